From an optimization exercise on the open Yosys and OpenROAD flow, aimed at small area, a short achievable clock period and few clock cycles per item; shortcuts taken in it are not production practice.
RTL that was checked went through simulation tests only; none was proved equivalent to the original.
Runs are listed by start time; runs that overlapped did not see each other's results, and the first one shown may already differ from the original design.
The series may have gaps, and a smaller design here may also do less where the tests do not look.
For runs 2, 3 and 5, only the layout was checked, not whether the RTL still works.

$ cat flow/config.mk
export PLATFORM = sky130hd
export DESIGN_NAME = fft
export DESIGN_NICKNAME = fft
export VERILOG_FILES = /design/flow/design.v
export SDC_FILE = /design/flow/constraint.sdc
export NUM_CORES = 4
export LEC_CHECK = 0
export CAP_MARGIN = 20
export CORE_MARGIN = 2
export CORE_UTILIZATION = 40
export SLEW_MARGIN = 20
$ cat flow/constraint.sdc
create_clock -name core_clock -period 10.0 [get_ports {clk}]
set_input_delay 2.0000 -clock core_clock [delete_from_list [all_inputs] [get_ports {clk}]]
set_output_delay 2.0000 -clock core_clock [all_outputs]
set_load 0.01 [all_outputs]
$ cat flow/design.v
module fft (
    input wire clk,
    input wire rst_n,
    input wire start,
    input wire [127:0] x_real_flat,
    input wire [127:0] x_imag_flat,
    output wire [127:0] X_real_flat,
    output wire [127:0] X_imag_flat,
    output logic done
);
    logic signed [15:0] x_real [0:7];
    logic signed [15:0] x_imag [0:7];
    logic signed [15:0] X_real [0:7];
    logic signed [15:0] X_imag [0:7];
    genvar g;
    generate
        for (g = 0; g < 8; g++) begin : g_flat
            assign x_real[g] = x_real_flat[16*g +: 16];
            assign x_imag[g] = x_imag_flat[16*g +: 16];
            assign X_real_flat[16*g +: 16] = X_real[g];
            assign X_imag_flat[16*g +: 16] = X_imag[g];
        end
    endgenerate
    logic signed [15:0] stage0_real [0:7];
    logic signed [15:0] stage0_imag [0:7];
    logic signed [15:0] stage1_real [0:7];
    logic signed [15:0] stage1_imag [0:7];
    logic signed [15:0] stage2_real [0:7];
    logic signed [15:0] stage2_imag [0:7];
    parameter signed [15:0] W8_0_REAL = 16'h0100;  
    parameter signed [15:0] W8_0_IMAG = 16'h0000;  
    parameter signed [15:0] W8_1_REAL = 16'h00B5;  
    parameter signed [15:0] W8_1_IMAG = 16'hFF4B;  
    parameter signed [15:0] W8_2_REAL = 16'h0000;  
    parameter signed [15:0] W8_2_IMAG = 16'hFF00;  
    parameter signed [15:0] W8_3_REAL = 16'hFF4B;  
    parameter signed [15:0] W8_3_IMAG = 16'hFF4B;  
    typedef enum logic [2:0] {
        IDLE,
        STAGE0,
        STAGE1,
        STAGE2,
        DONE
    } state_t;
    state_t state, next_state;
    function [2:0] bit_reverse;
        input [2:0] index;
        begin
            bit_reverse = {index[0], index[1], index[2]};
        end
    endfunction
    function void complex_mult;
        input signed [15:0] a_real; 
        input signed [15:0] a_imag;
        input signed [15:0] b_real;
        input signed [15:0] b_imag;
        output signed [15:0] result_real;
        output signed [15:0] result_imag;
        logic signed [31:0] temp_real;
        logic signed [31:0] temp_imag;
        begin
            temp_real = (a_real * b_real) - (a_imag * b_imag);
            temp_imag = (a_real * b_imag) + (a_imag * b_real);
            result_real = temp_real[23:8];  
            result_imag = temp_imag[23:8];  
        end
    endfunction
    task butterfly;
        input signed [15:0] a_real, a_imag;
        input signed [15:0] b_real, b_imag;
        input signed [15:0] w_real, w_imag;
        output signed [15:0] out1_real, out1_imag;
        output signed [15:0] out2_real, out2_imag;
        logic signed [15:0] wb_real, wb_imag;
        begin
            complex_mult(w_real, w_imag, b_real, b_imag, wb_real, wb_imag);
            out1_real = a_real + wb_real;
            out1_imag = a_imag + wb_imag;
            out2_real = a_real - wb_real;
            out2_imag = a_imag - wb_imag;
        end
    endtask
    always_ff @(posedge clk or negedge rst_n) begin
        if (!rst_n) begin
            state <= IDLE;
        end else begin
            state <= next_state;
        end
    end
    always_comb begin
        case (state)
            IDLE: next_state = start ? STAGE0 : IDLE;
            STAGE0: next_state = STAGE1;
            STAGE1: next_state = STAGE2;
            STAGE2: next_state = DONE;
            DONE: next_state = IDLE;
            default: next_state = IDLE;
        endcase
    end
    always_ff @(posedge clk) begin
        case (state)
            IDLE: begin
                done <= 1'b0;
                for (int i = 0; i < 8; i++) begin
                    stage0_real[i] <= x_real[bit_reverse(i)]; 
                    stage0_imag[i] <= x_imag[bit_reverse(i)];  
                end
            end
            STAGE0: begin
                butterfly(stage0_real[0], stage0_imag[0], stage0_real[1], stage0_imag[1], 
                         W8_0_REAL, W8_0_IMAG, stage1_real[0], stage1_imag[0], stage1_real[1], stage1_imag[1]);
                butterfly(stage0_real[2], stage0_imag[2], stage0_real[3], stage0_imag[3], 
                         W8_0_REAL, W8_0_IMAG, stage1_real[2], stage1_imag[2], stage1_real[3], stage1_imag[3]);
                butterfly(stage0_real[4], stage0_imag[4], stage0_real[5], stage0_imag[5], 
                         W8_0_REAL, W8_0_IMAG, stage1_real[4], stage1_imag[4], stage1_real[5], stage1_imag[5]);
                butterfly(stage0_real[6], stage0_imag[6], stage0_real[7], stage0_imag[7], 
                         W8_0_REAL, W8_0_IMAG, stage1_real[6], stage1_imag[6], stage1_real[7], stage1_imag[7]);
            end
            STAGE1: begin
                butterfly(stage1_real[0], stage1_imag[0], stage1_real[2], stage1_imag[2], 
                         W8_0_REAL, W8_0_IMAG, stage2_real[0], stage2_imag[0], stage2_real[2], stage2_imag[2]);
                butterfly(stage1_real[1], stage1_imag[1], stage1_real[3], stage1_imag[3], 
                         W8_2_REAL, W8_2_IMAG, stage2_real[1], stage2_imag[1], stage2_real[3], stage2_imag[3]);
                butterfly(stage1_real[4], stage1_imag[4], stage1_real[6], stage1_imag[6], 
                         W8_0_REAL, W8_0_IMAG, stage2_real[4], stage2_imag[4], stage2_real[6], stage2_imag[6]);
                butterfly(stage1_real[5], stage1_imag[5], stage1_real[7], stage1_imag[7], 
                         W8_2_REAL, W8_2_IMAG, stage2_real[5], stage2_imag[5], stage2_real[7], stage2_imag[7]);
            end
            STAGE2: begin
                butterfly(stage2_real[0], stage2_imag[0], stage2_real[4], stage2_imag[4], 
                         W8_0_REAL, W8_0_IMAG, X_real[0], X_imag[0], X_real[4], X_imag[4]);
                butterfly(stage2_real[1], stage2_imag[1], stage2_real[5], stage2_imag[5], 
                         W8_1_REAL, W8_1_IMAG, X_real[1], X_imag[1], X_real[5], X_imag[5]);
                butterfly(stage2_real[2], stage2_imag[2], stage2_real[6], stage2_imag[6], 
                         W8_2_REAL, W8_2_IMAG, X_real[2], X_imag[2], X_real[6], X_imag[6]);
                butterfly(stage2_real[3], stage2_imag[3], stage2_real[7], stage2_imag[7], 
                         W8_3_REAL, W8_3_IMAG, X_real[3], X_imag[3], X_real[7], X_imag[7]);
            end
            DONE: begin
                done <= 1'b1;
            end
        endcase
    end
endmodule
$ cat flow/run.sh
#!/bin/bash
# synth_recipe.tcl (not shown) runs the flow's synth.tcl, then flattens the netlist and writes it again
# the make line also repeats each setting of config.mk as NAME=value (left out here)
make -C /OpenROAD-flow-scripts/flow DESIGN_CONFIG=/design/flow/config.mk WORK_HOME=/design/flow/orfs CLKGATE_MAP_FILE= SYNTH_SCRIPT=/design/flow/synth_recipe.tcl finish
==> results.txt, run 1 <==
Setup path
The worst path required time is 10.52 ns. STA classifies the critical path startpoint as a flop. The classification of the worst setup path is flop to flop. STA classifies the critical path endpoint as a flop. Along the worst path, the maximum fanout reaches 8. The data arrival time at the worst-slack endpoint is 9.00 ns. The beginning of the worst register-to-register path is stage2_imag[5][6]$_DFFE_PN_.

The most critical setup path has its startpoint at stage2_imag[5][6]$_DFFE_PN_. The cell repeated most along the worst path is sky130_fd_sc_hd__inv_1. The largest individual stage delay along the critical path comes from the cell sky130_fd_sc_hd__edfxtp_1.

The largest stage delay on the critical path is 0.59 ns.

Detailed routing
In the routed design, unresolved DRC markers number 0. The wire length per cell after detailed routing is 21.17 um. The number of vias per cell is 5.148. Summed over all nets, wire length on met3 after detailed routing comes to 10,420 um. The total iterations of the first detailed-routing run is 7. Wire segments on met2 add up to 110,300 um in the final route. The number of vias after detailed routing is 57,380.

The wire length after detailed routing is 235,900 um. In the final routing, the length of wire on met1 measures 106,200 um. The number of nets with antenna violations after routing is 0.

The first routing iteration left 3,974 violations. The highest metal layer carrying signal wires in the routed design is met4.

Synthesis
The biggest area contributor in the post-synthesis netlist is sky130_fd_sc_hd__edfxtp_1. Of all flip-flops after synthesis, the portion carrying an async set or reset was 0.2988%. Summed over its instances, the top area cell type makes up 36.25% of the synthesized netlist area. For this run, the number of Yosys warnings is 11. The post-synthesis cell count is 7,859.

Yosys attributes the largest share of cell area to sky130_fd_sc_hd__edfxtp_1 (36%), sky130_fd_sc_hd__ha_1 (19%), sky130_fd_sc_hd__fa_1 (8.8%), sky130_fd_sc_hd__xnor2_1 (6.4%), sky130_fd_sc_hd__inv_1 (6.0%). The share of the Yosys chip area taken by registers is 36.34%. The summed instance area of the synthesized netlist is 0.08292 sq mm. Among all flip-flop cells after synthesis, the most frequent one is sky130_fd_sc_hd__edfxtp_1. The number of nets in the synthesized netlist is 9,709. Synthesis inferred 1,004 register bits.

Averaged over all synthesized cells, the footprint is 10.55 sq um. In this run, distinct cell masters in the synthesized netlist total 82. The number of enable flip-flop cells after synthesis is 1,001. Counting instances in the post-synthesis netlist gives the leading cell types as sky130_fd_sc_hd__inv_1 (1,316), sky130_fd_sc_hd__ha_1 (1,227), sky130_fd_sc_hd__edfxtp_1 (1,001). The library cell with the highest instance count after synthesis is sky130_fd_sc_hd__inv_1.

Run status
The flow ran to the end and the layout has no timing, DRC or antenna violations.

Timing
The post-route worst hold slack is 0.6911 ns. For the final routed database, the setup TNS stands at 0 ns. The maximum clock frequency is 0.1180 GHz.

Setup repair after global routing left no endpoint under its margin. Of the available clock period, the critical path in the final layout requires 84.78%. Measured against its own limit, the worst slew margin works out to 18.02%.

The slew at the pin closest to its max-slew limit is 1.230 ns. The final number of hold-violating endpoints is 0. The shortest period the worst path allows is 8.478 ns. The final number of max-transition violations was 0. The worst clock skew is 0.06745 ns.

The setup-violating endpoint count in the final report is 0.

Clock tree
The number of setup buffers added after CTS is 0. The buffer cell driving the clock tree root is sky130_fd_sc_hd__clkbuf_16. Counting along the longest clock path gives a buffer depth of 3. The number of sinks on the clock net is 1,004. The number of buffers added to fix hold violations after cts is 0.

The number of levels the H-tree was split into is 3. At the later pin of the worst-skew pair, clock insertion delay measures 0.80 ns. The number of clock buffers inserted by TritonCTS is 116.

TritonCTS built the clock tree. After clock tree synthesis, the clock-pin slew on the worst setup and hold paths is 0.06 ns. After clock tree synthesis, the repair step resized 0 gates.

Cells and area
Summing all multi-input logic gate instances after layout gives 0.04718 sq mm. The final layout net count is 10,190. Compared with the post-synthesis result, the final layout area differs by 14.53%. The fraction of final layout cells with drive strength greater than 1 is 3.544%. The number of filler instances in the final layout is 18,990.

The register cell area after layout is 0.03013 sq mm.

Place
Buffers placed on the I/O ports in this run total 515. Routability-driven placement finished with a final weighted congestion of 0.9284. The detailed placement HPWL is 195,200 um.

Global routing
Global routing used 21.97% of the available tracks across all layers. Summed over all layers, the global routing overflow is 0. The initial antenna violation count came to 21. The first global-routing pass estimated 348,300 um of wire.

The via count of the first global-routing pass is 57,330. The largest net degree at the start of global routing is 146.

Worst hold path
The worst hold path startpoint is state[0]$_DFF_PN0_. The tightest min-delay check is of the flop to flop type.

Floorplan
From bottom edge to top edge, the die measures 459.3 um. Row generation in the floorplan step produced 167 rows. After floorplanning, the core was sized to cover 0.2067 sq mm. The die extent in x is 459.3 um. The count of boundary I/O pins is 516. The die covers 0.2110 sq mm.

The initial utilization of the core area, before any placement, comes to 40.13%.

Flow run
Max-cap violations in this run came to 0.
through the flow:
stage          utilization, %  std cells  cell area (sq um)  worst slack, ns
2_1_floorplan               -       7859              82940            2.463
3_3_place_gp            44.01      10920              90950            1.614
3_5_place_dp            44.01      10920              90950            1.549
4_1_cts                 45.94      11140              94930            1.529
5_1_grt                 45.95      11140              94960            1.031
6_report                45.96      11150              94970            1.522
state kept, by name (all words and copies together), names as in the netlist:
register / cells
stage0_imag: 128
stage0_real: 128
X_imag: 124
X_real: 124
stage1_imag: 124
stage1_real: 124
stage2_imag: 124
stage2_real: 124
state: 3
done: 1
placed cells by master, fill, tap and decap left out, types with 43 or more instances in the layout:
cell	count
sky130_fd_sc_hd__a21o_1	89
sky130_fd_sc_hd__a21oi_1	435
sky130_fd_sc_hd__a31oi_1	59
sky130_fd_sc_hd__and3_1	72
sky130_fd_sc_hd__clkbuf_16	116
sky130_fd_sc_hd__clkdlybuf4s50_1	515
sky130_fd_sc_hd__edfxtp_1	1001
sky130_fd_sc_hd__fa_1	364
sky130_fd_sc_hd__ha_1	1227
sky130_fd_sc_hd__inv_1	1316
sky130_fd_sc_hd__nand2_1	314
sky130_fd_sc_hd__nand2b_1	97
sky130_fd_sc_hd__nand3_1	54
sky130_fd_sc_hd__nor2_1	401
sky130_fd_sc_hd__nor2b_1	116
sky130_fd_sc_hd__nor3_1	211
sky130_fd_sc_hd__o21a_1	49
sky130_fd_sc_hd__o21ai_0	202
sky130_fd_sc_hd__o21bai_1	159
sky130_fd_sc_hd__o311ai_0	59
sky130_fd_sc_hd__or2_2	43
sky130_fd_sc_hd__xnor2_1	606
sky130_fd_sc_hd__xor2_1	266
cell families after synthesis:
family / share of synthesized area (%)
adder cells (fa/ha/maj): 27.30
AO/OA/AOI/OAI: 10.91
buffers and inverters: 6.796
flip-flops: 36.34
XOR/XNOR: 9.238
AND/OR/NAND/NOR: 8.992
multiplexers: 0.4165
per-layer routing:
layer,GRT usage [%],up-vias
met5,0,-
met3,2.614,245
met4,8.163,0
met2,36.31,1316
met1,29.52,28040
li1,-,27770
path summary, 6_finish.rpt:
check                                           to  slack (ns)  cells after the start
max                        X_real[5][15]$_DFFE_PP_        1.52                     29
min                             state[2]$_DFF_PN0_        0.69                      1
max reg2reg                X_real[5][15]$_DFFE_PP_        1.52                     29
min reg2reg                     state[2]$_DFF_PN0_        0.69                      1
max in group asynchronous       state[2]$_DFF_PN0_        8.44                      1
min in group asynchronous       state[0]$_DFF_PN0_        1.41                      1
layout make-up:
type	count	area share, %
antenna	5	0.01317
clock buffer	132	3.120
clock inverter	86	1.068
inverter	1317	5.205
multi-input combinational	5365	49.68
sequential	1004	31.73
tap	2704	3.562
timing repair buffer	532	5.623
critical path, delay by kind of cell (launching register included):
| family | cells | cell delay (ns) |
|---|---|---|
| fa+ha+maj | 8 | 3.27 |
| xor+xnor | 2 | 0.23 |
| flops | 1 | 0.59 |
| compound gates | 11 | 2.87 |
| simple gates | 3 | 0.86 |
| buf+inv | 5 | 0.41 |
Testbench counts, summed over its fixed seeds: cycles 12,008, items 2,400.
Power of run 1 is not shown: default switching activity piles up to over one toggle a cycle in this logic, so the estimate is an artifact.
==> inputs of run 2 (changes only) <==
==> flow/design.v (replaced) <==
module fft (
    input wire clk,
    input wire rst_n,
    input wire start,
    input wire [127:0] x_real_flat,
    input wire [127:0] x_imag_flat,
    output wire [127:0] X_real_flat,
    output wire [127:0] X_imag_flat,
    output logic done
);
    logic signed [15:0] xr [0:7];
    logic signed [15:0] xi [0:7];
    logic signed [15:0] yr [0:7];
    logic signed [15:0] yi [0:7];
    genvar g;
    generate
        for (g = 0; g < 8; g++) begin : g_flat
            assign xr[g] = x_real_flat[16*g +: 16];
            assign xi[g] = x_imag_flat[16*g +: 16];
            assign X_real_flat[16*g +: 16] = yr[g];
            assign X_imag_flat[16*g +: 16] = yi[g];
        end
    endgenerate
    logic signed [15:0] ar [0:7];
    logic signed [15:0] ai [0:7];
    assign ar[0] = xr[0] + xr[4];  assign ai[0] = xi[0] + xi[4];
    assign ar[1] = xr[0] - xr[4];  assign ai[1] = xi[0] - xi[4];
    assign ar[2] = xr[2] + xr[6];  assign ai[2] = xi[2] + xi[6];
    assign ar[3] = xr[2] - xr[6];  assign ai[3] = xi[2] - xi[6];
    assign ar[4] = xr[1] + xr[5];  assign ai[4] = xi[1] + xi[5];
    assign ar[5] = xr[1] - xr[5];  assign ai[5] = xi[1] - xi[5];
    assign ar[6] = xr[3] + xr[7];  assign ai[6] = xi[3] + xi[7];
    assign ar[7] = xr[3] - xr[7];  assign ai[7] = xi[3] - xi[7];
    logic signed [15:0] br [0:7];
    logic signed [15:0] bi [0:7];
    assign br[0] = ar[0] + ar[2];  assign bi[0] = ai[0] + ai[2];
    assign br[2] = ar[0] - ar[2];  assign bi[2] = ai[0] - ai[2];
    assign br[4] = ar[4] + ar[6];  assign bi[4] = ai[4] + ai[6];
    assign br[6] = ar[4] - ar[6];  assign bi[6] = ai[4] - ai[6];
    assign br[1] = ar[1] + ai[3];  assign bi[1] = ai[1] - ar[3];
    assign br[3] = ar[1] - ai[3];  assign bi[3] = ai[1] + ar[3];
    assign br[5] = ar[5] + ai[7];  assign bi[5] = ai[5] - ar[7];
    assign br[7] = ar[5] - ai[7];  assign bi[7] = ai[5] + ar[7];
    logic signed [16:0] s5, d5, d7, n7;
    assign s5 = br[5] + bi[5];
    assign d5 = bi[5] - br[5];
    assign d7 = bi[7] - br[7];
    assign n7 = -br[7] - bi[7];
    logic signed [15:0] qr [0:7];
    logic signed [15:0] qi [0:7];
    logic signed [16:0] qs5, qd5, qd7, qn7;
    always_ff @(posedge clk) begin
        for (int i = 0; i < 8; i++) begin
            if (i != 5 && i != 7) begin
                qr[i] <= br[i];
                qi[i] <= bi[i];
            end
        end
        qs5 <= s5;
        qd5 <= d5;
        qd7 <= d7;
        qn7 <= n7;
    end
    always_ff @(posedge clk or negedge rst_n) begin
        if (!rst_n) done <= 1'b0;
        else        done <= start;
    end
    function automatic logic signed [15:0] m181(input logic signed [16:0] v);
        logic signed [24:0] p;
        begin
            p = (25'(v) <<< 7) + (25'(v) <<< 5) + (25'(v) <<< 4) + (25'(v) <<< 2) + 25'(v);
            m181 = p[23:8];
        end
    endfunction
    logic signed [15:0] p1r, p1i, p3r, p3i;
    assign p1r = m181(qs5);    
    assign p1i = m181(qd5);
    assign p3r = m181(qd7);    
    assign p3i = m181(qn7);
    assign yr[0] = qr[0] + qr[4];  assign yi[0] = qi[0] + qi[4];
    assign yr[4] = qr[0] - qr[4];  assign yi[4] = qi[0] - qi[4];
    assign yr[1] = qr[1] + p1r;    assign yi[1] = qi[1] + p1i;
    assign yr[5] = qr[1] - p1r;    assign yi[5] = qi[1] - p1i;
    assign yr[2] = qr[2] + qi[6];  assign yi[2] = qi[2] - qr[6];
    assign yr[6] = qr[2] - qi[6];  assign yi[6] = qi[2] + qr[6];
    assign yr[3] = qr[3] + p3r;    assign yi[3] = qi[3] + p3i;
    assign yr[7] = qr[3] - p3r;    assign yi[7] = qi[3] - p3i;
endmodule
==> run 2 against run 1 <==
Utilization grew 0.84 points. Setup slack lost 1.1 ns. First-iteration DRC count shrank 36%. Synthesized cell count shrank 22%. Critical endpoint is now X_imag_flat[62]. Via count shrank 27%. Critical path type is now flop to output pin. Final cell count shrank 27%. Design area shrank 41%. Sequential share of layout area shrank 23 points. Non-clock buffer count shrank 16. Area after synthesis shrank 42%. Count of clock-buffer cells in the layout shrank 86. Worst hold slack gained 0.84 ns.
==> results.txt, run 2 <==
Synthesis
The summed instance area of the synthesized netlist is 0.04850 sq mm. The number of enable flip-flop cells after synthesis is 0. Ranked by instance count, the synthesized netlist is headed by sky130_fd_sc_hd__inv_1 (1,078), sky130_fd_sc_hd__ha_1 (936), sky130_fd_sc_hd__xnor2_1 (536). The number of synthesized register bits is 253.

The async set-reset flop share out of synthesis is 0.3953%. In this run the mean area of a mapped cell was 7.914 sq um. Yosys printed 11 warnings.

The largest area contributor in the synthesized netlist is sky130_fd_sc_hd__ha_1. After synthesis, the largest area contributor takes up 24.15% of total cell area. Among all flip-flop cells after synthesis, the most frequent one is sky130_fd_sc_hd__dfxtp_1. The number of nets in the synthesized netlist is 7,544. The cell count after synthesis came out at 6,129. After synthesis, the cell types taking the most area are sky130_fd_sc_hd__ha_1 (24%), sky130_fd_sc_hd__dfxtp_1 (10%), sky130_fd_sc_hd__xnor2_1 (9.7%), sky130_fd_sc_hd__fa_1 (9.1%), sky130_fd_sc_hd__inv_1 (8.3%).

The library cell with the highest instance count after synthesis is sky130_fd_sc_hd__inv_1. The number of distinct library cells after synthesis is 93. The fraction of the yosys area taken by sequential cells is 10.45%.

Global routing
The global routing usage summed across all routing layers is 24.36%. The sum of overflow across all layers after global routing is 0. Entering global routing, the biggest net connects 14 pins. The first global-routing pass estimated 236,500 um of wire. The via count of the first global-routing pass is 40,550. The initial antenna violation count came to 13.

Floorplan
The die is 352.2 um tall. The effective utilization at floorplan is 40.38%. In this run the core area contains 127 standard-cell rows. The die extent in x is 352.2 um. The placeable core area is 0.1201 sq mm. 516 I/O pins were placed.

The die covers 0.1241 sq mm.

Run status
The run finished with no timing, DRC or antenna violations.

Timing
The slew at the pin closest to its max-slew limit is 1.105 ns. The maximum clock frequency is 0.1045 GHz. The final number of hold-violating endpoints is 0. For the final routed database, the setup TNS stands at 0 ns.

The final number of max-transition violations is 0. Across all hold checks on the routed design, the worst slack comes to 1.529 ns. Setup violations remaining at the end of the flow were counted as 0. Counting I/O delays and the setup requirement, the final critical path takes 9.574 ns. The worst pin sits at a relative slew slack of 25.17%.

Dividing the final minimum period by the clock period gives 95.74%. Setup repair after global routing left no endpoint under its margin.

Clock tree
The clock tree from TritonCTS is built. After clock tree synthesis, the clock-pin slew on the worst setup and hold paths is 0.07 ns. After clock tree synthesis, the repair step resized 0 gates. The post-CTS setup-driven buffer insertion count is 0.

The number of sinks on the clock net is 253. In this run the clock root is driven by a sky130_fd_sc_hd__clkbuf_16. Hold repair after CTS inserted 0 buffers. The number of clock buffers inserted by TritonCTS is 37. The number of buffers on the longest clock path is 3. The number of levels the H-tree was split into is 2.

Cells and area
Of the cells placed in the final design, the portion with a size suffix greater than 1 is 2.126%. The area growth from synthesis to layout is 15.91%. In the layout the commonest cells are sky130_fd_sc_hd__inv_1 (1,078), sky130_fd_sc_hd__ha_1 (936), sky130_fd_sc_hd__xnor2_1 (536). The number of filler instances in the final layout is 11,980. The most common cell after layout, fill and taps aside is sky130_fd_sc_hd__inv_1. In the final layout, the registers with the most flip-flops are qi: 93 flops, qr: 93 flops. For this run, the post-layout net count is 7,927.

Setup path
The worst path required time is 8.00 ns. The worst setup path is launched from a flop. The kind of cell adding the most delay to the critical path is compound AO/OA/AOI/OAI gates. The critical path goes through inv_1, fa_1, inv_1, fa_1, fa_1, ha_1, a21o_1, a21oi_1, or4b_1, a41oi_2, nor2_1, or2_1, a21oi_1, o21ba_2, xnor2_1, ha_1, and3_1, a21oi_1, o21ai_0, o41ai_1, nand4b_1, o211ai_1, clkdlybuf4s50_1. Along the worst path, the maximum fanout reaches 8. The data arrival time at the worst-slack endpoint is 7.57 ns. The slowest stage of the critical path belongs to the cell sky130_fd_sc_hd__o41ai_1. The endpoint type of the worst setup path is an output pin.

The largest stage delay on the critical path is 0.83 ns. The buffer and inverter count on the worst path is 3. The classification of the worst setup path is flop to output pin. The first element of the critical path is qn7[0]$_DFF_P_.

Detailed routing
For this run, design rule violations remaining after detail routing come to 0. The first detailed-routing pass ran for 6 iterations. The wire length after detailed routing is 156,100 um. Detailed routing inserted a total of 41,890 vias. The number of nets with antenna violations after routing is 0. The initial detailed-routing violation count is 2,534.

Dividing the detail-routed wire length by the instance count gives 19.14 um. The number of vias per cell is 5.136.

Flow run
The count of maximum capacitance violations is 0.

Place
The HPWL after detailed placement is 137,500 um. At the end of routability-driven placement, the weighted congestion stood at 0.9422. The count of buffers from port buffering is 515.

Worst hold path
The worst min-delay path category is primary input to asynchronous set/reset pin.
run 2: cell types whose count changed in the layout (fill, tap and decap cells not counted), moves of 70 or more:
cell and delta:
sky130_fd_sc_hd__inv_1 -238, sky130_fd_sc_hd__nand2_1 -162, sky130_fd_sc_hd__xnor2_1 -70, sky130_fd_sc_hd__clkbuf_16 -77, sky130_fd_sc_hd__fa_1 -144, sky130_fd_sc_hd__edfxtp_1 -1001
sky130_fd_sc_hd__dfxtp_1 +252, sky130_fd_sc_hd__ha_1 -291
run 2: path summary, 6_finish.rpt:
path	to	slack (ns)	depth (start not counted)
hold / removal	done$_DFF_PN0_	1.53	1
setup / recovery	X_imag_flat[62]	0.43	23
max in group asynchronous	done$_DFF_PN0_	8.38	1
min in group core_clock	done$_DFF_PN0_	1.83	1
run 2: through the flow:
| step | util [%] | setup slack (ns) | instance area (sq um) | instances |
|---|---|---|---|---|
| 4_1_cts | 46.78 | 0.3973 | 56200 | 8149 |
| 2_1_floorplan | - | 2.182 | 48500 | 6129 |
| 6_report | 46.80 | 0.4264 | 56220 | 8156 |
| 5_1_grt | 46.79 | 0.002975 | 56210 | 8152 |
| 3_5_place_dp | 45.76 | 1.051 | 54970 | 8085 |
| 3_3_place_gp | 45.76 | 1.101 | 54970 | 8085 |
run 2: layout make-up:
| type | count | area, sq um | area share, % |
|---|---|---|---|
| clock buffers | 46 | 1042 | 1.854 |
| well taps | 1612 | 2017 | 3.588 |
| diodes | 7 | 17.52 | 0.03116 |
| repair buffers | 516 | 5162 | 9.183 |
| clock inverters | 18 | 191.4 | 0.3405 |
| multi-input cells | 4626 | 38670 | 68.79 |
| flip-flops and latches | 253 | 5070 | 9.018 |
| inverters | 1078 | 4046 | 7.198 |
run 2: kinds of logic (layout without fill, tap and decap cells):
| kind of cell | count (synthesis) | count (layout) | share of synthesized area [%] |
|---|---|---|---|
| compound gates | 1360 | 1360 | 18.89 |
| simple gates | 1332 | 1332 | 13.50 |
| buf+inv | 1250 | 1658 | 9.816 |
| fa+ha+maj | 1158 | 1158 | 33.27 |
| xor+xnor | 769 | 769 | 13.93 |
| flops | 253 | 253 | 10.45 |
| mux | 7 | 7 | 0.1445 |
| other cells | 0 | 7 | 0 |
run 2: metal layers:
metal  up-vias  GRT usage, %  share of wire [%]
li1      21140             -                  -
met1     19570         32.99                 46
met2      1030         40.80                 46
met3       143         2.970                5.0
met4         6         6.299                2.7
met5         -             0              0.026
Power of run 2 is left out for the same reason.
--- run 3: outline of the changes from run 2 ---
flow/design.v: 88 -> 3425 lines; modules unchanged: 0
  fft: edited, 88 -> 3425 lines, shown in part
==> module fft as of run 3, first 36 of 3425 lines <==
module fft (
    input wire clk,
    input wire rst_n,
    input wire start,
    input wire [127:0] x_real_flat,
    input wire [127:0] x_imag_flat,
    output wire [127:0] X_real_flat,
    output wire [127:0] X_imag_flat,
    output logic done
);
    always_ff @(posedge clk or negedge rst_n) begin
        if (!rst_n) done <= 1'b0;
        else        done <= start;
    end
    wire n259 = x_real_flat[0] ^ x_real_flat[64];
    wire n260 = x_real_flat[0] & x_real_flat[64];
    wire n262 = ~x_real_flat[65];
    wire n263 = x_real_flat[1] ^ x_real_flat[65] ^ n260;
    wire n264 = (x_real_flat[1] & x_real_flat[65]) | (x_real_flat[1] & n260) | (x_real_flat[65] & n260);
    wire n266 = ~x_real_flat[66];
    wire n267 = x_real_flat[2] ^ x_real_flat[66] ^ n264;
    wire n268 = (x_real_flat[2] & x_real_flat[66]) | (x_real_flat[2] & n264) | (x_real_flat[66] & n264);
    wire n270 = ~x_real_flat[67];
    wire n271 = x_real_flat[3] ^ x_real_flat[67] ^ n268;
    wire n272 = (x_real_flat[3] & x_real_flat[67]) | (x_real_flat[3] & n268) | (x_real_flat[67] & n268);
    wire n274 = ~x_real_flat[68];
    wire n275 = x_real_flat[4] ^ x_real_flat[68] ^ n272;
    wire n276 = (x_real_flat[4] & x_real_flat[68]) | (x_real_flat[4] & n272) | (x_real_flat[68] & n272);
    wire n278 = ~x_real_flat[69];
    wire n279 = x_real_flat[5] ^ x_real_flat[69] ^ n276;
    wire n280 = (x_real_flat[5] & x_real_flat[69]) | (x_real_flat[5] & n276) | (x_real_flat[69] & n276);
    wire n282 = ~x_real_flat[70];
    wire n283 = x_real_flat[6] ^ x_real_flat[70] ^ n280;
    wire n284 = (x_real_flat[6] & x_real_flat[70]) | (x_real_flat[6] & n280) | (x_real_flat[70] & n280);
    wire n286 = ~x_real_flat[71];
    wire n287 = x_real_flat[7] ^ x_real_flat[71] ^ n284;
==> run 3 against run 2 <==
Via count decreased by 51%. Setup slack worse by 0.075 ns. Non-clock buffer count rose by 7. Final cell count shrank 42%. Die area shrank 28%. Worst hold slack improved by 0.036 ns. Flip-flop and latch count rose by 78. Still clean on timing, DRC and antenna. Area after synthesis is 28% lower.
==> results.txt, run 3 <==
Place
The last weighted congestion value of the routability-driven placer is 0.9593. Port buffering added 515 buffers. In this run the cell area measured after placement is 0.03962 sq mm. The detailed placement HPWL is 89,700 um. The number of placed cells counting well taps is 4,661.

Synthesis
Sequential cells were found to cover 19.01% of the synthesized design area. sky130_fd_sc_hd__inv_1 is the most common cell in the netlist. The summed instance area of the synthesized netlist is 0.03489 sq mm. The number of different library cells used by synthesis comes to 55. The mean post-synth cell area is 10.77 sq um.

For this run, asynchronously set or reset flops after synthesis account for 0.3021%. Sorting the synthesized cells by area gives the leading types as sky130_fd_sc_hd__fa_1 (43%), sky130_fd_sc_hd__dfxtp_1 (19%), sky130_fd_sc_hd__inv_1 (11%), sky130_fd_sc_hd__ha_1 (6.7%), sky130_fd_sc_hd__buf_4 (5.5%). The largest area contributor in the synthesized netlist is sky130_fd_sc_hd__fa_1.

The most used flip-flop cell after synthesis is sky130_fd_sc_hd__dfxtp_1. The number of nets handed over by synthesis was 4,441. Counting every instance in the synthesized netlist gives 3,240.

In this run, synthesis produced a sequential element count of 331. The number of enable flip-flop cells after synthesis is 0. The top cell type's share of synthesized area is 43.33%. For this run, the number of Yosys warnings is 1. Counting instances in the post-synthesis netlist gives the leading cell types as sky130_fd_sc_hd__inv_1 (1,000), sky130_fd_sc_hd__fa_1 (755), sky130_fd_sc_hd__dfxtp_1 (330).

Setup path
The sort of element at the start of the critical path is a flop. The critical path is of the flop to output pin type. Of all nets on the critical path, the largest fanout is 3.

For the worst setup path, the data arrival time is 7.65 ns. The endpoint type of the worst setup path is an output pin. The worst path required time is 8.00 ns.

Global routing
The total overflow left after global routing is 0. The first global-routing pass estimated 144,900 um of wire. The via count of the first global-routing pass is 23,250.

The global routing usage summed across all routing layers is 22.41%. Entering global routing, the biggest net connects 14 pins. The initial antenna violation count is 23.

Cells and area
From synthesis to final layout, the design area changed by 17.70%. The finished layout holds 4,753 standard cells, fillers aside. Leaving out fill and tap cells, the most frequent cells in the layout are sky130_fd_sc_hd__inv_1 (1,000), sky130_fd_sc_hd__fa_1 (754), sky130_fd_sc_hd__clkdlybuf4s50_1 (515). The most common cell after layout, fill and taps aside is sky130_fd_sc_hd__inv_1. Summing all non-filler instances in the final layout gives an area of 0.04106 sq mm. The fraction of final layout cells with drive strength greater than 1 is 3.154%. The final layout net count is 4,751.

Clock tree
The clock tree from TritonCTS is built. The number of levels the H-tree was split into is 2. The number of buffers added to fix hold violations after cts is 0.

The tree built by TritonCTS fans out to 331 sinks. The number of buffers on the longest clock path is 3. The clock slew seen by the registers of the worst setup and hold paths is 0.06 ns.

CTS placed an instance of sky130_fd_sc_hd__clkbuf_16 at the clock tree root. Clock tree synthesis inserted a total of 42 buffers.

Timing
Counting I/O delays and the setup requirement, the final critical path takes 9.648 ns. The final number of max-transition violations is 0. At the pin with the least slew margin, the transition time is 0.6815 ns.

Adding up every negative setup slack in the final design gives 0 ns. The final number of hold-violating endpoints was 0. Dividing the final minimum period by the clock period gives 96.48%. The setup-violating endpoint count in the final report is 0. The worst slew slack as a fraction of its limit is 54.57%. Setup repair after global routing left no endpoint under its margin.

Timing would allow up to 0.1036 GHz.

Floorplan
In this run the vertical extent of the chip is 299.3 um. The effective utilization at floorplan is 40.28%. For this design the top-level I/O count stands at 516.

The core region is 0.08662 sq mm. The die footprint is 0.08959 sq mm. From left edge to right edge, the die measures 299.3 um. The number of cell rows is 108.

Detailed routing
The wire length after detailed routing is 96,890 um. The number of vias per cell is 4.343. The initial detailed-routing violation count is 788. Before antenna repair, the detailed router went through 5 iterations. The final routed DRC violation total is 0. Dividing the detail-routed wire length by the instance count gives 20.39 um. Across all layers, the routed design uses 20,640 vias. Once detail routing completed, the nets flagged for antenna violations numbered 0.

Worst hold path
The worst min-delay path category is primary input to asynchronous set/reset pin.

Flow run
The count of maximum capacitance violations is 0.

Run status
The flow ran to the end and the layout has no timing, DRC or antenna violations.
==> run 3: cell count changes after synthesis, moves of 248 or more <==
cell                      before  now
sky130_fd_sc_hd__a21oi_1     471   69
sky130_fd_sc_hd__xnor2_1     536  210
sky130_fd_sc_hd__nor2_1      467   62
sky130_fd_sc_hd__ha_1        936  187
sky130_fd_sc_hd__buf_4         8  256
sky130_fd_sc_hd__fa_1        220  755
==> run 3: cell families after synthesis <==
family	synth area share, %
buffers and inverters	16.29
AND/OR/NAND/NOR	2.643
adder cells (fa/ha/maj)	51.32
AO/OA/AOI/OAI	3.321
flip-flops	19.01
XOR/XNOR	7.421
==> run 3: timing repair <==
item	CTS	global route
resized for setup	0	1
buffers inserted	0	0
endpoints found under the setup margin	0	2
==> run 3: area by class of cell <==
cell class	count	area, sq um
tap	1155	1445
inverter	1001	3757
timing repair buffer	523	5215
clock buffer	49	1117
fill	8119	45560
multi-input combinational	1651	22570
sequential	331	6631
antenna	15	37.54
clock inverter	28	284.0
==> run 3: layer usage <==
metal / track usage, % / up-vias / wire length, um
li1: - / 9647 / -
met1: 26.30 / 10340 / 37440
met2: 39.64 / 488 / 49210
met3: 5.581 / 143 / 6218
met4: 8.119 / 22 / 3892
met5: 0 / - / 126
==> run 3: worst paths after layout <==
check                        startpoint  depth (start not counted)              end
worst max-delay path       r836$_DFF_P_                         18  X_real_flat[95]
worst min-delay path              rst_n                          1   done$_DFF_PN0_
max in group asynchronous         rst_n                          1   done$_DFF_PN0_
min in group core_clock           start                          1   done$_DFF_PN0_
==> run 3: per-stage QoR <==
| stage | hold WS [ns] | worst slack, ns | utilization [%] |
|---|---|---|---|
| after floorplan | 1.704 | 1.117 | - |
| after global placement | 2.150 | 0.2695 | 45.74 |
| after detailed placement | 2.152 | 0.1782 | 45.74 |
| after CTS | 1.533 | 0.2009 | 47.36 |
| after global routing | 1.534 | 0.01754 | 47.37 |
| final | 1.565 | 0.3517 | 47.41 |
==> run 3: worst max-delay path, cell delays in order, from the launching register on <==
cell and delay, ns:
sky130_fd_sc_hd__dfxtp_1 0.34, sky130_fd_sc_hd__fa_1 0.64, sky130_fd_sc_hd__inv_1 0.08, sky130_fd_sc_hd__fa_1 0.66, sky130_fd_sc_hd__inv_1 0.10, sky130_fd_sc_hd__fa_1 0.38, sky130_fd_sc_hd__inv_1 0.07, sky130_fd_sc_hd__fa_1 0.48
sky130_fd_sc_hd__fa_1 0.44, sky130_fd_sc_hd__fa_1 0.39, sky130_fd_sc_hd__fa_1 0.38, sky130_fd_sc_hd__fa_1 0.39, sky130_fd_sc_hd__fa_1 0.47, sky130_fd_sc_hd__fa_1 0.42, sky130_fd_sc_hd__fa_1 0.53, sky130_fd_sc_hd__inv_1 0.09
sky130_fd_sc_hd__fa_1 0.41, sky130_fd_sc_hd__xnor2_1 0.22, sky130_fd_sc_hd__clkdlybuf4s50_1 0.57
Power of run 3 is left out for the same reason.
## Run 4: large edit since run 3, in outline
flow/design.v: 3425 -> 2918 lines; modules unchanged: 0
  fft: edited, 3425 -> 2914 lines, shown in part
  fa: new, 4 lines
==> module fft as of run 4, first 41 of 2914 lines <==
module fft (
    input wire clk,
    input wire rst_n,
    input wire start,
    input wire [127:0] x_real_flat,
    input wire [127:0] x_imag_flat,
    output wire [127:0] X_real_flat,
    output wire [127:0] X_imag_flat,
    output logic done
);
    always_ff @(posedge clk or negedge rst_n) begin
        if (!rst_n) done <= 1'b0;
        else        done <= start;
    end
    wire n259 = x_real_flat[0] ^ x_real_flat[64];
    wire n260 = x_real_flat[0] & x_real_flat[64];
    wire n263, n264;
    fa u263 (.a(x_real_flat[1]), .b(x_real_flat[65]), .c(n260), .s(n263), .co(n264));
    wire n267, n268;
    fa u267 (.a(x_real_flat[2]), .b(x_real_flat[66]), .c(n264), .s(n267), .co(n268));
    wire n271, n272;
    fa u271 (.a(x_real_flat[3]), .b(x_real_flat[67]), .c(n268), .s(n271), .co(n272));
    wire n275, n276;
    fa u275 (.a(x_real_flat[4]), .b(x_real_flat[68]), .c(n272), .s(n275), .co(n276));
    wire n279, n280;
    fa u279 (.a(x_real_flat[5]), .b(x_real_flat[69]), .c(n276), .s(n279), .co(n280));
    wire n283, n284;
    fa u283 (.a(x_real_flat[6]), .b(x_real_flat[70]), .c(n280), .s(n283), .co(n284));
    wire n287, n288;
    fa u287 (.a(x_real_flat[7]), .b(x_real_flat[71]), .c(n284), .s(n287), .co(n288));
    wire n291, n292;
    fa u291 (.a(x_real_flat[8]), .b(x_real_flat[72]), .c(n288), .s(n291), .co(n292));
    wire n295, n296;
    fa u295 (.a(x_real_flat[9]), .b(x_real_flat[73]), .c(n292), .s(n295), .co(n296));
    wire n299, n300;
    fa u299 (.a(x_real_flat[10]), .b(x_real_flat[74]), .c(n296), .s(n299), .co(n300));
    wire n303, n304;
    fa u303 (.a(x_real_flat[11]), .b(x_real_flat[75]), .c(n300), .s(n303), .co(n304));
    wire n307, n308;
    fa u307 (.a(x_real_flat[12]), .b(x_real_flat[76]), .c(n304), .s(n307), .co(n308));
    wire n311, n312;
==> module fa as of run 4 <==
module fa (input wire a, input wire b, input wire c, output wire s, output wire co);
    assign s = a ^ b ^ c;
    assign co = (a & b) | (a & c) | (b & c);
endmodule
--- a/flow/config.mk
+++ b/flow/config.mk
@@ -8,4 +8,6 @@
 export CAP_MARGIN = 20
 export CORE_MARGIN = 2
-export CORE_UTILIZATION = 40
+export CORE_UTILIZATION = 30
 export SLEW_MARGIN = 20
+export SYNTH_HIERARCHICAL = 1
+export SYNTH_MINIMUM_KEEP_SIZE = 0
==> run 4 against run 3 <==
Still clean. Critical path depth is 1 lower. Flip-flop and latch count is 30 lower. Count of clock-buffer cells in the layout is 9 higher. Die area is 13% higher. Sequential share of layout area is 0.55 points higher. Area after synthesis is 15% lower. Fmax is 0.16% lower. Setup slack worse by 0.015 ns. Worst hold slack better by 0.00069 ns. Non-clock buffer count is 5 lower. Final cell count is 22% lower. Routed wire length is 9.3% lower. Critical path type unchanged. Critical endpoint is now X_real_flat[127]. Largest cell class unchanged. Highest routed layer unchanged.
==> results.txt, run 4 <==
Run status
The run finished with no timing, DRC or antenna violations.

Clock tree
Buffers inserted during clock tree synthesis total 42. The number of buffers on the longest clock path is 3. TritonCTS built the clock tree. CTS built an H-tree with a depth of 2.

The clock slew seen by the registers of the worst setup and hold paths is 0.06 ns. Clock tree synthesis found a total of 301 sinks. The buffer cell driving the clock tree root is sky130_fd_sc_hd__clkbuf_16. The post-CTS setup-driven buffer insertion count is 0.

Global routing
The global-route wire length before repair is 127,200 um. Global routing used 34.53% of the available met2 tracks. After global routing the overflow that remains totals 0. The largest net degree at the start of global routing is 12.

Global routing consumed, on the met3 layer, 4.751% of the routing resources. The global routing usage summed across all routing layers is 18.12%. Global routing used 20.08% of the available met1 tracks. The via count of the first global-routing pass is 18,160. The routing layer with the top usage in global route is met2.

The initial antenna violation count came to 20.

Detailed routing
The total iterations of the first detailed-routing run is 4. Dividing the detail-routed wire length by the instance count gives 23.61 um. Summed over all layers, the routed wires come to 87,900 um.

The final route contains 14,670 vias. The initial detailed-routing violation count is 529. The detail route stage leaves a number of antenna-violating nets equal to 0. In the routed layout, each cell is associated on average with a via count of 3.941. The final routed DRC violation total is 0.

Worst hold path
The min-delay analysis places its worst path in the category primary input to asynchronous set/reset pin.

Synthesis
Yosys printed 7 warnings. The most common cell in the synthesized netlist is sky130_fd_sc_hd__fa_1. The number of synthesized register bits is 301. The fraction of the yosys area taken by sequential cells is 20.36%. The summed instance area of the synthesized netlist is 0.02961 sq mm. sky130_fd_sc_hd__fa_1 takes more of the synthesized area than any other cell.

The most used flip-flop cell after synthesis is sky130_fd_sc_hd__dfxtp_1. The number of distinct library cells after synthesis is 11. The post-synthesis cell count is 2,063. Yosys mapped a number of flops with a built-in enable equal to 0.

The mean post-synth cell area is 14.36 sq um. After synthesis, the most frequently instantiated cells are sky130_fd_sc_hd__fa_1 (926), sky130_fd_sc_hd__inv_1 (444), sky130_fd_sc_hd__dfxtp_1 (300). The number of nets in the synthesized netlist is 3,306.

Yosys attributes the largest share of cell area to sky130_fd_sc_hd__fa_1 (63%), sky130_fd_sc_hd__dfxtp_1 (20%), sky130_fd_sc_hd__buf_4 (5.9%), sky130_fd_sc_hd__inv_1 (5.6%), sky130_fd_sc_hd__ha_1 (2.5%). Counting flops with an async set or reset pin after synthesis yields a share of 0.3322%. The top cell type's share of synthesized area is 62.60%.

Setup path
STA classifies the critical path startpoint as a flop. In this run the worst path has a maximum fanout of 3. At the worst endpoint, the arrival time is 7.66 ns.

STA puts the critical path data required time at 8.00 ns. The critical path is of the flop to output pin type. STA classifies the critical path endpoint as an output pin.

Place
After legalization and detailed placement, the total HPWL measured 83,450 um. At the end of routability-driven placement, the weighted congestion stood at 0.8692. Port buffering added 515 buffers. At the placement stage, the worst setup path has a slack of 0.4031 ns.

Cells and area
Relative to the synthesized area, the layout overhead comes to 21.97%. Cells with a size suffix above 1 make up 3.919% of the layout. In the layout the commonest cells are sky130_fd_sc_hd__fa_1 (924), sky130_fd_sc_hd__clkdlybuf4s50_1 (515), sky130_fd_sc_hd__inv_1 (444).

The number of filler instances in the final layout is 9,501. The final layout net count is 3,635. The most common cell after layout, fill and taps aside is sky130_fd_sc_hd__fa_1.

Timing
For the pin with the worst max-slew slack, the measured transition is 0.5729 ns. The final number of hold-violating endpoints is 0. Setup repair after global routing left no endpoint under its margin. The final number of max-transition violations is 0.

The final-layout setup total negative slack is 0 ns. The worst slew slack as a fraction of its limit is 61.53%. For this run, the top clock speed supported by timing is 0.1035 GHz. Of the available clock period, the critical path in the final layout requires 96.63%. After layout, the minimum clock period comes to 9.663 ns.

Setup violations remaining at the end of the flow were counted as 0. Across all setup checks in the final design, the least slack found is 0.3366 ns.

Floorplan
The total area inside the core boundary comes to 0.09813 sq mm. The number of cell rows is 115. The initial utilization of the core area, before any placement, comes to 30.18%. The die covers 0.1012 sq mm. The floorplan step set the die height to 318.2 um.

The die extent in x is 318.2 um. Pin placement for this block handled 516 I/O pins.

Flow run
The tool flagged a number of max-cap violations equal to 0.
-- run 4: cell count changes in the layout (fill, tap and decap cells not counted), moves of 38 or more --
cell                      change
sky130_fd_sc_hd__inv_1      -556
sky130_fd_sc_hd__fa_1       +170
sky130_fd_sc_hd__xnor2_1    -157
sky130_fd_sc_hd__ha_1       -129
sky130_fd_sc_hd__a21oi_1     -69
sky130_fd_sc_hd__nand2_1     -64
sky130_fd_sc_hd__nor2_1      -62
sky130_fd_sc_hd__xor2_1      -49
sky130_fd_sc_hd__maj3_1      -38
-- run 4: per-module statistics from Yosys, one instance, submodules excluded --
| module | copies in the design | cells | flops+latches |
|---|---|---|---|
| fft | 1 | 1137 | 301 |
| fa | 926 | 1 | 0 |
-- run 4: metal layers --
metal | part of all wire (%) | vias up
met5 | 0.14 | -
met4 | 1.9 | 22
met3 | 6.4 | 92
met2 | 56 | 346
met1 | 36 | 7919
li1 | - | 6292
-- run 4: repair_timing --
action	CTS	global route
hold endpoints to repair	0	0
hold buffers	0	0
resized for setup	0	6
setup endpoints to repair	0	5
-- run 4: stage by stage --
stage                     hold WS [ns]  utilization [%]  instance area, sq um  cells
after global placement           2.149            35.34                 34680   3635
after CTS                        1.521            36.74                 36050   3711
final                            1.566            36.81                 36120   3723
after floorplan                  1.704                -                 29610   2063
after global routing             1.532            36.79                 36100   3715
after detailed placement         2.157            35.34                 34680   3635
-- run 4: cell type report --
type	instances	area, sq um	area share, %
multi-input cells	1085	20240	56.02
diodes	12	30.03	0.08313
clock buffers	58	1221	3.381
well taps	1287	1610	4.458
repair buffers	518	5177	14.33
clock inverters	18	148.9	0.4122
flip-flops and latches	301	6031	16.70
inverters	444	1667	4.614
-- run 4: worst max-delay path: stages, from the launching register on --
cell and delay (ns):
sky130_fd_sc_hd__dfxtp_1 0.41, sky130_fd_sc_hd__inv_1 0.08, sky130_fd_sc_hd__fa_1 0.58, sky130_fd_sc_hd__inv_1 0.07, sky130_fd_sc_hd__fa_2 0.64, sky130_fd_sc_hd__fa_1 0.52, sky130_fd_sc_hd__fa_1 0.43, sky130_fd_sc_hd__fa_1 0.39
sky130_fd_sc_hd__fa_1 0.40, sky130_fd_sc_hd__fa_1 0.47, sky130_fd_sc_hd__fa_1 0.42, sky130_fd_sc_hd__fa_1 0.38, sky130_fd_sc_hd__fa_1 0.57, sky130_fd_sc_hd__inv_1 0.08, sky130_fd_sc_hd__fa_1 0.41, sky130_fd_sc_hd__fa_1 0.39
sky130_fd_sc_hd__xor2_1 0.24, sky130_fd_sc_hd__clkdlybuf4s50_1 0.58
-- run 4: cells by family (layout without fill, tap and decap cells) --
logic type / Yosys count / in the layout / share of synthesized area (%)
flops: 301 / 301 / 20.36
buf+inv: 677 / 1038 / 11.53
simple gates: 3 / 3 / 0.05491
xor+xnor: 86 / 86 / 2.543
other cells: 0 / 12 / 0
fa+ha+maj: 996 / 996 / 65.50
-- run 4: path summary, 6_finish.rpt --
path,to,from,cells after the start,slack [ns]
max in group asynchronous,done$_DFF_PN0_,rst_n,1,8.33
min in group core_clock,done$_DFF_PN0_,start,1,1.87
hold / removal,done$_DFF_PN0_,rst_n,1,1.57
setup / recovery,X_real_flat[127],r1030$_DFF_P_,17,0.34
Testbench counts for the RTL of run 4, summed over its fixed seeds: cycles 2,408, items 2,400.
Power of run 4 is left out for the same reason.
--- run 5: outline of the changes from run 4 ---
flow/design.v: 2918 -> 3918 lines; modules unchanged: 1
  fft: edited, 2914 -> 3904 lines, shown in part
  hpg: new, 4 lines
  icy: new, 3 lines
  xs: new, 3 lines
==> module fft as of run 5, first 41 of 3904 lines <==
module fft (
    input wire clk,
    input wire rst_n,
    input wire start,
    input wire [127:0] x_real_flat,
    input wire [127:0] x_imag_flat,
    output wire [127:0] X_real_flat,
    output wire [127:0] X_imag_flat,
    output logic done
);
    always_ff @(posedge clk or negedge rst_n) begin
        if (!rst_n) done <= 1'b0;
        else        done <= start;
    end
    wire n259 = x_real_flat[0] ^ x_real_flat[64];
    wire n260 = x_real_flat[0] & x_real_flat[64];
    wire n263, n264;
    fa u263 (.a(x_real_flat[1]), .b(x_real_flat[65]), .c(n260), .s(n263), .co(n264));
    wire n267, n268;
    fa u267 (.a(x_real_flat[2]), .b(x_real_flat[66]), .c(n264), .s(n267), .co(n268));
    wire n271, n272;
    fa u271 (.a(x_real_flat[3]), .b(x_real_flat[67]), .c(n268), .s(n271), .co(n272));
    wire n275, n276;
    fa u275 (.a(x_real_flat[4]), .b(x_real_flat[68]), .c(n272), .s(n275), .co(n276));
    wire n279, n280;
    fa u279 (.a(x_real_flat[5]), .b(x_real_flat[69]), .c(n276), .s(n279), .co(n280));
    wire n283, n284;
    fa u283 (.a(x_real_flat[6]), .b(x_real_flat[70]), .c(n280), .s(n283), .co(n284));
    wire n287, n288;
    fa u287 (.a(x_real_flat[7]), .b(x_real_flat[71]), .c(n284), .s(n287), .co(n288));
    wire n291, n292;
    fa u291 (.a(x_real_flat[8]), .b(x_real_flat[72]), .c(n288), .s(n291), .co(n292));
    wire n322 = x_imag_flat[0] ^ x_imag_flat[64];
    wire n323 = x_imag_flat[0] & x_imag_flat[64];
    wire n326, n327;
    fa u326 (.a(x_imag_flat[1]), .b(x_imag_flat[65]), .c(n323), .s(n326), .co(n327));
    wire n330, n331;
    fa u330 (.a(x_imag_flat[2]), .b(x_imag_flat[66]), .c(n327), .s(n330), .co(n331));
    wire n334, n335;
    fa u334 (.a(x_imag_flat[3]), .b(x_imag_flat[67]), .c(n331), .s(n334), .co(n335));
    wire n338, n339;
==> module hpg as of run 5 <==
module hpg (input wire a, input wire b, output wire p, output wire g);
    assign p = a ^ b;
    assign g = a & b;
endmodule
==> module icy as of run 5 <==
module icy (input wire p, input wire g, input wire c, output wire cn);
    assign cn = ~(g | (p & c));
endmodule
==> module xs as of run 5 <==
module xs (input wire p, input wire c, output wire s);
    assign s = p ^ c;
endmodule
==> run 5 against run 4 <==
Now fails the layout checks on antenna violations. Flip-flop and latch count is 17 higher. Non-clock buffer count down 3. Via count is 51% higher. Area after synthesis grew 20%. Count of clock-buffer cells in the layout decreased by 3. Critical path depth grew 5. Worst hold slack worse by 0.010 ns. Die area up 19%. Fmax grew 16%. Critical path type unchanged.
==> results.txt, run 5 <==
Timing
Setup repair after global routing left no endpoint under its margin. The final number of max-transition violations is 0. The setup-violating endpoint count in the final report is 0. The slew at the pin closest to its max-slew limit is 0.8955 ns. After routing, the total negative slack on setup checks comes to 0 ns.

The maximum clock frequency is 0.1202 GHz. Headroom to the max-slew limit came out at 39.87%. The shortest period the worst path allows is 8.321 ns.

Across all setup checks in the final design, the least slack found is 1.679 ns. The share of the cycle needed by the critical path after routing is 83.21%. The final number of hold-violating endpoints is 0.

Global routing
The via count of the first global-routing pass is 23,920. The initial antenna violation count is 32. The global-route wire length before repair is 159,900 um. The global routing usage summed across all routing layers is 18.67%. Global routing finished with a remaining overflow of 0.

The largest net degree at the start of global routing is 13.

Synthesis
Sorting the synthesized cells by how often they occur yields sky130_fd_sc_hd__inv_1 (651), sky130_fd_sc_hd__ha_1 (524), sky130_fd_sc_hd__xor2_1 (498). The number of enable flip-flop cells after synthesis is 0. The async set-reset flop share out of synthesis is 0.3145%. The largest area contributor in the synthesized netlist is sky130_fd_sc_hd__fa_1.

By area the synthesized netlist is led by sky130_fd_sc_hd__fa_1 (25%), sky130_fd_sc_hd__ha_1 (18%), sky130_fd_sc_hd__dfxtp_1 (18%), sky130_fd_sc_hd__xor2_1 (12%), sky130_fd_sc_hd__a21oi_2 (12%). The synthesized netlist contains 27 unique library cells. In the post-synthesis netlist, the cell with the most instances is sky130_fd_sc_hd__inv_1. Synthesis produced a netlist with a net count of 4,456. The mapped netlist covers 0.03546 sq mm.

Sequential cells were found to cover 17.97% of the synthesized design area. The number of warning messages in the yosys log is 7. Synthesis produced 3,225 cells. In this run the biggest area consumer among cell types represents 25.29% of the synthesized area. The most used flip-flop cell after synthesis is sky130_fd_sc_hd__dfxtp_1. In this run, synthesis produced a sequential element count of 318. The mean post-synth cell area is 11.00 sq um.

Flow run
Max-cap violations in this run came to 0.

Place
Timing analysis after detailed placement gives a worst setup slack of 2.191 ns. The congestion estimate from routability-driven global placement came to 0.8887. The count of buffers added on input and output ports is 515.

The detailed placement HPWL is 104,000 um.

Setup path
The largest stage delay on the critical path is 0.61 ns. The critical path crosses 22 cells after its start point. The sort of element at the start of the critical path is a flop. The classification of the worst setup path is flop to output pin. The worst path required time is 8.00 ns. For this design, the slowest cell found on the critical path is sky130_fd_sc_hd__xnor2_1. The worst setup path is captured at an output pin. The largest driver fanout on the critical path is 7. Among the stages of the critical path, the cell type that occurs most often is sky130_fd_sc_hd__a21oi_2. Among cell families on the critical path, the largest total delay comes from adder cells. The signal on the critical path passes through inv_1, ha_1, a21oi_2, a21oi_2, xnor2_1, inv_1, ha_1, xor2_1, inv_1, ha_1, a21oi_2, xor2_1, inv_1, ha_1, a21oi_2, xor2_1, inv_1, ha_1, a21oi_2, a21oi_2, xor2_1, clkdlybuf4s50_1. The buffer and inverter count on the worst path is 6.

The data arrival time at the worst-slack endpoint is 6.32 ns.

Clock tree
The number of clock buffers added by TritonCTS is 41. The number of levels the H-tree was split into is 2. The root buffer cell chosen for the clock tree is sky130_fd_sc_hd__clkbuf_16. The count of instances resized after the clock tree is built is 0. TritonCTS built the clock tree. The number of buffers added to fix hold violations after cts is 0. The number of sinks on the clock net is 318. The clock slew seen by the registers of the worst setup and hold paths is 0.06 ns. The number of buffers on the longest clock path is 3.

In this run the post-CTS setup repair buffer count came out at 0.

Detailed routing
The wire length after detailed routing is 112,200 um. The detailed router finished its first iteration with 803 violations. Once detail routing completed, the nets flagged for antenna violations numbered 1. In the routed layout, each cell is associated on average with a via count of 4.281. The total iterations of the first detailed-routing run is 5.

The final routed DRC violation total is 0. The wire length per cell after detailed routing is 21.73 um. The number of vias after detailed routing is 22,120.

Floorplan
The die extent in x is 347.8 um. The die footprint is 0.1210 sq mm. The initial utilization of the core area, before any placement, comes to 30.15%. In this run the vertical extent of the chip is 347.8 um. During I/O placement, the number of pins put on the boundary was 516.

The floorplan step defined a core boundary enclosing 0.1176 sq mm. After floorplanning, the core was divided into 126 placement rows.

Cells and area
The final layout net count is 4,816. Relative to the synthesized area, the layout overhead comes to 19.91%. After filler insertion, the fill cell instance count of the layout stands at 11,740. Of the cells placed in the final design, the portion with a size suffix greater than 1 is 15.37%. The top cell types in the final layout, fill and taps aside, are sky130_fd_sc_hd__inv_1 (651), sky130_fd_sc_hd__ha_1 (524), sky130_fd_sc_hd__clkdlybuf4s50_1 (515). The library cell used most frequently in the layout, excluding fill and tap cells, is sky130_fd_sc_hd__inv_1.

Worst hold path
The worst hold path belongs to the class primary input to asynchronous set/reset pin.

Run status
The flow ran to the end, but the layout failed its checks. The run did not pass the layout checks because of antenna violations.
run 5: changes by cell type after synthesis, moves of 17 or more:
cell	change
sky130_fd_sc_hd__ha_1	+466
sky130_fd_sc_hd__inv_1	+207
sky130_fd_sc_hd__dfxtp_1	+17
sky130_fd_sc_hd__buf_4	-35
sky130_fd_sc_hd__xor2_1	+470
sky130_fd_sc_hd__fa_1	-478
sky130_fd_sc_hd__a21oi_2	+478
run 5: cells by family after synthesis:
family	count (synthesis)	synth area share [%]
AOI/OAI and AO/OA	486	11.99
xor gates and xnor gates	568	14.67
adders and majority gates	976	43.89
buffers and inverters	849	11.08
DFF	318	17.97
and+or+nand+nor	28	0.4022
run 5: final timing paths:
kind | end | start | slack (ns)
max | X_imag_flat[95] | r1668$_DFF_P_ | 1.68
max in group asynchronous | done$_DFF_PN0_ | rst_n | 8.35
min | done$_DFF_PN0_ | rst_n | 1.56
min in group core_clock | r47$_DFF_P_ | x_real_flat[45] | 1.85
run 5: layer usage:
metal | wire length, um | track usage (%) | vias to the layer above
met5 | 204 | 0 | -
met4 | 3429 | 5.371 | 30
met1 | 46910 | 22.61 | 10750
li1 | - | - | 10680
met2 | 54200 | 32.34 | 524
met3 | 7506 | 5.001 | 127
run 5: through the flow:
step	hold slack, ns	util (%)	cells	instance area [sq um]
finish	1.556	36.16	5166	42530
global route	1.532	36.14	5155	42500
CTS	1.512	36.13	5153	42490
detailed placement	2.151	34.91	5078	41050
global placement	2.156	34.91	5078	41050
floorplan	1.704	-	3225	35460
run 5: area by class of cell:
class                      instances  area, sq um  area share (%)
multi-input combinational       2058        25160           59.17
sequential                       318         6371           14.98
timing repair buffer             515         5155           12.12
inverter                         651         2444           5.746
tap                             1536         1922           4.519
clock buffer                      55         1191           2.801
clock inverter                    20        247.7          0.5826
antenna                           13        32.53         0.07650
run 5: modules after synthesis, one instance, submodules excluded:
module	copies in the design	flip-flops and latches	area, sq um	cells
fa	448	0	20.02	1
fft	1	318	12140	1343
icy	478	0	8.758	1
hpg	478	0	12.51	1
xs	478	0	8.758	1
Power of run 5 is left out for the same reason.
==> inputs of run 6 (changes only) <==
==> flow/design.v: back to that of run 4 <==
==> flow/flow/run.sh (new file) <==
#!/bin/bash
# Layout flow: the standard ORFS flow (standard.sh), with the input and
# output port buffers made sky130_fd_sc_hd__buf_1 instead of the flow's default
# buffer. Every port still gets its own buffer.
set -euo pipefail
bash standard.sh "BUFFER_PORTS_ARGS=-buffer_cell sky130_fd_sc_hd__buf_1" finish > standard_flow.log 2>&1
==> flow/standard.sh (new file) <==
#!/bin/bash
# synth_recipe.tcl (not shown) runs the flow's synth.tcl, then flattens the netlist and writes it again
# the make line also repeats each setting of config.mk as NAME=value (left out here)
make -C /OpenROAD-flow-scripts/flow DESIGN_CONFIG=/design/flow/config.mk WORK_HOME=/design/flow/orfs CLKGATE_MAP_FILE= SYNTH_SCRIPT=/design/flow/synth_recipe.tcl "${@:-finish}"
removed: flow/run.sh
==> run 6 against run 5 <==
Via count fell by 33%. Largest cell class unchanged. Synthesized cell count fell by 36%. Global-route usage fell by 0.50 points. Fmax fell by 12%. Critical endpoint unchanged. The run now finishes clean. Sequential share of layout area rose by 3.3 points. Non-clock buffer count rose by 3. First-iteration DRC count fell by 12%. Design area fell by 22%. Critical path depth fell by 6. Worst hold slack got worse by 0.37 ns. Setup slack got worse by 1.2 ns.
==> results.txt, run 6 <==
Synthesis
The number of distinct library cells after synthesis is 11. The top cell type's share of synthesized area is 62.60%. Yosys printed 7 warnings. Sorting the synthesized cells by area gives the leading types as sky130_fd_sc_hd__fa_1 (63%), sky130_fd_sc_hd__dfxtp_1 (20%), sky130_fd_sc_hd__buf_4 (5.9%), sky130_fd_sc_hd__inv_1 (5.6%), sky130_fd_sc_hd__ha_1 (2.5%). Yosys mapped a number of flops with a built-in enable equal to 0. In the synthesized netlist the async set-or-reset flop fraction comes to 0.3322%. The post-synthesis cell count is 2,063. The commonest cells after synthesis are sky130_fd_sc_hd__fa_1 (926), sky130_fd_sc_hd__inv_1 (444), sky130_fd_sc_hd__dfxtp_1 (300). The mean post-synth cell area is 14.36 sq um. Counting every net in the synthesized netlist gives 3,306. The fraction of the yosys area taken by sequential cells is 20.36%.

The number of synthesized register bits is 301. The summed instance area of the synthesized netlist is 0.02961 sq mm. The largest area contributor in the synthesized netlist is sky130_fd_sc_hd__fa_1. In the synthesized netlist the dominant register cell turns out to be sky130_fd_sc_hd__dfxtp_1. Yosys instantiated no cell more often than sky130_fd_sc_hd__fa_1.

Setup path
Data on the critical path is required at its endpoint by 8.00 ns. The data arrival time at the worst-slack endpoint is 7.50 ns. STA classifies the critical path endpoint as an output pin. The cell repeated most along the worst path is sky130_fd_sc_hd__fa_1. The buffer and inverter count on the worst path is 3. Broken down by cell family, the worst path's largest delay share belongs to adder cells. The largest stage delay on the critical path is 0.79 ns. The largest driver fanout on the critical path is 11. Traced cell by cell, the critical path runs through inv_1, fa_1, fa_1, fa_1, xor2_2, fa_1, fa_1, fa_1, fa_1, fa_1, fa_1, inv_1, fa_1, fa_1, xor2_1, buf_1.

STA classifies the critical path startpoint as a flop. The setup path with the least slack is of type flop to output pin. The slowest cell on the critical path is sky130_fd_sc_hd__xor2_2.

Cells and area
The core utilization of the finished layout is 33.59%. In the layout the commonest cells are sky130_fd_sc_hd__fa_1 (926), sky130_fd_sc_hd__buf_1 (515), sky130_fd_sc_hd__inv_1 (444). The number of filler instances in the final layout is 9,831. Across the whole layout, storage elements account for 0.006031 sq mm. The area growth from synthesis to final layout is 11.29%.

The finished layout holds 3,723 standard cells, fillers aside. Leaving out fill and tap cells, the most frequent cell in the layout is sky130_fd_sc_hd__fa_1. Summing all multi-input logic gate instances after layout gives 0.02020 sq mm. Of the cells placed in the final design, the portion with a size suffix greater than 1 is 3.595%. The final layout net count is 3,633.

Floorplan
The die extent in x is 318.2 um. The die footprint is 0.1012 sq mm. The die is 318.2 um tall. The effective utilization at floorplan is 30.18%.

The number of cell rows is 115. The count of boundary I/O pins is 516. The floorplan step defined a core boundary enclosing 0.09813 sq mm.

Clock tree
The buffer cell driving the clock tree root is sky130_fd_sc_hd__clkbuf_16. The number of clock buffers inserted by TritonCTS is 40. The number of setup buffers added after CTS is 0. The clock net in this run drives a total of 301 sinks.

TritonCTS built the clock tree. The number of buffers on the longest clock path is 3. The count of instances resized after the clock tree is built is 0. The clock tree synthesis step divided the H-tree into 2 levels.

Buffers inserted to repair hold after CTS numbered 0. After clock tree synthesis, the clock-pin slew on the worst setup and hold paths is 0.06 ns.

Global routing
The sum of overflow across all layers after global routing is 0. For this run, the total global-route usage over all layers was measured as 18.17%. The global-route wire length before repair is 126,900 um. The initial antenna violation count was 29. Entering global routing, the biggest net connects 14 pins. The via count of the first global-routing pass is 17,930.

Detailed routing
The wire length per cell after detailed routing is 23.69 um. In the routed design, unresolved DRC markers number 0. The pre-antenna-repair detailed-routing pass consisted of 5 iterations.

The number of vias per cell is 3.990. Detailed routing inserted a total of 14,850 vias. In this run, the number of DRC markers left after iteration 0 of detailed routing was 707. The number of nets with antenna violations after routing is 0. After detailed routing, the total wire length is 88,190 um.

Timing
Summed over all failing endpoints, the final setup total negative slack is 0 ns. Dividing the final minimum period by the clock period gives 94.99%. Counting I/O delays and the setup requirement, the final critical path takes 9.499 ns.

The final number of max-transition violations is 0. Setup violations remaining at the end of the flow were counted as 0. Derived from the worst setup path, the maximum achievable clock frequency is 0.1053 GHz.

Measured against its own limit, the worst slew margin works out to 36.28%. At the pin with the least slew margin, the transition time is 0.9550 ns. Setup slack on the critical path of the routed design comes to 0.5014 ns.

The final number of hold-violating endpoints is 0. Setup repair after global routing left no endpoint under its margin.

Place
In this run, placement finished with an instance count of 3,635. The count of buffers from port buffering is 515. OpenSTA, run right after detailed placement, puts the worst setup slack at 0.7557 ns. The detailed placement HPWL is 84,000 um. The congestion estimate from routability-driven global placement came to 0.8971.

Run status
The run finished with no timing, DRC or antenna violations.

Worst hold path
In this run the worst hold path is classified as primary input to asynchronous set/reset pin.

Flow run
The tool flagged a number of max-cap violations equal to 0.
-- run 6: cell count changes in the layout (fill, tap and decap cells not counted), moves of 8 or more --
cell	before	now
sky130_fd_sc_hd__maj3_2	0	12
sky130_fd_sc_hd__xor2_1	498	26
sky130_fd_sc_hd__nor2_1	8	0
sky130_fd_sc_hd__buf_1	0	515
sky130_fd_sc_hd__inv_1	651	444
sky130_fd_sc_hd__clkdlybuf4s50_1	515	0
sky130_fd_sc_hd__ha_1	524	58
sky130_fd_sc_hd__fa_1	448	926
sky130_fd_sc_hd__dfxtp_1	317	300
sky130_fd_sc_hd__a21oi_2	478	0
-- run 6: kinds of logic after synthesis --
family                     share of synthesized area, %
and+or+nand+nor                                 0.05491
buffers and inverters                             11.53
DFF                                               20.36
adders and majority gates                         65.50
xor gates and xnor gates                          2.543
-- run 6: layout make-up --
| class | instances | share of cell area [%] |
|---|---|---|
| Timing Repair Buffer | 518 | 5.934 |
| Multi-Input combinational cell | 1085 | 61.28 |
| Clock buffer | 47 | 3.242 |
| Tap cell | 1287 | 4.886 |
| Antenna cell | 16 | 0.1215 |
| Clock inverter | 25 | 1.177 |
| Inverter | 444 | 5.057 |
| Sequential cell | 301 | 18.30 |
-- run 6: final timing paths --
| path | slack [ns] | end | startpoint | cells past startpoint |
|---|---|---|---|---|
| worst max-delay path | 0.50 | X_imag_flat[95] | r996$_DFF_P_ | 16 |
| worst min-delay path | 1.18 | done$_DFF_PN0_ | rst_n | 1 |
| max in group asynchronous | 8.72 | done$_DFF_PN0_ | rst_n | 1 |
| min in group core_clock | 1.53 | done$_DFF_PN0_ | start | 1 |
-- run 6: per-stage QoR --
step	area (sq um)	hold WS (ns)
3_5_place_dp	31460	1.765
2_1_floorplan	29610	1.704
3_3_place_gp	31460	1.762
5_1_grt	32930	1.149
4_1_cts	32920	1.137
6_report	32960	1.185
-- run 6: per-layer routing --
metal | GRT usage (%) | wire [um] | up-vias
met2 | 33.76 | 48260 | 436
met3 | 5.991 | 7277 | 110
li1 | - | - | 6295
met1 | 19.21 | 29560 | 7987
met5 | 0 | 149 | -
met4 | 5.919 | 2943 | 26
-- run 6: modules after synthesis (local to each module, per instance) --
module	cell area [sq um]	copies in the design
fft	11080	1
fa	20.02	926
Testbench counts for the RTL of run 6, summed over its fixed seeds: cycles 2,408, items 2,400.
Power of run 6 is left out for the same reason.
==> run 7: too many edits to list; what changed since run 6 <==
flow/design.v: 2918 -> 2918 lines; modules unchanged: 1
  fft: edited, 2914 -> 2914 lines, shown in part
==> module fft as of run 7, first 41 of 2914 lines <==
module fft (
    input wire clk,
    input wire rst_n,
    input wire start,
    input wire [127:0] x_real_flat,
    input wire [127:0] x_imag_flat,
    output wire [127:0] X_real_flat,
    output wire [127:0] X_imag_flat,
    output logic done
);
    always_ff @(posedge clk or negedge rst_n) begin
        if (!rst_n) done <= 1'b0;
        else        done <= start;
    end
    wire n259 = x_real_flat[0] ^ x_real_flat[64];
    wire n260 = x_real_flat[0] & x_real_flat[64];
    wire n263, n264;
    fa u263 (.a(x_real_flat[1]), .b(x_real_flat[65]), .c(n260), .s(n263), .co(n264));
    wire n267, n268;
    fa u267 (.a(x_real_flat[2]), .b(x_real_flat[66]), .c(n264), .s(n267), .co(n268));
    wire n271, n272;
    fa u271 (.a(x_real_flat[3]), .b(x_real_flat[67]), .c(n268), .s(n271), .co(n272));
    wire n275, n276;
    fa u275 (.a(x_real_flat[4]), .b(x_real_flat[68]), .c(n272), .s(n275), .co(n276));
    wire n279, n280;
    fa u279 (.a(x_real_flat[5]), .b(x_real_flat[69]), .c(n276), .s(n279), .co(n280));
    wire n283, n284;
    fa u283 (.a(x_real_flat[6]), .b(x_real_flat[70]), .c(n280), .s(n283), .co(n284));
    wire n287, n288;
    fa u287 (.a(x_real_flat[7]), .b(x_real_flat[71]), .c(n284), .s(n287), .co(n288));
    wire n291, n292;
    fa u291 (.a(x_real_flat[8]), .b(x_real_flat[72]), .c(n288), .s(n291), .co(n292));
    wire n295, n296;
    fa u295 (.a(x_real_flat[9]), .b(x_real_flat[73]), .c(n292), .s(n295), .co(n296));
    wire n299, n300;
    fa u299 (.a(x_real_flat[10]), .b(x_real_flat[74]), .c(n296), .s(n299), .co(n300));
    wire n303, n304;
    fa u303 (.a(x_real_flat[11]), .b(x_real_flat[75]), .c(n300), .s(n303), .co(n304));
    wire n307, n308;
    fa u307 (.a(x_real_flat[12]), .b(x_real_flat[76]), .c(n304), .s(n307), .co(n308));
    wire n311, n312;
==> run 7 against run 6 <==
Fmax grew 5.2%. Synthesized cell count shrank 0.34%. Still clean. Area after synthesis shrank 0.27%. Sequential share of layout area grew 0.068 points. Largest cell class unchanged.
==> results.txt, run 7 <==
Run status
The run finished with no timing, DRC or antenna violations.

Synthesis
Of the post-synthesis cell area, the dominant cell type holds 62.77%. The number of synthesized register bits is 301. For this run, the number of Yosys warnings is 7. For this run, asynchronously set or reset flops after synthesis account for 0.3322%. The simple-gate area share of the yosys netlist is 0.2584%. The cell count after synthesis came out at 2,056.

Summing the areas of all compound-gate instances in the mapped netlist gives 0% of the synthesized area. Yosys mapped a number of flops with a built-in enable equal to 0. The share of the Yosys chip area taken by registers is 20.42%. Yosys attributes the largest share of cell area to sky130_fd_sc_hd__fa_1 (63%), sky130_fd_sc_hd__dfxtp_1 (20%), sky130_fd_sc_hd__buf_4 (6.1%), sky130_fd_sc_hd__inv_1 (5.4%), sky130_fd_sc_hd__ha_1 (1.9%). Among all cell types in the netlist, the one instantiated most often is sky130_fd_sc_hd__fa_1. The number of nets in the synthesized netlist is 3,285. The combinational family with the most area after synthesis is adder cells.

The mean post-synth cell area is 14.37 sq um. The fraction of synthesized cell area in xor and xnor cells is 2.758%. Among all flip-flop cells after synthesis, the most frequent one is sky130_fd_sc_hd__dfxtp_1. The summed instance area of the synthesized netlist is 0.02953 sq mm.

The share of synthesized area spent on multiplexers is 0%. The largest total area in the synthesized netlist belongs to sky130_fd_sc_hd__fa_1. The commonest cells after synthesis are sky130_fd_sc_hd__fa_1 (926), sky130_fd_sc_hd__inv_1 (423), sky130_fd_sc_hd__dfxtp_1 (300). The synthesized netlist devotes 65.09% of its cell area to adder and majority cells. Counting distinct cell types in the post-synthesis netlist gives 13.

Global routing
The sum of overflow across all layers after global routing is 0. The global-route wire length before repair is 128,300 um. The via count of the first global-routing pass was 17,600.

The global routing usage summed across all routing layers is 18.53%. Entering global routing, the biggest net connects 13 pins. The initial antenna violation count is 38.

Setup path
The worst setup path is captured at an output pin. Following the worst setup path forward leads to its endpoint at X_real_flat[95]. On the worst path, the slowest cell contributes a delay of 0.77 ns. The largest driver fanout on the critical path is 3. Walking the worst path, the cells encountered are xor2_1, xnor2_1, inv_1, fa_1, fa_1, fa_1, fa_1, fa_1, fa_1, inv_1, fa_1, fa_1, fa_1, fa_1, xor2_1, buf_1.

For this design, the slowest cell found on the critical path is sky130_fd_sc_hd__fa_1. The number of logic stages on the critical path including buffering is 16. The kind of cell adding the most delay to the critical path is adder cells. The buffer and inverter count on the worst path is 3.

The classification of the worst setup path is flop to output pin. The worst setup path is launched from a flop. The cell repeated most along the worst path is sky130_fd_sc_hd__fa_1. The most critical setup path has its startpoint at r804$_DFF_P_. Data on the critical path arrives at its endpoint at 7.03 ns. At the worst endpoint, the required time is 8.00 ns.

Cells and area
Relative to the synthesized area, the layout overhead comes to 11.18%. Leaving out fill and tap cells, the most frequent cell in the layout is sky130_fd_sc_hd__fa_1. The fraction of final layout cells with drive strength greater than 1 is 3.896%. The filler cells instantiated in the layout total 9,771. The final layout net count is 3,609. The library cells used most frequently in the layout, excluding fill and tap cells, are sky130_fd_sc_hd__fa_1 (926), sky130_fd_sc_hd__buf_1 (515), sky130_fd_sc_hd__inv_1 (423).

Detailed routing
The detailed router put a total of 34,020 um of wire on met1. After detailed routing, the number of vias per cell comes to 4.029. After detailed routing, no signal wire sits above met5. The wire length after detailed routing is 91,080 um. The number of vias after detailed routing is 14,940. In the detailed route, the total length drawn on met3 is 8134 um. The initial detailed-routing violation count is 644. The total iterations of the first detailed-routing run is 5.

Dividing the detail-routed wire length by the instance count gives 24.56 um. The routed length on met2 is 46,220 um. The number of nets with antenna violations after routing is 0. After detailed routing, the number of remaining DRC violations is 0.

Place
After legalization and detailed placement, the total HPWL measured 87,010 um. Buffers placed on the I/O ports in this run total 515. The last weighted congestion value of the routability-driven placer is 0.8996. Prior to clock tree synthesis, the placed netlist has a worst setup slack of 0.3784 ns.

Timing
The maximum clock frequency is 0.1107 GHz. The final number of hold-violating endpoints is 0. Setup violations remaining at the end of the flow were counted as 0.

Setup slack on the critical path of the routed design comes to 0.9673 ns. For the pin with the worst max-slew slack, the measured transition is 0.5365 ns. Setup repair after global routing left no endpoint under its margin. The smallest clock period supported by the final layout is computed as 9.033 ns. The worst slew slack as a fraction of its limit is 63.98%. The post-route worst hold slack is 1.149 ns.

After routing, the total negative slack on setup checks comes to 0 ns. After layout, the worst path uses 90.33% of the clock period. The final number of max-transition violations is 0.

Floorplan
The die extent in x is 317.8 um. The effective utilization at floorplan is 30.14%. The placeable core area is 0.09799 sq mm. The die boundary height is 317.8 um. Pin placement for this block handled 516 I/O pins. The die footprint is 0.1010 sq mm. The number of cell rows is 115.

Clock tree
The tree built by TritonCTS fans out to 301 sinks. The number of buffers added to fix hold violations after cts is 0. The H-tree generated during clock tree synthesis spans 2 levels. Clock tree synthesis inserted a total of 42 buffers. CTS placed an instance of sky130_fd_sc_hd__clkbuf_16 at the clock tree root. Clock-pin slew was measured on the worst setup and hold paths at 0.06 ns.

Once the clock tree was built, the resizer swapped 0 gates to a different size. No sink is reached through more buffers than the 3 on the longest clock path. The clock tree from TritonCTS is built. The post-CTS setup-driven buffer insertion count is 0.

Worst hold path
The worst min-delay path category is primary input to asynchronous set/reset pin.

Flow run
The tool flagged a number of max-cap violations equal to 0.
[run 7: cell count changes in the layout (fill, tap and decap cells not counted), sizes merged, moves of 5 or more]
cell	previous run	this run
inv	448	427
ha	58	44
clkbuf	47	56
diode	16	9
nand2	1	8
xor2	28	33
[run 7: modules after synthesis (local to each module, per instance)]
module  copies in the design  flops+latches
fft                        1            301
fa                       926              0
[run 7: cell type report]
cell class	count	area, sq um	area share, %
multi-input combinational	1092	20140	61.35
clock inverter	21	265.3	0.8078
tap	1287	1610	4.904
clock buffer	56	1204	3.666
sequential	301	6031	18.37
antenna	9	22.52	0.06859
timing repair buffer	520	1971	6.002
inverter	423	1588	4.836
[run 7: cells by family (layout without fill, tap and decap cells)]
logic type / count (synthesis) / after routing
adders and majority gates: 982 / 982
buffers and inverters: 663 / 1020
DFF: 301 / 301
xor gates and xnor gates: 93 / 93
and+or+nand+nor: 17 / 17
other: 0 / 9
[run 7: stage by stage]
step	instance area (sq um)	std cells	utilization, %
final	32840	3709	33.51
after global routing	32810	3700	33.49
after CTS	32810	3700	33.49
after detailed placement	31340	3623	31.99
after global placement	31340	3623	31.99
after floorplan	29530	2056	-
[run 7: routing by layer]
layer | up-vias | GRT usage (%)
li1 | 6268 | -
met1 | 8022 | 21.77
met2 | 462 | 31.99
met3 | 140 | 6.872
met4 | 50 | 4.614
met5 | - | 0
[run 7: worst min path at each step]
| stage | end | slack, ns |
|---|---|---|
| 6_report | done$_DFF_PN0_ | 1.15 |
| 5_1_grt | done$_DFF_PN0_ | 1.13 |
| 4_1_cts | done$_DFF_PN0_ | 1.10 |
| 3_5_place_dp | done$_DFF_PN0_ | 1.77 |
| 3_3_place_gp | done$_DFF_PN0_ | 1.76 |
| 2_1_floorplan | done$_DFF_PN0_ | 1.70 |
Testbench counts for the RTL of run 7, summed over its fixed seeds: cycles 2,408, items 2,400.
Power of run 7 is left out for the same reason.
==> run 8: too many edits to list; what changed since run 7 <==
flow/design.v: 2918 -> 3697 lines; modules unchanged: 1
  fft: edited, 2914 -> 3680 lines, shown in part
  hpg: new, 4 lines
  icy: new, 3 lines
  ncy: new, 3 lines
  xs: new, 3 lines
==> module fft as of run 8, first 41 of 3680 lines <==
module fft (
    input wire clk,
    input wire rst_n,
    input wire start,
    input wire [127:0] x_real_flat,
    input wire [127:0] x_imag_flat,
    output wire [127:0] X_real_flat,
    output wire [127:0] X_imag_flat,
    output logic done
);
    always_ff @(posedge clk or negedge rst_n) begin
        if (!rst_n) done <= 1'b0;
        else        done <= start;
    end
    wire n259 = x_real_flat[0] ^ x_real_flat[64];
    wire n260 = x_real_flat[0] & x_real_flat[64];
    wire n263, n264;
    fa u263 (.a(x_real_flat[1]), .b(x_real_flat[65]), .c(n260), .s(n263), .co(n264));
    wire n267, n268;
    fa u267 (.a(x_real_flat[2]), .b(x_real_flat[66]), .c(n264), .s(n267), .co(n268));
    wire n271, n272;
    fa u271 (.a(x_real_flat[3]), .b(x_real_flat[67]), .c(n268), .s(n271), .co(n272));
    wire n275, n276;
    fa u275 (.a(x_real_flat[4]), .b(x_real_flat[68]), .c(n272), .s(n275), .co(n276));
    wire n279, n280;
    fa u279 (.a(x_real_flat[5]), .b(x_real_flat[69]), .c(n276), .s(n279), .co(n280));
    wire n283, n284;
    fa u283 (.a(x_real_flat[6]), .b(x_real_flat[70]), .c(n280), .s(n283), .co(n284));
    wire n287, n288;
    fa u287 (.a(x_real_flat[7]), .b(x_real_flat[71]), .c(n284), .s(n287), .co(n288));
    wire n291, n292;
    fa u291 (.a(x_real_flat[8]), .b(x_real_flat[72]), .c(n288), .s(n291), .co(n292));
    wire n322 = x_imag_flat[0] ^ x_imag_flat[64];
    wire n323 = x_imag_flat[0] & x_imag_flat[64];
    wire n326, n327;
    fa u326 (.a(x_imag_flat[1]), .b(x_imag_flat[65]), .c(n323), .s(n326), .co(n327));
    wire n330, n331;
    fa u330 (.a(x_imag_flat[2]), .b(x_imag_flat[66]), .c(n327), .s(n330), .co(n331));
    wire n334, n335;
    fa u334 (.a(x_imag_flat[3]), .b(x_imag_flat[67]), .c(n331), .s(n334), .co(n335));
    wire n338, n339;
==> module hpg as of run 8 <==
module hpg (input wire a, input wire b, output wire p, output wire g);
    assign p = a ^ b;
    assign g = a & b;
endmodule
==> module icy as of run 8 <==
module icy (input wire p, input wire g, input wire c, output wire cn);
    assign cn = ~(g | (p & c));
endmodule
==> module ncy as of run 8 <==
module ncy (input wire p, input wire g, input wire c, output wire co);
    assign co = g | (p & c);
endmodule
==> module xs as of run 8 <==
module xs (input wire p, input wire c, output wire s);
    assign s = p ^ c;
endmodule
==> run 8 against run 7 <==
Setup slack gained 1.2 ns. Area after synthesis grew 13%. Die area grew 13%. Synthesized cell count grew 36%. Routed wire length grew 6.8%. Utilization shrank 0.18 points.
==> results.txt, run 8 <==
Floorplan
In this run the standard cell core region covers 0.1104 sq mm. The effective utilization at floorplan is 30.17%. The die boundary height is 337.2 um. After floorplanning, the core was divided into 122 placement rows.

The floorplan step defined a die boundary enclosing 0.1137 sq mm. The die is 337.2 um wide. In this run the count of I/O pins placed on the die edge is 516.

Detailed routing
The count of nets left with antenna violations once routing finished came out at 0. The amount of wire on met3 after detailed routing is 5172 um. The initial detailed-routing violation count is 694.

The routed length on met2 is 49,490 um. The wire length per cell after detailed routing is 20.92 um. The first detailed-routing pass ran for 5 iterations. The detailed router put a total of 38,220 um of wire on met1. The uppermost metal layer occupied by signal nets is met5. The number of vias per cell is 4.145.

Summed over all layers, the routed wires come to 97,260 um. The final routed DRC violation total is 0. The number of vias after detailed routing is 19,270.

Clock tree
After clock tree synthesis, the setup repair step added 0 buffers. The number of levels the H-tree was split into is 2. The clock slew seen by the registers of the worst setup and hold paths is 0.06 ns.

The buffer cell driving the clock tree root is sky130_fd_sc_hd__clkbuf_16. The number of buffers on the longest clock path is 3. The clock tree from TritonCTS is built. The count of instances resized after the clock tree is built is 0. In this run, CTS created clock tree buffers numbering 42.

The clock drives 318 sinks. The number of buffers added to fix hold violations after cts is 0.

Place
The count of buffers from port buffering is 515. The detailed placement HPWL is 90,230 um. Routability-driven placement finished with a final weighted congestion of 0.8738.

Timing
Measured against its own limit, the worst slew margin works out to 30.64%. The final number of max-transition violations came to 0. At the pin with the least slew margin, the transition time is 1.033 ns. The worst path uses 78.69% of the clock period. For the finished layout, the period the worst path requires is 7.869 ns. Setup violations remaining at the end of the flow were counted as 0. The final-layout setup total negative slack is 0 ns.

The final number of hold-violating endpoints is 0. Setup repair after global routing left no endpoint under its margin. The maximum clock frequency is 0.1271 GHz.

Setup path
The number of buffers and inverters on the critical path is 3. For the worst setup path, the data required time is 8.00 ns. Data on the critical path arrives at its endpoint at 5.87 ns. Tracing the worst setup path back leads to its startpoint at r1768$_DFF_P_. The largest stage delay on the critical path is 0.83 ns. The signal on the critical path passes through inv_1, fa_1, xnor2_1, ha_1, a21o_1, xor2_1, ha_1, a21o_1, xor2_1, ha_1, a21o_1, xor2_1, inv_1, ha_1, a21o_1, a21o_1, xor2_1, buf_1. The capturing element of the worst setup path is X_real_flat[127]. The sort of element at the start of the critical path is a flop.

The slowest cell on the critical path is sky130_fd_sc_hd__xnor2_1. The kind of cell adding the most delay to the critical path is XOR/XNOR gates. Counting buffers and inverters, the worst setup path is 18 cells deep. The critical path is of the flop to output pin type. The largest driver fanout on the critical path is 11. The worst setup path is captured at an output pin. Counting stages on the worst path, the most repeated cell is sky130_fd_sc_hd__a21o_1.

Cells and area
For this run, the post-layout net count is 4,361. The number of filler instances in the final layout is 11,170. The area growth from synthesis to final layout is 10.48%.

The most common cell after layout, fill and taps aside is sky130_fd_sc_hd__fa_1. In the layout the commonest cells are sky130_fd_sc_hd__fa_1 (560), sky130_fd_sc_hd__buf_1 (515), sky130_fd_sc_hd__inv_1 (431). The post-route netlist has 2.726% of its cells at a drive strength greater than 1.

Flow run
The count of maximum capacitance violations is 0.

Synthesis
The number of synthesized register bits is 318. The synthesized design contains 0 enable-type register cells. The most used flip-flop cell after synthesis is sky130_fd_sc_hd__dfxtp_1.

During synthesis, Yosys emitted a total of 7 warnings. In the post-synthesis netlist, the cell with the most instances is sky130_fd_sc_hd__fa_1. Yosys attributes the largest share of cell area to sky130_fd_sc_hd__fa_1 (34%), sky130_fd_sc_hd__dfxtp_1 (19%), sky130_fd_sc_hd__ha_1 (16%), sky130_fd_sc_hd__xor2_1 (10%), sky130_fd_sc_hd__a21o_1 (8.3%).

The async set-reset flop share out of synthesis is 0.3145%. The synthesized netlist contains 19 unique library cells. The mean post-synth cell area is 11.87 sq um.

Synthesis produced 2,804 cells. The summed instance area of the synthesized netlist is 0.03330 sq mm. The fraction of the yosys area taken by sequential cells is 19.13%. The largest area contributor in the synthesized netlist is sky130_fd_sc_hd__fa_1.

The top cell type's share of synthesized area is 33.67%. Counting instances in the post-synthesis netlist gives the leading cell types as sky130_fd_sc_hd__fa_1 (560), sky130_fd_sc_hd__inv_1 (431), sky130_fd_sc_hd__ha_1 (416). Synthesis produced a netlist with a net count of 4,039.

Global routing
The global-route wire length before repair is 139,100 um. Entering global routing, the biggest net connects 14 pins. The via count of the first global-routing pass was 21,470. The initial antenna violation count is 15. Global routing used 17.39% of the available tracks across all layers. The sum of overflow across all layers after global routing is 0.

Worst hold path
The worst min-delay path category is primary input to asynchronous set/reset pin.

Run status
The flow ran to the end and the layout has no timing, DRC or antenna violations.
run 8: cell types whose count changed after synthesis, moves of 7 or more:
cell / delta
sky130_fd_sc_hd__a21o_1: +366
sky130_fd_sc_hd__dfxtp_1: +17
sky130_fd_sc_hd__fa_1: -366
sky130_fd_sc_hd__ha_1: +372
sky130_fd_sc_hd__inv_1: +8
sky130_fd_sc_hd__xnor2_1: -14
sky130_fd_sc_hd__xnor3_1: +7
sky130_fd_sc_hd__xor2_1: +354
run 8: layout make-up:
class,instances,area [sq um],share of cell area (%)
antenna,5,12.51,0.03401
clock buffer,56,1225,3.330
clock inverter,17,237.7,0.6462
inverter,431,1618,4.398
multi-input combinational,1815,23510,63.90
sequential,318,6371,17.32
tap,1488,1862,5.061
timing repair buffer,518,1956,5.316
run 8: how the worst min path moves through the flow:
stage,from,end
floorplan,rst_n,done$_DFF_PN0_
global placement,rst_n,done$_DFF_PN0_
detailed placement,rst_n,done$_DFF_PN0_
CTS,rst_n,done$_DFF_PN0_
global route,rst_n,done$_DFF_PN0_
finish,rst_n,done$_DFF_PN0_
run 8: through the flow:
stage / hold WS [ns] / setup slack [ns] / std cells / instance area [sq um] / util, %
2_1_floorplan: 1.704 / 2.757 / 2804 / 33300 / -
3_3_place_gp: 1.763 / 2.258 / 4570 / 35310 / 32.00
6_report: 1.143 / 2.131 / 4648 / 36790 / 33.33
4_1_cts: 1.092 / 2.005 / 4643 / 36780 / 33.32
3_5_place_dp: 1.766 / 2.167 / 4570 / 35310 / 32.00
5_1_grt: 1.120 / 1.709 / 4646 / 36780 / 33.33
run 8: logic make-up after synthesis:
family | Yosys count | share of synthesized area [%]
compound gates | 366 | 8.252
simple gates | 11 | 0.1390
flops | 318 | 19.13
buf+inv | 671 | 10.27
fa+ha+maj | 988 | 49.68
xor+xnor | 450 | 12.52
run 8: Yosys stat by module, one instance, submodules excluded:
module	cells	copies in the design
fa	1	560
fft	1146	1
hpg	1	366
ncy	1	366
xs	1	366
run 8: layer usage:
metal	track usage [%]	up-vias
met1	19.82	9417
met2	31.25	404
li1	-	9295
met4	7.380	22
met3	3.768	129
met5	0	-
Testbench counts for the RTL of run 8, summed over its fixed seeds: cycles 2,408, items 2,400.
Power of run 8 is left out for the same reason.
## Run 9: large edit since run 8, in outline
flow/design.v: 3697 -> 3827 lines; modules unchanged: 5
  fft: edited, 3680 -> 3810 lines, shown in part
==> module fft, changes in run 9, first 37 of 2632 lines <==
@@ -31,4 +31,6 @@
     wire n291, n292;
     fa u291 (.a(x_real_flat[8]), .b(x_real_flat[72]), .c(n288), .s(n291), .co(n292));
+    wire n295, n296;
+    fa u295 (.a(x_real_flat[9]), .b(x_real_flat[73]), .c(n292), .s(n295), .co(n296));
     wire n322 = x_imag_flat[0] ^ x_imag_flat[64];
     wire n323 = x_imag_flat[0] & x_imag_flat[64];
@@ -49,4 +51,6 @@
     wire n354, n355;
     fa u354 (.a(x_imag_flat[8]), .b(x_imag_flat[72]), .c(n351), .s(n354), .co(n355));
+    wire n358, n359;
+    fa u358 (.a(x_imag_flat[9]), .b(x_imag_flat[73]), .c(n355), .s(n358), .co(n359));
     wire n385 = x_real_flat[0] ^ ~x_real_flat[64];
     wire n387 = x_real_flat[0] | ~x_real_flat[64];
@@ -67,4 +71,6 @@
     wire n402, n403;
     fa u402 (.a(x_real_flat[8]), .b(~x_real_flat[72]), .c(n401), .s(n402), .co(n403));
+    wire n404, n405;
+    fa u404 (.a(x_real_flat[9]), .b(~x_real_flat[73]), .c(n403), .s(n404), .co(n405));
     wire n419 = x_imag_flat[0] ^ ~x_imag_flat[64];
     wire n421 = x_imag_flat[0] | ~x_imag_flat[64];
@@ -85,4 +91,6 @@
     wire n436, n437;
     fa u436 (.a(x_imag_flat[8]), .b(~x_imag_flat[72]), .c(n435), .s(n436), .co(n437));
+    wire n438, n439;
+    fa u438 (.a(x_imag_flat[9]), .b(~x_imag_flat[73]), .c(n437), .s(n438), .co(n439));
     wire n453 = x_real_flat[32] ^ x_real_flat[96];
     wire n454 = x_real_flat[32] & x_real_flat[96];
@@ -103,4 +111,6 @@
     wire n485, n486;
     fa u485 (.a(x_real_flat[40]), .b(x_real_flat[104]), .c(n482), .s(n485), .co(n486));
+    wire n489, n490;
+    fa u489 (.a(x_real_flat[41]), .b(x_real_flat[105]), .c(n486), .s(n489), .co(n490));
     wire n516 = x_imag_flat[32] ^ x_imag_flat[96];
     wire n517 = x_imag_flat[32] & x_imag_flat[96];
@@ -121,4 +131,6 @@
     wire n548, n549;
==> run 9 against run 8 <==
Still clean. Critical path depth fell by 2. Design area rose by 1.9%. Routed wire length rose by 2.4%. First-iteration DRC count fell by 11%. Via count rose by 3.9%. Final cell count rose by 2.9%. Global-route usage rose by 0.090 points. Die area rose by 1.9%. Worst hold slack barely moved. Area after synthesis rose by 1.9%. Fmax rose by 7.8%. Utilization barely moved.
==> results.txt, run 9 <==
Run status
The flow ran to the end and the layout has no timing, DRC or antenna violations.

Timing
The worst slew slack as a fraction of its limit is 48.83%. The final number of max-transition violations is 0. The slew at the pin closest to its max-slew limit is 0.7650 ns.

Setup violations remaining at the end of the flow were counted as 0. Of the available clock period, the critical path in the final layout requires 72.98%. Setup repair after global routing left no endpoint under its margin. Based on the critical path, the design can be clocked at up to 0.1370 GHz. The final-layout setup total negative slack is 0 ns.

The final number of hold-violating endpoints is 0. The shortest period the worst path allows is 7.298 ns.

Synthesis
When the netlist entered floorplanning its net count stood at 4,154. The summed instance area of the synthesized netlist is 0.03394 sq mm. The fraction of the yosys area taken by sequential cells is 18.95%. After synthesis, the share of flip-flops with an asynchronous set or reset is 0.3115%. The library cell with the highest instance count after synthesis is sky130_fd_sc_hd__fa_1.

The number of synthesized register bits is 321. Yosys mapped a number of flops with a built-in enable equal to 0. The commonest cells after synthesis are sky130_fd_sc_hd__fa_1 (498), sky130_fd_sc_hd__ha_1 (472), sky130_fd_sc_hd__xor2_1 (448). The top cell type's share of synthesized area is 29.37%.

The most used flip-flop cell after synthesis is sky130_fd_sc_hd__dfxtp_1. After synthesis, the netlist uses 20 different library cells. The biggest area contributor in the post-synthesis netlist is sky130_fd_sc_hd__fa_1.

The post-synthesis cell count is 2,925. Yosys attributes the largest share of cell area to sky130_fd_sc_hd__fa_1 (29%), sky130_fd_sc_hd__dfxtp_1 (19%), sky130_fd_sc_hd__ha_1 (17%), sky130_fd_sc_hd__xor2_1 (12%), sky130_fd_sc_hd__a21o_1 (9.5%). The number of warning messages in the yosys log is 7.

The mean post-synth cell area is 11.60 sq um.

Floorplan
The floorplan has 123 rows. 516 I/O pins were placed. Once the floorplan was initialized, standard cells occupied 30.21% of the core. The die extent in x is 340.4 um. The floorplan step defined a die boundary enclosing 0.1158 sq mm. The core region is 0.1123 sq mm. The die is 340.4 um tall.

Detailed routing
In this run the remaining antenna-violating nets after routing total 0. The final routed DRC violation total is 0. Wires add up to 99,600 um. Dividing the detail-routed via count by the number of cells gives 4.186. Detailed routing inserted a total of 20,030 vias. The initial detailed-routing violation count is 620. The total iterations of the first detailed-routing run is 4. The wire length per cell after detailed routing is 20.82 um.

Global routing
The largest net degree at the start of global routing is 13. Summed over all layers, the global routing overflow is 0. The initial antenna violation count is 11. The via count of the first global-routing pass came to 22,150. The global routing usage summed across all routing layers is 17.48%. The first global-routing pass estimated 145,400 um of wire.

Setup path
The data arrival time at the worst-slack endpoint is 7.84 ns. STA classifies the critical path endpoint as a flop. The critical path starts at x_real_flat[81]. The worst setup path is launched from a primary input. The worst path required time is 10.54 ns. The worst setup path is of the primary input to flop kind. The largest driver fanout on the critical path is 3.

Clock tree
Buffers inserted to repair hold after CTS numbered 0. The number of levels the H-tree was split into is 2. The clock tree from TritonCTS is built. TritonCTS created 45 clock buffers.

The buffer cell driving the clock tree root is sky130_fd_sc_hd__clkbuf_16. The number of buffers on the longest clock path is 3. The count of instances resized after the clock tree is built is 0. Once the clock tree was built, the setup fixing pass inserted 0 buffers. For this design, the sink count on the clock tree is 321. The clock slew seen by the registers of the worst setup and hold paths is 0.06 ns.

Place
Summed over all nets, the half-perimeter wirelength after detailed placement is 91,910 um. The last weighted congestion value of the routability-driven placer is 0.8542. Port buffering added 515 buffers.

Cells and area
Leaving out fill and tap cells, the most frequent cell in the layout is sky130_fd_sc_hd__buf_1. The area growth from synthesis to final layout is 10.45%. The top cell types in the final layout, fill and taps aside, are sky130_fd_sc_hd__buf_1 (515), sky130_fd_sc_hd__fa_1 (498), sky130_fd_sc_hd__ha_1 (472). For this run, the post-layout net count is 4,478. The fraction of final layout cells with drive strength greater than 1 is 2.681%.

Worst hold path
In this run the worst hold path is classified as primary input to asynchronous set/reset pin.

Flow run
Across the run, the number of max-cap violations was 0.
==> run 9: kinds of logic (layout without fill, tap and decap cells) <==
family	Yosys count	count (layout)	share of synthesized area, %
AND/OR/NAND/NOR	17	17	0.2249
buffers and inverters	663	1020	9.986
other	0	3	0
adder cells (fa/ha/maj)	982	982	47.15
flip-flops	321	321	18.95
XOR/XNOR	514	514	14.23
AO/OA/AOI/OAI	428	428	9.466
==> run 9: final cells by class <==
class / count / area, sq um
antenna: 3 / 7.507
clock buffer: 60 / 1262
clock inverter: 20 / 252.7
fill: 11580 / 74860
inverter: 423 / 1588
multi-input combinational: 1941 / 24120
sequential: 321 / 6431
tap: 1500 / 1877
timing repair buffer: 517 / 1948
==> run 9: final timing paths <==
path                                   to  depth (start not counted)
setup / recovery            r2613$_DFF_P_                         16
hold / removal             done$_DFF_PN0_                          1
max in group asynchronous  done$_DFF_PN0_                          1
min in group core_clock       r80$_DFF_P_                          1
==> run 9: per-layer routing <==
metal / track usage [%] / wire length (um) / vias up
met5: 0 / 83 / -
met4: 4.112 / 2219 / 14
met3: 3.050 / 4674 / 98
met2: 33.24 / 53330 / 378
met1: 20.13 / 39300 / 9749
li1: - / - / 9789
==> run 9: Yosys stat by module (local to each module, per instance) <==
module  times used  cells
hpg            428      1
fa             498      1
ncy            428      1
fft              1   1143
xs             428      1
==> run 9: per-stage QoR <==
step / cells / hold slack [ns] / setup WS (ns) / instance area (sq um) / utilization, %
5_1_grt: 4784 / 1.103 / 2.509 / 37490 / 33.37
6_report: 4785 / 1.143 / 2.702 / 37490 / 33.37
3_3_place_gp: 4702 / 1.762 / 2.141 / 35970 / 32.01
4_1_cts: 4782 / 1.084 / 2.585 / 37480 / 33.36
3_5_place_dp: 4702 / 1.764 / 2.079 / 35970 / 32.01
2_1_floorplan: 2925 / 1.704 / 2.902 / 33940 / -
==> run 9: critical path, stage by stage <==
cell                      delay (ns)
sky130_fd_sc_hd__buf_1          0.13
sky130_fd_sc_hd__inv_1          0.06
sky130_fd_sc_hd__ha_1           0.30
sky130_fd_sc_hd__xor2_1         0.54
sky130_fd_sc_hd__fa_1           0.57
sky130_fd_sc_hd__fa_1           0.45
sky130_fd_sc_hd__fa_1           0.42
sky130_fd_sc_hd__a21o_1         0.20
sky130_fd_sc_hd__xor2_1         0.41
sky130_fd_sc_hd__ha_1           0.34
sky130_fd_sc_hd__xor2_1         0.34
sky130_fd_sc_hd__fa_1           0.49
sky130_fd_sc_hd__maj3_1         0.36
sky130_fd_sc_hd__maj3_1         0.39
sky130_fd_sc_hd__xor2_1         0.64
sky130_fd_sc_hd__nor2b_1        0.20
Testbench counts for the RTL of run 9, summed over its fixed seeds: cycles 2,408, items 2,400.
Power of run 9 is left out for the same reason.
==> inputs of run 10 (changes only) <==
--- a/flow/config.mk
+++ b/flow/config.mk
@@ -9,4 +9,5 @@
 export CORE_MARGIN = 2
 export CORE_UTILIZATION = 30
+export SETUP_SLACK_MARGIN = 3
 export SLEW_MARGIN = 20
 export SYNTH_HIERARCHICAL = 1
==> run 10 against run 9 <==
Utilization is 1.2 points higher. Non-clock buffer count is 15 higher. Flip-flop and latch count stayed put. Fmax rose by 6.0%. Worst hold slack worse by 0.011 ns. Count of clock-buffer cells in the layout shrank 2. Critical endpoint is now r3390$_DFF_P_.
==> results.txt, run 10 <==
Place
The setup slack at placement is 2.257 ns. Counting tap cells, the placed design contains a total of 4,703 instances. Once detailed placement completed, the half-perimeter wirelength came to 93,050 um.

The last weighted congestion value of the routability-driven placer is 0.8490. The count of buffers from port buffering is 515.

Synthesis
Synthesis inferred 321 register bits. Of the post-synthesis cell area, the dominant cell type holds 29.37%. The summed instance area of the synthesized netlist is 0.03394 sq mm.

The async set-reset flop share out of synthesis is 0.3115%. The fraction of the yosys area taken by sequential cells is 18.95%. The post-synthesis cell count is 2,925. The number of enable flip-flop cells after synthesis is 0. Sorting the synthesized cells by how often they occur yields sky130_fd_sc_hd__fa_1 (498), sky130_fd_sc_hd__ha_1 (472), sky130_fd_sc_hd__xor2_1 (448). Among all cell types in the netlist, the one instantiated most often is sky130_fd_sc_hd__fa_1. Sorting the synthesized cells by area gives the leading types as sky130_fd_sc_hd__fa_1 (29%), sky130_fd_sc_hd__dfxtp_1 (19%), sky130_fd_sc_hd__ha_1 (17%), sky130_fd_sc_hd__xor2_1 (12%), sky130_fd_sc_hd__a21o_1 (9.5%). Yosys printed 7 warnings. The number of nets in the synthesized netlist is 4,154. The synthesized design spends more area on one cell type than any other, namely sky130_fd_sc_hd__fa_1. The most used flip-flop cell after synthesis is sky130_fd_sc_hd__dfxtp_1. The number of distinct library cells after synthesis is 20. The mean post-synth cell area is 11.60 sq um.

Setup path
On the worst path, the slowest cell contributes a delay of 0.58 ns. Counting buffers and inverters, the worst setup path is 17 cells deep. The worst setup path is captured at a flop. In this run the worst setup path begins at x_imag_flat[16]. The worst setup path is launched from a primary input. The classification of the worst setup path is primary input to flop. The largest driver fanout on the critical path is 3. On the critical path, the stage with the largest delay is an instance of sky130_fd_sc_hd__fa_2. The kind of cell adding the most delay to the critical path is adder cells. The buffer and inverter count on the worst path is 3. The worst path required time is 10.50 ns. The critical path goes through buf_1, inv_1, ha_2, inv_1, ha_1, fa_1, fa_2, fa_2, ha_2, fa_2, ha_1, fa_1, fa_2, fa_1, nor4_1, nand2_1, fa_1. For the worst setup path, the data arrival time is 7.38 ns.

Global routing
The sum of overflow across all layers after global routing is 0. For this run, the total global-route usage over all layers was measured as 17.56%. The via count of the first global-routing pass is 21,630. The global-route wire length before repair is 144,400 um. The largest net degree at the start of global routing is 14. The initial antenna violation count is 12.

Detailed routing
The total iterations of the first detailed-routing run is 5. The number of vias after detailed routing is 20,170. The number of nets with antenna violations after routing is 0. In the routed layout, each cell is associated on average with a via count of 4.199. The wire length per cell after detailed routing is 21.06 um. The initial detailed-routing violation count is 789.

The wire length after detailed routing is 101,100 um. The final routed DRC violation total is 0.

Floorplan
Measured along the x axis, the die boundary spans 340.4 um. From bottom edge to top edge, the die measures 340.4 um. The placeable core area is 0.1123 sq mm. The die covers 0.1158 sq mm. The initial utilization of the core area, before any placement, comes to 30.21%.

The count of boundary I/O pins is 516. The number of cell rows is 123.

Clock tree
The number of sinks on the clock net is 321. TritonCTS built the clock tree. The buffer cell driving the clock tree root is sky130_fd_sc_hd__clkbuf_16. Clock-pin slew was measured on the worst setup and hold paths at 0.06 ns. The number of levels the H-tree was split into is 2.

The number of buffers on the longest clock path is 3. For this design, the CTS-stage hold fixing added 0 buffers. The number of clock buffers inserted by TritonCTS is 45.

Cells and area
The number of cells in the finished layout apart from fillers is 4,803. The final layout net count is 4,493. The library cell used most frequently in the layout, excluding fill and tap cells, is sky130_fd_sc_hd__buf_1. Compared with the post-synthesis result, the final layout area differs by 14.37%. The layout has 11,400 filler cells. The post-route netlist has 8.270% of its cells at a drive strength greater than 1. In the layout the commonest cells are sky130_fd_sc_hd__buf_1 (510), sky130_fd_sc_hd__ha_1 (465), sky130_fd_sc_hd__fa_1 (460).

Timing
The worst-case setup margin in the final layout is 3.116 ns. The final number of hold-violating endpoints is 0. The maximum clock frequency is 0.1453 GHz. Setup repair after global routing could not meet its margin everywhere. Subtracting the final worst setup slack from the clock period gives 6.884 ns. For the final routed database, the setup TNS stands at 0 ns. The final number of max-transition violations was 0. Across all hold checks on the routed design, the worst slack comes to 1.131 ns. At the pin with the least slew margin, the transition time is 0.5248 ns. The final critical path takes up 68.84% of the cycle. Setup violations remaining at the end of the flow were counted as 0.

The worst slew slack as a fraction of its limit is 64.90%.

Flow run
The count of maximum capacitance violations is 0.

Worst hold path
The worst min-delay path category is primary input to asynchronous set/reset pin.

Run status
The flow ran to the end and the layout has no timing, DRC or antenna violations.
[run 10: cell counts after synthesis]
No cell type changed its count.
[run 10: worst max-delay path by stage]
stage                                   to
after global routing         r2249$_DFF_P_
after CTS                 X_real_flat[111]
after floorplan              r3327$_DFF_P_
final                        r3390$_DFF_P_
after global placement       r2573$_DFF_P_
after detailed placement     r2573$_DFF_P_
[run 10: stage by stage]
stage                     util [%]  cell area [sq um]
after global routing         34.55              38820
after floorplan                  -              34010
after global placement       32.08              36040
after detailed placement     32.08              36040
final                        34.56              38820
after CTS                    33.61              37760
[run 10: final cells by class]
cell class	count	area, sq um	share of cell area, %
sequential	321	6437	16.58
tap	1500	1877	4.834
inverter	423	1588	4.090
timing repair buffer	532	2067	5.324
multi-input combinational	1941	25200	64.91
clock buffer	58	1308	3.368
antenna	2	5.005	0.01289
clock inverter	26	339.1	0.8734
[run 10: cells by family (layout without fill, tap and decap cells)]
family                     Yosys count  in the layout  synth area share, %
xor gates and xnor gates           514            514                14.23
and+or+nand+nor                     17             17               0.2249
AOI/OAI and AO/OA                  428            428                9.466
buffers and inverters              663           1039                9.986
adders and majority gates          982            982                47.15
other                                0              2                    0
DFF                                321            321                18.95
[run 10: routing by layer]
metal  routed length, um  track usage, %  vias up
met2               52370           32.20      441
met4                3529           5.699       14
li1                    -               -     9750
met3                5673           3.614      123
met1               39480           20.24     9839
met5                  88               0        -
[run 10: repair_timing]
action / CTS / global route
resized for setup: 27 / 137
endpoints found under the hold margin: 0 / 0
setup endpoints to repair: 19 / 48
pin swaps: 2 / 32
buffers inserted: 0 / 14
[run 10: Yosys stat by module, one instance, submodules excluded]
module,flops+latches,cell area [sq um]
ncy,0,7.507
xs,0,8.758
fft,321,11660
hpg,0,12.51
fa,0,20.02
Power of run 10 is left out for the same reason.
==> inputs of run 11 (changes only) <==
--- a/flow/config.mk
+++ b/flow/config.mk
@@ -9,4 +9,6 @@
 export CORE_MARGIN = 2
 export CORE_UTILIZATION = 30
+export CTS_CLUSTER_DIAMETER = 80
+export CTS_CLUSTER_SIZE = 40
 export SETUP_SLACK_MARGIN = 3
 export SLEW_MARGIN = 20
==> run 11 against run 10 <==
Synthesized cell count is the same. Die area stayed put. Sequential share of layout area grew 0.21 points. Largest cell class unchanged. Fmax shrank 0.49%. Final cell count fell by 0.42%. Flip-flop and latch count is the same. Worst hold slack better by 0.016 ns. Critical endpoint is now r3391$_DFF_P_. Setup slack got worse by 0.034 ns. Critical path type unchanged. Critical path depth stayed put.
==> results.txt, run 11 <==
Detailed routing
The wire length after detailed routing is 100,300 um. The pre-antenna-repair detailed-routing pass consisted of 5 iterations. Once detail routing completed, the nets flagged for antenna violations numbered 0.

The wire length per cell after detailed routing is 20.97 um. In the routed layout, each cell is associated on average with a via count of 4.198. After detailed routing, the number of remaining DRC violations is 0. The routed layout has 20,080 vias. The initial detailed-routing violation count is 718.

Global routing
Global routing used 32.80% of the available met2 tracks. Entering global routing, the biggest net connects 31 pins. The routing layer with the top usage in global route is met2. The global routing usage summed across all routing layers is 17.41%. The initial antenna violation count is 12. The fraction of met3 tracks used by global routing is 3.105%. The met1 usage is 20.42%. The global-route wire length before repair is 143,800 um.

The total overflow left after global routing is 0. The via count of the first global-routing pass was 21,500.

Synthesis
The area fraction in compound gates after synthesis is 9.466%. The largest area contributor in the synthesized netlist is sky130_fd_sc_hd__fa_1. Of the total synthesized cell area, the portion taken by AND, OR, NAND and NOR gates is 0.2249%. The library cell with the highest instance count after synthesis is sky130_fd_sc_hd__fa_1.

The number of nets in the synthesized netlist is 4,154. The share of synthesized area spent on multiplexers is 0%. The mean post-synth cell area is 11.60 sq um. After synthesis, flip-flops and latches occupy 18.95% of the total area. After synthesis, the largest family of logic cells by area is adder cells. In the synthesized netlist, the cells that appear most often are sky130_fd_sc_hd__fa_1 (498), sky130_fd_sc_hd__ha_1 (472), sky130_fd_sc_hd__xor2_1 (448). The adder-cell share of the synthesized area is 47.15%. Counting flops with an async set or reset pin after synthesis yields a share of 0.3115%. For this run, the leading register cell type out of synthesis is sky130_fd_sc_hd__dfxtp_1.

After synthesis, the netlist uses 20 different library cells. The Yosys step of the flow raised 7 warnings. The summed instance area of the synthesized netlist is 0.03394 sq mm. The number of synthesized register bits is 321. The post-synthesis cell count is 2,925. The fraction of synthesized cell area in xor and xnor cells is 14.23%. The top cell type's share of synthesized area is 29.37%. By area the synthesized netlist is led by sky130_fd_sc_hd__fa_1 (29%), sky130_fd_sc_hd__dfxtp_1 (19%), sky130_fd_sc_hd__ha_1 (17%), sky130_fd_sc_hd__xor2_1 (12%), sky130_fd_sc_hd__a21o_1 (9.5%). The number of enable flip-flop cells after synthesis is 0.

Run status
The run finished with no timing, DRC or antenna violations.

Cells and area
In the final layout, the share of cells above drive strength 1 is 7.008%. The total area of multi-input combinational cells is 0.02495 sq mm. After routing the design area is 0.03833 sq mm.

Leaving out fill and tap cells, the most frequent cell in the layout is sky130_fd_sc_hd__buf_1. The final layout contains 4,484 nets. In the layout the commonest cells are sky130_fd_sc_hd__buf_1 (510), sky130_fd_sc_hd__ha_1 (469), sky130_fd_sc_hd__fa_1 (465). The register cell area after layout is 0.006437 sq mm. The number of filler instances in the final layout is 11,470. Measured on the finished design, the core utilization comes to 34.11%. From synthesis to final layout, the design area changed by 12.91%.

Timing
At the pin with the least slew margin, the transition time is 0.5825 ns. Setup violations remaining at the end of the flow were counted as 0. Setup total negative slack on the finished layout was measured at 0 ns. Setup repair after global routing could not meet its margin everywhere. The final number of max-transition violations is 0. The share of the cycle needed by the critical path after routing is 69.18%. The final number of hold-violating endpoints is 0.

The maximum clock frequency is 0.1445 GHz. Headroom to the max-slew limit came out at 61.03%. The shortest period the worst path allows is 6.918 ns.

Clock tree
The clock tree from TritonCTS is built. The number of levels the H-tree was split into is 2. Clock-pin slew was measured on the worst setup and hold paths at 0.06 ns. The buffer cell driving the clock tree root is sky130_fd_sc_hd__clkbuf_16. The clock net in this run drives a total of 321 sinks. The number of clock buffers inserted by TritonCTS is 35. The number of buffers added to fix hold violations after cts is 0. Counting along the longest clock path gives a buffer depth of 3.

Floorplan
The die boundary height is 340.4 um. The die covers 0.1158 sq mm. The effective utilization at floorplan is 30.21%. The count of boundary I/O pins is 516.

In this run the horizontal extent of the chip is 340.4 um. The number of cell rows is 123. The total area inside the core boundary comes to 0.1123 sq mm.

Setup path
The data arrival time at the worst-slack endpoint is 7.39 ns. The endpoint type of the worst setup path is a flop. The worst path required time is 10.47 ns.

The sort of element at the start of the critical path is a primary input. The largest driver fanout on the critical path is 3. The classification of the worst setup path is primary input to flop.

Place
Input and output buffers added on the ports amount to 515. The placed cell area is 0.03604 sq mm. The last weighted congestion value of the routability-driven placer is 0.8490. Once detailed placement completed, the half-perimeter wirelength came to 93,050 um.

Flow run
Across the run, the number of max-cap violations was 0.

Worst hold path
The tightest min-delay check is of the primary input to asynchronous set/reset pin type.
-- run 11: cell counts after synthesis --
No cell type changed its count.
-- run 11: critical path, cell delays in order --
cell and delay [ns]:
sky130_fd_sc_hd__buf_1 0.10, sky130_fd_sc_hd__inv_1 0.05, sky130_fd_sc_hd__ha_1 0.38, sky130_fd_sc_hd__inv_1 0.10, sky130_fd_sc_hd__ha_1 0.23, sky130_fd_sc_hd__fa_1 0.55
sky130_fd_sc_hd__fa_2 0.37, sky130_fd_sc_hd__fa_2 0.58, sky130_fd_sc_hd__ha_2 0.19, sky130_fd_sc_hd__fa_2 0.47, sky130_fd_sc_hd__ha_1 0.32, sky130_fd_sc_hd__fa_1 0.42
sky130_fd_sc_hd__fa_2 0.35, sky130_fd_sc_hd__fa_1 0.44, sky130_fd_sc_hd__nor4_1 0.23, sky130_fd_sc_hd__nand2_1 0.19, sky130_fd_sc_hd__fa_1 0.43
-- run 11: cell families after synthesis --
group	count (synthesis)
adder cells (fa/ha/maj)	982
XOR/XNOR	514
buffers and inverters	663
AND/OR/NAND/NOR	17
flip-flops	321
AO/OA/AOI/OAI	428
-- run 11: path summary, 6_finish.rpt --
check / from / to / slack [ns] / depth (start not counted)
setup / recovery: x_imag_flat[16] / r3391$_DFF_P_ / 3.08 / 17
hold / removal: rst_n / done$_DFF_PN0_ / 1.15 / 1
max in group asynchronous: rst_n / done$_DFF_PN0_ / 8.76 / 1
min in group core_clock: x_imag_flat[109] / r239$_DFF_P_ / 1.45 / 1
-- run 11: Yosys stat by module (local to each module, per instance) --
module,flip-flops and latches,times used
fft,321,1
fa,0,498
hpg,0,428
xs,0,428
ncy,0,428
-- run 11: stage by stage --
step / worst slack [ns] / std cells / hold slack, ns
floorplan: 3.019 / 2925 / 1.704
global placement: 2.274 / 4703 / 1.762
detailed placement: 2.257 / 4703 / 1.764
CTS: 3.001 / 4767 / 1.097
global route: 2.894 / 4782 / 1.120
finish: 3.082 / 4783 / 1.147
-- run 11: layer usage --
layer / up-vias / wire [um]
li1: 9727 / -
met1: 9886 / 40080
met2: 358 / 53290
met3: 92 / 4826
met4: 18 / 1970
met5: - / 109
-- run 11: area by class of cell --
type | count | share of cell area, %
multi-input combinational | 1941 | 65.10
sequential | 321 | 16.80
timing repair buffer | 533 | 5.413
tap | 1500 | 4.897
inverter | 423 | 4.143
clock buffer | 36 | 2.351
clock inverter | 28 | 1.293
antenna | 1 | 0.006529
-- run 11: what timing repair did --
item	in CTS	in global routing
buffers inserted	0	15
pin swaps	0	25
endpoints found under the setup margin	18	48
resized for setup	22	107
Power of run 11 is left out for the same reason.

==> port drivers added, routing unchanged <==
Ports are ideal in the flow. The routed layouts listed here were re-timed in OpenROAD.
Step 1 assumes that a clkbuf_16 drives the clock port and a buf_2 every other input.
Step 2 adds t to the input delays and takes it off the output delays; t is the mean of the earliest and latest rising clock arrival at the registers after step 1. Input paths then give back, and output paths get back, about the clock's delay inside the block.
Slacks: ideal / step 1 / step 2; pairs: ideal / step 1.
| run | shift t [ns] | setup slack, ns | worst register clock-pin slew, ns |
|---|---|---|---|
| run 1 | 0.855 | 1.522 / 1.522 / 1.522 | 0.07 / 0.07 |
| run 2 | 0.653 | 0.426 / 0.357 / 1.009 | 0.07 / 0.07 |
| run 3 | 0.647 | 0.352 / 0.284 / 0.211 | 0.07 / 0.07 |
| run 4 | 0.643 | 0.337 / 0.270 / 0.473 | 0.08 / 0.08 |
| run 5 | 0.649 | 1.679 / 1.611 / 2.260 | 0.07 / 0.07 |
| run 6 | 0.635 | 0.501 / 0.435 / 0.801 | 0.07 / 0.07 |
| run 7 | 0.644 | 0.967 / 0.907 / 0.433 | 0.06 / 0.06 |
| run 8 | 0.690 | 2.131 / 2.066 / 2.185 | 0.07 / 0.07 |
| run 9 | 0.689 | 2.702 / 2.735 / 2.056 | 0.06 / 0.06 |
| run 10 | 0.687 | 3.116 / 3.074 / 2.470 | 0.06 / 0.06 |
| run 11 | 0.686 | 3.082 / 3.081 / 2.434 | 0.11 / 0.11 |
The setup slack of run 11, which loses most, moves by -0.001 ns with the drivers and by -0.648 ns with both steps.
